This is an optimization exercise on Yosys and OpenROAD, whose aim is small area, a short achievable clock period and few clock cycles, not a production implementation. RTL that was checked went through simulation tests only; none was proved equivalent to the original. Order is by start time. A run may have started before the one above it ended, and the first run may already hold edits. Some runs may be left out. An edit can pass the tests and still lose a function that they never use. Function not checked in run 2: the RTL went through the layout flow alone. No activity file was given, so power comes from the tool's default toggle rates.

[flow/config.mk]
export PLATFORM = sky130hd
export DESIGN_NAME = micro_riscv
export DESIGN_NICKNAME = micro_riscv
export VERILOG_FILES = /design/flow/design.v
export SDC_FILE = /design/flow/constraint.sdc
export NUM_CORES = 8
export LEC_CHECK = 0
export CAP_MARGIN = 40
export CORE_MARGIN = 2
export CORE_UTILIZATION = 30
export PLACE_DENSITY = 0.5
export SLEW_MARGIN = 40
[flow/constraint.sdc]
create_clock -name core_clock -period 16.0 [get_ports {clk_i}]
set_input_delay 3.2000 -clock core_clock [delete_from_list [all_inputs] [get_ports {clk_i}]]
set_output_delay 3.2000 -clock core_clock [all_outputs]
set_load 0.01 [all_outputs]
[flow/design.v]
package cpu_pkg;
parameter RESET_ADDR = 32'h00000000;
parameter OPC_LOAD   = 7'h03;
parameter OPC_IMM    = 7'h13;
parameter OPC_STORE  = 7'h23;
parameter OPC_ALSU   = 7'h33;
parameter OPC_BRANCH = 7'h63;
parameter OPC_SYSTEM = 7'h73;
parameter OPC_AUIPC  = 7'h17;
parameter OPC_LUI    = 7'h37;
parameter OPC_JALR   = 7'h67;
parameter OPC_JAL    = 7'h6F;
parameter F3_BEQ =  3'b000;
parameter F3_BNE =  3'b001;
parameter F3_BLT =  3'b100;
parameter F3_BGE =  3'b101;
parameter F3_ADD  = 3'b000;
parameter F3_SLL  = 3'b001;
parameter F3_SRL  = 3'b101;
parameter F3_OR   = 3'b110;
parameter F3_AND  = 3'b111;
parameter F3_XOR  = 3'b100;
parameter F3_LW   = 3'b010;
typedef enum logic [2:0] { IMM_I, IMM_U, IMM_UJ, IMM_SB, IMM_S } imm_t;
typedef enum logic [3:0] { ALU_ADD, ALU_SUB, ALU_XOR, ALU_OR,
                           ALU_AND, ALU_SRL, ALU_SRA, ALU_SLL,
                           ALU_EQ, ALU_NE, ALU_GES, ALU_LTS } alu_op_t;
endpackage
import cpu_pkg::*;
module alu(
  input logic [31:0]  alu_rs1_i,
  input logic [31:0]  alu_rs2_i,
  input cpu_pkg::alu_op_t alu_op_i,
  output logic        alu_branch_o,
  output logic [31:0] alu_result_o
);
  always_comb begin
    case(alu_op_i)
      default: alu_result_o = 32'b0;
      ALU_ADD: alu_result_o = alu_rs1_i + alu_rs2_i;             
      ALU_SUB: alu_result_o = alu_rs1_i - alu_rs2_i;             
      ALU_XOR: alu_result_o = alu_rs1_i ^ alu_rs2_i;             
      ALU_OR:  alu_result_o = alu_rs1_i | alu_rs2_i;             
      ALU_AND: alu_result_o = alu_rs1_i & alu_rs2_i;             
      ALU_SRL: alu_result_o = alu_rs1_i >> alu_rs2_i;            
      ALU_SRA: alu_result_o = $signed(alu_rs1_i) >>> alu_rs2_i;  
      ALU_SLL: alu_result_o = alu_rs1_i <<  alu_rs2_i;           
    endcase
  end
  logic is_equal, is_greater;
  assign is_equal = alu_rs1_i == alu_rs2_i;
  assign is_greater = $signed(alu_rs1_i) > $signed(alu_rs2_i);
  always_comb begin
    case(alu_op_i)
      default: alu_branch_o = 1'b0;
      ALU_EQ:  alu_branch_o = is_equal;
      ALU_NE:  alu_branch_o = ~is_equal;
      ALU_LTS: alu_branch_o = ~is_greater & ~is_equal;
      ALU_GES: alu_branch_o = is_greater | is_equal;
    endcase
  end
endmodule
module register_file (
  input  logic        clk_i,
  input  logic        reset_i,
  input  logic [4:0]  read_reg_1_i,
  output logic [31:0] read_data_1_o,
  input  logic [4:0]  read_reg_2_i,
  output logic [31:0] read_data_2_o,
  input  logic        write_i,
  input  logic [4:0]  write_reg_i,
  input  logic [31:0] write_data_i
);
  logic [31:0] regs [1:31];
  assign read_data_1_o = (read_reg_1_i == 5'd0) ? 32'd0 : regs[read_reg_1_i];
  assign read_data_2_o = (read_reg_2_i == 5'd0) ? 32'd0 : regs[read_reg_2_i];
  always_ff @(posedge clk_i or posedge reset_i) begin
    if (reset_i) begin
      for (int i = 1; i < 32; i++) regs[i] <= 32'd0;
    end else if (write_i && write_reg_i != 5'd0) begin
      regs[write_reg_i] <= write_data_i;
    end
  end
endmodule
import cpu_pkg::*;
module micro_riscv(
  input logic         clk_i,
  input logic         reset_i,
  output logic [31:0] cpu_data_addr_o,
  input  logic [31:0] cpu_data_rdata_i,
  output logic [31:0] cpu_data_wdata_o,
  output logic        cpu_data_re_o,
  output logic        cpu_data_we_o,
  output logic [31:0] cpu_instr_addr_o,
  input  logic [31:0] cpu_instr_rdata_i,
  output logic        cpu_finish_o
);
  logic illegal_insn, cpu_halt;
  assign cpu_finish_o = illegal_insn | cpu_halt;
  logic [31:0] PC_p, PC_n;  
  logic [31:0] PC_incr;
  logic [31:0] PC_alu;
  logic PC_src;
  assign PC_incr = PC_p + 4;
  always_comb begin
    PC_n = PC_p;
    casez({cpu_halt, PC_src})
      2'b1?: PC_n = PC_p;
      2'b01: PC_n = PC_alu;
      2'b00: PC_n = PC_incr;
    endcase
  end
  assign cpu_instr_addr_o = PC_p;
  always_ff @(posedge clk_i or posedge reset_i) begin
    if (reset_i) begin
      PC_p <= RESET_ADDR;
    end else begin
      PC_p <= PC_n;
    end
  end
  logic [6:0]  opcode;
  logic [2:0]  funct3;
  logic [6:0]  funct7;
  logic [11:0] funct12;
  logic [4:0]  rd;
  logic [4:0]  rs1;
  logic [4:0]  rs2;
  logic rs1_valid, rs2_valid;
  logic [31:0] Instruction;
  assign Instruction = cpu_instr_rdata_i;
  assign opcode  = Instruction[6:0];
  assign funct3  = Instruction[14:12];
  assign funct7  = Instruction[31:25];
  assign funct12 = Instruction[31:20];
  assign rd      = Instruction[11:7];
  assign rs1     = rs1_valid ? Instruction[19:15] : 5'b0;
  assign rs2     = rs2_valid ? Instruction[24:20] : 5'b0;
  logic signed [31:0] reg_data_1, reg_data_2, reg_write_data;
  logic alu_reg_write;
  register_file reg_file_i (
    .clk_i         (clk_i),
    .reset_i       (reset_i),
    .read_reg_1_i  (rs1),
    .read_data_1_o (reg_data_1),
    .read_reg_2_i  (rs2),
    .read_data_2_o (reg_data_2),
    .write_i       (alu_reg_write),
    .write_reg_i   (rd),
    .write_data_i  (reg_write_data)
  );
  logic alu_src, alu_is_branch, alu_is_jump, alu_mem_write, alu_mem_read,
        mem_to_reg, alu_pc_reg_src;
  cpu_pkg::imm_t imm_sel;
  cpu_pkg::alu_op_t alu_operator;
  always_comb begin
    alu_operator   = ALU_ADD;
    imm_sel        = IMM_I;
    alu_src        = 1'b0;
    alu_is_branch  = 1'b0;
    alu_is_jump    = 1'b0;
    alu_mem_read   = 1'b0;
    alu_mem_write  = 1'b0;
    alu_reg_write  = 1'b0;
    mem_to_reg     = 1'b0;
    alu_pc_reg_src = 1'b0;
    illegal_insn   = 1'b0;
    cpu_halt       = 1'b0;
    rs1_valid      = 1'b0;
    rs2_valid      = 1'b0;
    case(opcode)
      OPC_JAL: begin
        alu_operator  = ALU_ADD;
        imm_sel       = IMM_UJ;
        alu_is_jump   = 1'b1;
        alu_reg_write = 1'b1;
      end
      OPC_JALR: begin
        alu_operator   = ALU_ADD;
        imm_sel        = IMM_I;
        rs1_valid      = 1'b1;
        alu_is_jump    = 1'b1;
        alu_reg_write  = 1'b1;
        alu_pc_reg_src = 1'b1;
      end
      OPC_BRANCH: begin
        imm_sel       = IMM_SB;
        alu_is_branch = 1'b1;
        rs1_valid     = 1'b1;
        rs2_valid     = 1'b1;
        case (funct3)
          F3_BEQ:  alu_operator = ALU_EQ;
          F3_BNE:  alu_operator = ALU_NE;
          F3_BLT:  alu_operator = ALU_LTS;
          F3_BGE:  alu_operator = ALU_GES;
          default: illegal_insn = 1'b1;
        endcase
      end
      OPC_LOAD: begin
        alu_operator  = ALU_ADD;
        imm_sel       = IMM_I;
        rs1_valid     = 1'b1;
        alu_reg_write = 1'b1;
        alu_src       = 1'b1;
        alu_mem_read  = 1'b1;
        mem_to_reg    = 1'b1;
      end
      OPC_STORE: begin
        alu_operator  = ALU_ADD;
        imm_sel       = IMM_S;
        rs1_valid     = 1'b1;
        rs2_valid     = 1'b1;
        alu_src       = 1'b1;
        alu_mem_write = 1'b1;
      end
      OPC_LUI: begin
        alu_operator  = ALU_ADD;
        imm_sel       = IMM_U;
        alu_src       = 1'b1;
        alu_reg_write = 1'b1;
      end
      OPC_IMM: begin
        imm_sel       = IMM_I;
        rs1_valid     = 1'b1;
        alu_src       = 1'b1;
        alu_reg_write = 1'b1;
        case (funct3)
          default: illegal_insn = 1'b1;
          F3_ADD:  alu_operator = ALU_ADD;   
        endcase
      end
      OPC_ALSU: begin
        alu_reg_write = 1'b1;
        rs1_valid     = 1'b1;
        rs2_valid     = 1'b1;
        case ({funct7, funct3})
          {7'b000_0000, F3_ADD}: alu_operator = ALU_ADD;    
          {7'b010_0000, F3_ADD}: alu_operator = ALU_SUB;    
          {7'b000_0000, F3_XOR}: alu_operator = ALU_XOR;    
          {7'b000_0000, F3_OR }: alu_operator = ALU_OR;     
          {7'b000_0000, F3_AND}: alu_operator = ALU_AND;    
          {7'b000_0000, F3_SLL}: alu_operator = ALU_SLL;    
          {7'b000_0000, F3_SRL}: alu_operator = ALU_SRL;    
          {7'b010_0000, F3_SRL}: alu_operator = ALU_SRA;    
          default:               illegal_insn = 1'b1;
        endcase
      end
      OPC_SYSTEM: begin
        if({funct12, Instruction[19:15], funct3, rd } == 25'b0000000000010000000000000) begin
          cpu_halt = 1'b1;
        end else begin
          illegal_insn = 1'b1;
        end
      end
      default: begin
        illegal_insn = 1'b1;
      end
    endcase
    if(illegal_insn) begin
      alu_operator   = ALU_ADD;
      imm_sel        = IMM_I;
      alu_src        = 1'b0;
      alu_is_branch  = 1'b0;
      alu_is_jump    = 1'b0;
      alu_mem_write  = 1'b0;
      alu_mem_read   = 1'b0;
      alu_reg_write  = 1'b0;
      mem_to_reg     = 1'b0;
      alu_pc_reg_src = 1'b0;
      cpu_halt       = 1'b0;
      rs1_valid      = 1'b0;
      rs2_valid      = 1'b0;
    end
  end
  logic signed [31:0] i_imm;
  logic signed [31:0] s_imm;
  logic signed [31:0] sb_imm;
  logic signed [31:0] u_imm;
  logic signed [31:0] uj_imm;
  logic signed [31:0] alu_imm;
  assign i_imm = {{20{Instruction[31]}}, Instruction[31:20]};
  assign s_imm = {{20{Instruction[31]}}, Instruction[31:25], Instruction[11:7]};
  assign sb_imm = {{19{Instruction[31]}}, Instruction[31], Instruction[7], Instruction[30:25], Instruction[11:8], 1'b0};
  assign u_imm = {Instruction[31:12], 12'b0};
  assign uj_imm = {{12{Instruction[31]}}, Instruction[19:12], Instruction[20], Instruction[30:21], 1'b0};
  always_comb begin
    alu_imm = i_imm;  
    case(imm_sel)
      IMM_U:  alu_imm = u_imm;  
      IMM_UJ: alu_imm = uj_imm;  
      IMM_SB: alu_imm = sb_imm;  
      IMM_S:  alu_imm = s_imm;   
    endcase
  end
  logic signed [31:0] alu_data_2;
  logic signed [31:0] alu_result;
  logic alu_branch_o;
  assign alu_data_2 = alu_src? alu_imm : reg_data_2;
  alu alu_i (
    .alu_rs1_i    (reg_data_1),
    .alu_rs2_i    (alu_data_2),
    .alu_op_i     (alu_operator),
    .alu_branch_o (alu_branch_o),
    .alu_result_o (alu_result)
  );
  assign PC_alu = (alu_pc_reg_src? reg_data_1 : PC_p) + alu_imm;
  assign PC_src = (alu_branch_o & alu_is_branch) |   
                   alu_is_jump;                      
  assign cpu_data_addr_o  = alu_result;
  assign cpu_data_wdata_o = reg_data_2;
  assign cpu_data_re_o    = alu_mem_read;
  assign cpu_data_we_o    = alu_mem_write;
  always_comb begin
    reg_write_data = alu_result;
    priority casez ({mem_to_reg, alu_is_jump})
      2'b?1: reg_write_data = PC_incr;
      2'b0?: reg_write_data = alu_result;
      2'b1?: reg_write_data = cpu_data_rdata_i;
    endcase
  end
endmodule
[flow/run.sh]
#!/bin/bash
# synth_recipe.tcl (not shown) runs the flow's synth.tcl, then flattens the netlist and writes it again
# the make line also repeats each setting of config.mk as NAME=value (left out here)
make -C /OpenROAD-flow-scripts/flow DESIGN_CONFIG=/design/flow/config.mk WORK_HOME=/design/flow/orfs CLKGATE_MAP_FILE= SYNTH_SCRIPT=/design/flow/synth_recipe.tcl finish
==> results.toml, run 1 <==
[run_status]
status = "finished clean"

[setup_path]
r2r-start = "reg_file_i.regs[18][17]"
startpoint = "cpu_instr_rdata_i[5]"
cp_common_cell = "buf_4"
required_ps = 12800
start_kind = "input pin"
cp_slowest_cell = "clkdlybuf4s50_1"
rr_worst_depth = 25
arrival_ps = 12400
crit_fanout = 32
slowest_delay_ps = 810
rrSetupSlack_ps = 7320
critPathCapture = "cpu_data_addr_o[31]"
path_class = "in2out"
r2r_end = "PC_p[23]"
endpoint_kind = "primary output"

[clocking]
clkSinkCount = 1024
cts_tree = "built"
clkTransAtPathRegs_ps = 60
cts_buffer_depth = 3
cts_hold_buf = 0
cts_setup_buffers = 0
cts_made_buffers = 131
cts_max_level = 4
cts-root-buf = "clkbuf_16"
cts-resized-gates = 0
clock_latency_ps = 870

[routing]
routed_wl_um = 644000
viasPerCell = 7.56
wire_per_inst_um = 52.8
dr_total_vias = 92169
drtPass1Iterations = 14
drc = 0
first_iter_violations = 18794
ant_nets = 0

[final_layout]
area_growth_pct = 20.1
instances_no_fill = 12191
drive_gt1_share_pct = 20.2
nNetsFinal = 8943

[sta]
fin_worst_skew_ps = 79.7
rsz0062_at_grt = "no"
final.period_utilization_pct = 97.5
slew_headroom_pct = 25.1
setup_viol = 0
clock.fmax_ghz = 0.0641
final_hold_viol_count = 0
period_needed_ps = 15600
maxSlewViolCount = 0
worstMarginPinSlew_ps = 1120
worst_slack_ps = 402

[die]
fp.dieW_um = 498
coreArea_mm2 = 0.243
std_cell_rows = 181
io_pins = 165
start_util_pct = 30.1
die_h_um = 498
fp.dieArea_mm2 = 0.248

[global_route]
grt_max_degree = 101
track_usage_pct = 50.0
grt_pass1_wl_um = 827000
overflow = 0
first_global_vias = 80951
antenna_found_initial = 119

[yosys]
netlist_top_cells_area = "dfrtp_1 35%, mux2_2 5.8%, o31ai_1 4.3%, nand2_1 4.2%, a21oi_1 3.8%"
avgSynthCellArea_um2 = 8.50
async_flop_share_pct = 100
ys_seq_elements = 1024
syn_area_mm2 = 0.0732
synth_cells = 8617
synth_nets = 8818
synth-edff-count = 0
ys_types = 116
yosysWarnings = 4
ys_seq_area_share_pct = 35.0
synth_flop_cell = "dfrtp_1"
synth_top_area_cell = "dfrtp_1"
synth.top_cell.area_share_pct = 35.0

[placed_design]
hpwlAfterDp_um = 470000
place_worst_setup_slack_ps = 715
port_buffers = 164
dpl.cell_count = 11799
place_congestion = 1.19

[job]
drv_cap = 0

[power]
ir_worst_vdd_uv = 94.1
pwr_density_cell_mw_per_mm2 = 83.2
power_mw = 7.31
p_leak_nw = 35.4

[worst_hold_path]
hold_path.class = "reg2reg"
-- cells in the mapped netlist (all sizes together), types with 82 or more instances --
master	number
mux2i	151
nand2	816
a211oi	82
a22oi	365
nand4	104
a22o	94
nand3	303
ha	132
inv	154
o21ai	486
o31ai	479
and3	98
nor4	94
buf	279
o211ai	82
a21oi	560
a221oi	85
mux2	378
nor2	701
dfrtp	1024
a31oi	161
nor3	235
clkbuf	602
-- layout make-up --
class                           instances  area [um^2]
Inverter                              154          583
Clock inverter                         45          688
Antenna cell                          146          365
Tap cell                             3202         4010
Sequential cell                      1024        25600
Timing Repair Buffer                  873         7740
Clock buffer                          189         3910
Multi-Input combinational cell       6558        45000
Fill cell                           24976       155000
-- power breakdown --
| part | switching [mW] | total (mW) | internal, mW |
|---|---|---|---|
| sequential | 0.105 | 2.73 | 2.63 |
| clock | 1.39 | 3.28 | 1.89 |
| combinational | 0.926 | 1.30 | 0.376 |
| total | 2.42 | 7.31 | 4.89 |
-- how the worst min path moves through the flow --
stage / cells past startpoint / endpoint / startpoint
2_1_floorplan: 2 / reg_file_i.regs[14][29] / reg_file_i.regs[14][29]
3_3_place_gp: 2 / reg_file_i.regs[1][0] / reg_file_i.regs[1][0]
3_5_place_dp: 2 / reg_file_i.regs[1][0] / reg_file_i.regs[1][0]
4_1_cts: 2 / reg_file_i.regs[1][0] / reg_file_i.regs[1][0]
5_1_grt: 2 / reg_file_i.regs[1][0] / reg_file_i.regs[1][0]
6_report: 2 / reg_file_i.regs[14][29] / reg_file_i.regs[14][29]
-- layer usage --
layer	track usage (%)	vias to the layer above	share of wire [%]
met2	65.3	9942	38
met3	27.7	3302	15
li1	-	33278	-
met1	59.1	45597	37
met5	3.20	-	0.15
met4	39.7	50	10
-- per-stage QoR --
step / hold slack, ps / utilization, % / TNS, ps / cell area (um^2)
after floorplan: 449 / - / -1345470 / 73200
after detailed placement: 475 / 34.0 / 0 / 82700
after global placement: 463 / 33.6 / 0 / 81600
final: 490 / 36.2 / 0 / 87900
after global routing: 527 / 36.1 / 0 / 87600
after CTS: 488 / 35.9 / 0 / 87300
-- critical path: cells and delay by family --
| kind | cells | cell delay (ps) |
|---|---|---|
| AOI/OAI and AO/OA | 14 | 4520 |
| buffers and inverters | 7 | 2810 |
| and+or+nand+nor | 6 | 1350 |
| adders and majority gates | 1 | 420 |
-- flip-flops by register name, indices dropped and copies added, names as in the netlist --
name and flops:
reg_file_i.regs 992, PC_p 32
-- layout by cell type, fill, tap and decap left out, drive strengths merged, types with 94 or more instances in the layout --
cell type and instances:
a21oi 560, a22o 94, a22oi 365, a31oi 161
and3 98, buf 717, clkbuf 191, clkdlybuf4s50 154
dfrtp 1024, diode 146, ha 132, inv 159
mux2 378, mux2i 151, nand2 816, nand3 303
nand4 104, nor2 701, nor3 235, nor4 94
o21ai 486, o31ai 479
-- logic make-up after synthesis --
group,count (synthesis),share of synthesized area (%)
AOI/OAI and AO/OA,3108,30.1
xor gates and xnor gates,65,0.777
adders and majority gates,135,2.34
buffers and inverters,1035,5.92
DFF,1024,35.0
muxes,536,8.09
and+or+nand+nor,2714,17.8
Testbench counts, summed over its fixed seeds: cycles 31,722.
==> inputs of run 2 (changes only) <==
==> flow/design.v (replaced) <==
package cpu_pkg;
parameter RESET_ADDR = 32'h00000000;
parameter OPC_LOAD   = 7'h03;
parameter OPC_IMM    = 7'h13;
parameter OPC_STORE  = 7'h23;
parameter OPC_ALSU   = 7'h33;
parameter OPC_BRANCH = 7'h63;
parameter OPC_SYSTEM = 7'h73;
parameter OPC_AUIPC  = 7'h17;
parameter OPC_LUI    = 7'h37;
parameter OPC_JALR   = 7'h67;
parameter OPC_JAL    = 7'h6F;
typedef enum logic [2:0] { RES_ADD, RES_XOR, RES_OR, RES_AND,
                           RES_SHIFT, RES_LUI, RES_LINK } res_sel_t;
endpackage
import cpu_pkg::*;
module alu(
  input  logic [31:0] alu_rs1_i,
  input  logic [31:0] alu_rs2_i,       
  input  logic [31:0] alu_imm_i,       
  input  logic        alu_use_imm_i,   
  input  logic        alu_sub_i,
  input  logic        alu_sra_i,       
  input  logic        alu_left_i,      
  input  cpu_pkg::res_sel_t alu_sel_i,
  input  logic [31:0] alu_link_i,
  input  logic [2:0]  alu_funct3_i,    
  output logic        alu_branch_o,
  output logic [31:0] alu_sum_o,
  output logic [31:0] alu_result_o
);
  logic [31:0] op2;
  assign op2 = alu_use_imm_i ? alu_imm_i : alu_rs2_i;
  assign alu_sum_o = alu_rs1_i + (alu_sub_i ? ~op2 : op2) + {31'd0, alu_sub_i};
  logic [31:0] sh_in, sh_out, sh_rev;
  logic        sh_big, sh_fill;
  always_comb begin
    for (int i = 0; i < 32; i++) sh_in[i] = alu_left_i ? alu_rs1_i[31-i] : alu_rs1_i[i];
  end
  assign sh_big  = |alu_rs2_i[31:5];
  assign sh_fill = alu_sra_i & alu_rs1_i[31];
  always_comb begin
    if (sh_big) sh_out = {32{sh_fill}};
    else        sh_out = 32'($signed({sh_fill, sh_in}) >>> alu_rs2_i[4:0]);
    for (int i = 0; i < 32; i++) sh_rev[i] = alu_left_i ? sh_out[31-i] : sh_out[i];
  end
  always_comb begin
    case (alu_sel_i)
      RES_XOR:   alu_result_o = alu_rs1_i ^ alu_rs2_i;
      RES_OR:    alu_result_o = alu_rs1_i | alu_rs2_i;
      RES_AND:   alu_result_o = alu_rs1_i & alu_rs2_i;
      RES_SHIFT: alu_result_o = sh_rev;
      RES_LUI:   alu_result_o = alu_imm_i;
      RES_LINK:  alu_result_o = alu_link_i;
      default:   alu_result_o = alu_sum_o;
    endcase
  end
  logic is_equal, is_less;
  assign is_equal = alu_rs1_i == alu_rs2_i;
  assign is_less  = $signed(alu_rs1_i) < $signed(alu_rs2_i);
  always_comb begin
    case (alu_funct3_i)
      3'b000:  alu_branch_o = is_equal;
      3'b001:  alu_branch_o = ~is_equal;
      3'b100:  alu_branch_o = is_less;
      default: alu_branch_o = ~is_less;    
    endcase
  end
endmodule
module register_file (
  input  logic        clk_i,
  input  logic        reset_i,
  input  logic [4:0]  read_reg_1_i,
  output logic [31:0] read_data_1_o,
  input  logic [4:0]  read_reg_2_i,
  output logic [31:0] read_data_2_o,
  input  logic        write_i,
  input  logic [4:0]  write_reg_i,
  input  logic [31:0] write_data_i
);
  logic [31:0] regs [1:31];
  logic [31:1] valid;
  always_comb begin
    read_data_1_o = 32'd0;
    read_data_2_o = 32'd0;
    for (int i = 1; i < 32; i++) begin
      if (read_reg_1_i == 5'(i) && valid[i]) read_data_1_o = regs[i];
      if (read_reg_2_i == 5'(i) && valid[i]) read_data_2_o = regs[i];
    end
  end
  always_ff @(posedge clk_i or posedge reset_i) begin
    if (reset_i) begin
      valid <= '0;
    end else if (write_i && write_reg_i != 5'd0) begin
      valid[write_reg_i] <= 1'b1;
    end
  end
  always_ff @(posedge clk_i) begin
    if (write_i && write_reg_i != 5'd0) begin
      regs[write_reg_i] <= write_data_i;
    end
  end
endmodule
import cpu_pkg::*;
module micro_riscv(
  input logic         clk_i,
  input logic         reset_i,
  output logic [31:0] cpu_data_addr_o,
  input  logic [31:0] cpu_data_rdata_i,
  output logic [31:0] cpu_data_wdata_o,
  output logic        cpu_data_re_o,
  output logic        cpu_data_we_o,
  output logic [31:0] cpu_instr_addr_o,
  input  logic [31:0] cpu_instr_rdata_i,
  output logic        cpu_finish_o
);
  logic [31:0] pc_f;                  
  logic        v_x;                   
  logic [31:0] ir_x;                  
  logic [31:0] res_m;                 
  logic [31:0] wd_m;                  
  logic [4:0]  rd_m;
  logic        we_m, ld_m, st_m, fin_m;
  assign cpu_instr_addr_o = pc_f;
  assign cpu_data_addr_o  = res_m;
  assign cpu_data_wdata_o = wd_m;
  assign cpu_data_re_o    = ld_m;
  assign cpu_data_we_o    = st_m;
  assign cpu_finish_o     = fin_m;
  logic [6:0] opcode;
  logic [2:0] funct3;
  logic [6:0] funct7;
  logic [4:0] rs1, rs2, rd;
  assign opcode = ir_x[6:0];
  assign funct3 = ir_x[14:12];
  assign funct7 = ir_x[31:25];
  assign rs1    = ir_x[19:15];
  assign rs2    = ir_x[24:20];
  assign rd     = ir_x[11:7];
  logic d_jal, d_jalr, d_br, d_ld, d_st, d_wr, d_use1, d_use2, d_fin;
  logic d_imm, d_sub, d_sra, d_left;
  cpu_pkg::res_sel_t d_sel;
  logic [31:0] d_immv;
  always_comb begin
    d_jal  = 1'b0; d_jalr = 1'b0; d_br = 1'b0; d_ld = 1'b0; d_st = 1'b0;
    d_wr   = 1'b0; d_use1 = 1'b0; d_use2 = 1'b0; d_fin = 1'b0;
    d_imm  = 1'b0; d_sub  = 1'b0; d_sra  = 1'b0; d_left = 1'b0;
    d_sel  = RES_ADD;
    d_immv = {{20{ir_x[31]}}, ir_x[31:20]};                           
    case (opcode)
      OPC_JAL:  begin d_jal = 1'b1; d_wr = 1'b1; d_sel = RES_LINK; end
      OPC_JALR: begin d_jalr = 1'b1; d_wr = 1'b1; d_use1 = 1'b1; d_imm = 1'b1; d_sel = RES_LINK; end
      OPC_BRANCH: begin
        d_use1 = 1'b1; d_use2 = 1'b1;
        if (funct3[1]) d_fin = 1'b1; else d_br = 1'b1;
      end
      OPC_LOAD: begin d_ld = 1'b1; d_wr = 1'b1; d_use1 = 1'b1; d_imm = 1'b1; end
      OPC_STORE: begin
        d_st = 1'b1; d_use1 = 1'b1; d_use2 = 1'b1; d_imm = 1'b1;
        d_immv = {{20{ir_x[31]}}, ir_x[31:25], ir_x[11:7]};             
      end
      OPC_LUI: begin
        d_wr = 1'b1; d_sel = RES_LUI;
        d_immv = {ir_x[31:12], 12'b0};                                   
      end
      OPC_IMM: begin
        if (funct3 == 3'b000) begin d_wr = 1'b1; d_use1 = 1'b1; d_imm = 1'b1; end
        else d_fin = 1'b1;
      end
      OPC_ALSU: begin
        d_use1 = 1'b1; d_use2 = 1'b1; d_wr = 1'b1;
        d_sub  = funct7[5];
        d_sra  = funct7[5];
        d_left = ~funct3[2];
        case (funct3)
          3'b000:  begin d_sel = RES_ADD;   if (funct7 != 7'h00 && funct7 != 7'h20) d_fin = 1'b1; end
          3'b101:  begin d_sel = RES_SHIFT; if (funct7 != 7'h00 && funct7 != 7'h20) d_fin = 1'b1; end
          3'b001:  begin d_sel = RES_SHIFT; if (funct7 != 7'h00) d_fin = 1'b1; end
          3'b100:  begin d_sel = RES_XOR;   if (funct7 != 7'h00) d_fin = 1'b1; end
          3'b110:  begin d_sel = RES_OR;    if (funct7 != 7'h00) d_fin = 1'b1; end
          3'b111:  begin d_sel = RES_AND;   if (funct7 != 7'h00) d_fin = 1'b1; end
          default: d_fin = 1'b1;
        endcase
      end
      default: d_fin = 1'b1;     
    endcase
    if (d_fin) begin
      d_jal = 1'b0; d_jalr = 1'b0; d_br = 1'b0; d_ld = 1'b0; d_st = 1'b0; d_wr = 1'b0;
      d_use1 = 1'b0; d_use2 = 1'b0;
    end
  end
  logic [31:0] rf_rd1, rf_rd2, rs1v, rs2v;
  logic        fwd1, fwd2, lu;
  logic        wb_we;
  logic [31:0] wb_data;
  register_file reg_file_i (
    .clk_i         (clk_i),
    .reset_i       (reset_i),
    .read_reg_1_i  (rs1),
    .read_data_1_o (rf_rd1),
    .read_reg_2_i  (rs2),
    .read_data_2_o (rf_rd2),
    .write_i       (wb_we),
    .write_reg_i   (rd_m),
    .write_data_i  (wb_data)
  );
  assign fwd1 = we_m & (rd_m == rs1);
  assign fwd2 = we_m & (rd_m == rs2);
  assign lu   = ld_m & ((fwd1 & d_use1) | (fwd2 & d_use2));    
  assign rs1v = fwd1 ? res_m : rf_rd1;
  assign rs2v = fwd2 ? res_m : rf_rd2;
  logic        br_cond;
  logic [31:0] sum, result;
  alu alu_i (
    .alu_rs1_i     (rs1v),
    .alu_rs2_i     (rs2v),
    .alu_imm_i     (d_immv),
    .alu_use_imm_i (d_imm),
    .alu_sub_i     (d_sub),
    .alu_sra_i     (d_sra),
    .alu_left_i    (d_left),
    .alu_sel_i     (d_sel),
    .alu_link_i    (pc_f),
    .alu_funct3_i  (funct3),
    .alu_branch_o  (br_cond),
    .alu_sum_o     (sum),
    .alu_result_o  (result)
  );
  logic [31:0] bj_imm, bj_imm_m4, bj_tgt;
  assign bj_imm    = opcode[3] ? {{12{ir_x[31]}}, ir_x[19:12], ir_x[20], ir_x[30:21], 1'b0}
                               : {{20{ir_x[31]}}, ir_x[7], ir_x[30:25], ir_x[11:8], 1'b0};
  assign bj_imm_m4 = bj_imm - 32'd4;
  assign bj_tgt    = pc_f + bj_imm_m4;
  logic fire, redirect;
  assign fire     = v_x & ~lu & ~fin_m;
  assign redirect = fire & (d_jal | d_jalr | (d_br & br_cond));
  assign wb_we   = we_m;
  assign wb_data = ld_m ? cpu_data_rdata_i : res_m;
  always_ff @(posedge clk_i or posedge reset_i) begin
    if (reset_i) begin
      pc_f  <= RESET_ADDR;
      v_x   <= 1'b0;
      we_m  <= 1'b0;
      ld_m  <= 1'b0;
      st_m  <= 1'b0;
      fin_m <= 1'b0;
    end else if (!fin_m) begin
      we_m  <= fire & d_wr & (rd != 5'd0);
      ld_m  <= fire & d_ld;
      st_m  <= fire & d_st;
      fin_m <= fire & d_fin;
      if (!(v_x & lu)) begin
        v_x  <= ~redirect;
        pc_f <= redirect ? (d_jalr ? sum : bj_tgt) : pc_f + 32'd4;
      end
    end
  end
  always_ff @(posedge clk_i) begin
    if (!(v_x & lu) && !fin_m) ir_x <= cpu_instr_rdata_i;
    res_m <= result;
    wd_m  <= rs2v;
    rd_m  <= rd;
  end
endmodule
==> run 2 against run 1 <==
Against the previous run: core utilization decreased by 0.73 points; setup slack gained 5900 ps; first-iteration DRC count is 33% lower; via count is 34% lower; clock-buffer cell count fell by 18; register-to-register slack worse by 1100 ps; critical path depth fell by 3; non-clock buffer count fell by 416; still clean on timing, DRC and antenna; maximum frequency grew 60%; clock skew is 15 ps lower.
==> results.toml, run 2 <==
[run_status]
status = "finished clean"

[global_route]
grt_use_met2_pct = 52.5
gr-usage-met1_pct = 46.4
overflow = 0
track_usage_pct = 36.8
top_usage_layer = "met2"
met3_usage_pct = 14.9
grt_max_degree = 70
first_global_vias = 55449
antenna_found_initial = 44
grt_pass1_wl_um = 535000

[sta]
rsz0062_at_grt = "no"
setup_viol = 0
period_needed_ps = 9750
final.period_utilization_pct = 60.9
slew_headroom_pct = 34.2
worstMarginPinSlew_ps = 985
fin_worst_skew_ps = 65.1
clock.fmax_ghz = 0.103
tns_ps = 0
maxSlewViolCount = 0
final_hold_viol_count = 0

[setup_path]
slowest_delay_ps = 930
path_class = "reg2reg"
crit_fanout = 69
required_ps = 16740
rr_worst_depth = 25
critical_path_depth = 25
cp_slowest_cell = "a21oi_1"
critPathBufInv = 4
start_kind = "flop"
arrival_ps = 10480
endpoint_kind = "flop"
cp_top_family = "simple AND/OR/NAND/NOR gates"
rrSetupSlack_ps = 6250
cp_common_cell = "buf_4"

[yosys]
synth-edff-count = 1024
ys_types = 114
yosysWarnings = 3
synth_commonest_cells = "1024 x edfxtp_1, 397 x nand2_1, 354 x a22oi_1"
avgSynthCellArea_um2 = 10.9
synth_most_common_cell = "edfxtp_1"
synth_top_area_cell = "edfxtp_1"
synth_nets = 6014
netlist_top_cells_area = "edfxtp_1 49%, a22oi_1 4.2%, ha_1 3.4%, nand3_1 2.7%, dfrtp_1 2.7%"
synth_flop_cell = "edfxtp_1"
async_flop_share_pct = 5.86
syn_area_mm2 = 0.0630
ys_seq_area_share_pct = 53.7
synth_cells = 5774
synth.top_cell.area_share_pct = 48.8
ys_seq_elements = 1161

[final_layout]
largest_register_ffs = 992
layout_common_cells = "1024 x edfxtp_1, 396 x nand2_1, 354 x a22oi_1, 340 x nand3_1, 285 x nor2_1"
final_common_cell = "edfxtp_1"
area_growth_pct = 17.7
top_register = "reg_file_i.regs"
nNetsFinal = 6184
drive_gt1_share_pct = 12.7
instances_no_fill = 8878

[placed_design]
place_congestion = 1.05
dpl.cell_count = 8600
port_buffers = 164
hpwlAfterDp_um = 291000

[clocking]
cts_max_level = 4
clkTransAtPathRegs_ps = 70
clkSinkCount = 1161
cts_buffer_depth = 3
cts_hold_buf = 0
cts_tree = "built"
cts_setup_buffers = 0
cts_made_buffers = 142
cts-root-buf = "clkbuf_16"
cts-resized-gates = 0
clock_latency_ps = 870

[routing]
ant_nets = 0
dr_total_vias = 60473
drc = 0
first_iter_violations = 12620
viasPerCell = 6.81
routed_wl_um = 410000
wire_per_inst_um = 46.2
drtPass1Iterations = 8

[die]
fp.dieArea_mm2 = 0.214
fp.dieW_um = 462
io_pins = 165
std_cell_rows = 168
start_util_pct = 30.1
die_h_um = 462
coreArea_mm2 = 0.209

[worst_hold_path]
hold_depth = 0
hold_path.class = "reg2reg"

[job]
drv_cap = 0
-- run 2: path summary, 6_finish.rpt --
| check | from | end |
|---|---|---|
| max reg2reg | ir_x[17] | pc_f[23] |
| max | ir_x[17] | pc_f[23] |
| min | ir_x[10] | rd_m[3] |
| min in group asynchronous | reset_i | pc_f[27] |
| min reg2reg | ir_x[10] | rd_m[3] |
| max in group asynchronous | reset_i | reg_file_i.valid[23] |
-- run 2: final cells by class --
cell class,count,area (um^2)
multi-input cells,4059,27700
well taps,2805,3510
flip-flops and latches,1161,33800
inverters,123,463
diodes,16,40.0
fillers,20861,135000
repair buffers,457,3950
clock buffers,171,3690
clock inverters,86,967
-- run 2: cell families (layout without fill, tap and decap cells) --
| family | count (synthesis) | after routing | synth area share [%] |
|---|---|---|---|
| flip-flops | 1161 | 1161 | 53.7 |
| adder cells (fa/ha/maj) | 174 | 174 | 3.48 |
| XOR/XNOR | 115 | 115 | 1.60 |
| buffers and inverters | 554 | 837 | 3.64 |
| other | 0 | 16 | 0 |
| AND/OR/NAND/NOR | 2027 | 2027 | 17.0 |
| multiplexers | 100 | 100 | 1.68 |
| AO/OA/AOI/OAI | 1643 | 1643 | 18.9 |
-- run 2: routing by layer --
metal | routed length (um) | vias to the layer above
met2 | 168000 | 5595
li1 | - | 23220
met3 | 57100 | 1309
met1 | 155000 | 30315
met4 | 29700 | 34
met5 | 463 | -
-- run 2: per-stage QoR --
step           utilization [%]  worst slack [ps]  area, um^2  hold WS (ps)
2_1_floorplan                -              9950       63000           381
3_5_place_dp              33.1              6950       69200           547
5_1_grt                   35.4              6300       74100           525
4_1_cts                   35.3              6910       73900           540
6_report                  35.5              6250       74200           532
3_3_place_gp              32.9              6190       68800           538
Power of run 2 is not shown: the default activity estimate is doubtful for this run.
==> inputs of run 3 (changes only) <==
--- a/flow/design.v
+++ b/flow/design.v
@@ -71,33 +71,35 @@
   input  logic        clk_i,
   input  logic        reset_i,
-  input  logic [4:0]  read_reg_1_i,
+  input  logic [31:1] read_sel_1_i,
   output logic [31:0] read_data_1_o,
-  input  logic [4:0]  read_reg_2_i,
+  input  logic [31:1] read_sel_2_i,
   output logic [31:0] read_data_2_o,
   input  logic        write_i,
   input  logic [4:0]  write_reg_i,
-  input  logic [31:0] write_data_i
+  input  logic [31:0] write_data_i,
+  output logic [31:1] write_en_o,      
+  output logic [31:1] valid_next_o     
 );
   logic [31:0] regs [1:31];
   logic [31:1] valid;
   always_comb begin
+    for (int i = 1; i < 32; i++) write_en_o[i] = write_i & (write_reg_i == 5'(i));
+  end
+  assign valid_next_o = valid | write_en_o;
+  always_comb begin
     read_data_1_o = 32'd0;
     read_data_2_o = 32'd0;
     for (int i = 1; i < 32; i++) begin
-      if (read_reg_1_i == 5'(i) && valid[i]) read_data_1_o = regs[i];
-      if (read_reg_2_i == 5'(i) && valid[i]) read_data_2_o = regs[i];
+      read_data_1_o = read_data_1_o | ({32{read_sel_1_i[i]}} & regs[i]);
+      read_data_2_o = read_data_2_o | ({32{read_sel_2_i[i]}} & regs[i]);
     end
   end
   always_ff @(posedge clk_i or posedge reset_i) begin
-    if (reset_i) begin
-      valid <= '0;
-    end else if (write_i && write_reg_i != 5'd0) begin
-      valid[write_reg_i] <= 1'b1;
-    end
-  end
-  always_ff @(posedge clk_i) begin
-    if (write_i && write_reg_i != 5'd0) begin
-      regs[write_reg_i] <= write_data_i;
-    end
+    if (reset_i) valid <= '0;
+    else         valid <= valid_next_o;
+  end
+  genvar g;
+  for (g = 1; g < 32; g++) begin : r
+    always_ff @(posedge clk_i) if (write_en_o[g]) regs[g] <= write_data_i;
   end
 endmodule
@@ -118,4 +120,9 @@
   logic        v_x;                   
   logic [31:0] ir_x;                  
+  logic        x_jal, x_jalr, x_br, x_ld, x_st, x_wr, x_fin, x_imm, x_sub, x_sra, x_left;
+  cpu_pkg::res_sel_t x_sel;
+  logic [31:1] sel1_x, sel2_x;        
+  logic        fwd1_x, fwd2_x;        
+  logic        lu_x;                  
   logic [31:0] res_m;                 
   logic [31:0] wd_m;                  
@@ -128,18 +135,19 @@
   assign cpu_data_we_o    = st_m;
   assign cpu_finish_o     = fin_m;
-  logic [6:0] opcode;
-  logic [2:0] funct3;
-  logic [6:0] funct7;
-  logic [4:0] rs1, rs2, rd;
-  assign opcode = ir_x[6:0];
-  assign funct3 = ir_x[14:12];
-  assign funct7 = ir_x[31:25];
-  assign rs1    = ir_x[19:15];
-  assign rs2    = ir_x[24:20];
-  assign rd     = ir_x[11:7];
+  logic [31:0] instr;
+  logic [6:0]  opcode;
+  logic [2:0]  funct3;
+  logic [6:0]  funct7;
+  logic [4:0]  rs1, rs2, rd;
+  assign instr  = cpu_instr_rdata_i;
+  assign opcode = instr[6:0];
+  assign funct3 = instr[14:12];
+  assign funct7 = instr[31:25];
+  assign rs1    = instr[19:15];
+  assign rs2    = instr[24:20];
+  assign rd     = instr[11:7];
   logic d_jal, d_jalr, d_br, d_ld, d_st, d_wr, d_use1, d_use2, d_fin;
   logic d_imm, d_sub, d_sra, d_left;
   cpu_pkg::res_sel_t d_sel;
-  logic [31:0] d_immv;
   always_comb begin
     d_jal  = 1'b0; d_jalr = 1'b0; d_br = 1'b0; d_ld = 1'b0; d_st = 1'b0;
@@ -147,5 +155,4 @@
     d_imm  = 1'b0; d_sub  = 1'b0; d_sra  = 1'b0; d_left = 1'b0;
     d_sel  = RES_ADD;
-    d_immv = {{20{ir_x[31]}}, ir_x[31:20]};                           
     case (opcode)
       OPC_JAL:  begin d_jal = 1'b1; d_wr = 1'b1; d_sel = RES_LINK; end
@@ -155,13 +162,7 @@
         if (funct3[1]) d_fin = 1'b1; else d_br = 1'b1;
       end
-      OPC_LOAD: begin d_ld = 1'b1; d_wr = 1'b1; d_use1 = 1'b1; d_imm = 1'b1; end
-      OPC_STORE: begin
-        d_st = 1'b1; d_use1 = 1'b1; d_use2 = 1'b1; d_imm = 1'b1;
-        d_immv = {{20{ir_x[31]}}, ir_x[31:25], ir_x[11:7]};             
-      end
-      OPC_LUI: begin
-        d_wr = 1'b1; d_sel = RES_LUI;
-        d_immv = {ir_x[31:12], 12'b0};                                   
-      end
+      OPC_LOAD:  begin d_ld = 1'b1; d_wr = 1'b1; d_use1 = 1'b1; d_imm = 1'b1; end
+      OPC_STORE: begin d_st = 1'b1; d_use1 = 1'b1; d_use2 = 1'b1; d_imm = 1'b1; end
+      OPC_LUI:   begin d_wr = 1'b1; d_sel = RES_LUI; end
       OPC_IMM: begin
         if (funct3 == 3'b000) begin d_wr = 1'b1; d_use1 = 1'b1; d_imm = 1'b1; end
@@ -189,25 +190,44 @@
       d_use1 = 1'b0; d_use2 = 1'b0;
     end
+    if (rd == 5'd0) d_wr = 1'b0;
+  end
+  logic [31:1] wen, valid_next, dec1, dec2;
+  logic        f_fwd1, f_fwd2, f_lu;
+  logic [4:0]  rd_x;
+  assign rd_x   = ir_x[11:7];
+  assign f_fwd1 = v_x & x_wr & (rd_x == rs1);
+  assign f_fwd2 = v_x & x_wr & (rd_x == rs2);
+  assign f_lu   = x_ld & ((f_fwd1 & d_use1) | (f_fwd2 & d_use2));
+  logic [31:1] rd_sel_ok;
+  always_comb begin
+    for (int i = 1; i < 32; i++) begin
+      rd_sel_ok[i] = valid_next[i] & ~(v_x & x_wr & (rd_x == 5'(i)));
+      dec1[i] = (rs1 == 5'(i)) & rd_sel_ok[i];
+      dec2[i] = (rs2 == 5'(i)) & rd_sel_ok[i];
+    end
   end
   logic [31:0] rf_rd1, rf_rd2, rs1v, rs2v;
-  logic        fwd1, fwd2, lu;
-  logic        wb_we;
   logic [31:0] wb_data;
   register_file reg_file_i (
     .clk_i         (clk_i),
     .reset_i       (reset_i),
-    .read_reg_1_i  (rs1),
+    .read_sel_1_i  (sel1_x),
     .read_data_1_o (rf_rd1),
-    .read_reg_2_i  (rs2),
+    .read_sel_2_i  (sel2_x),
     .read_data_2_o (rf_rd2),
-    .write_i       (wb_we),
+    .write_i       (we_m),
     .write_reg_i   (rd_m),
-    .write_data_i  (wb_data)
+    .write_data_i  (wb_data),
+    .write_en_o    (wen),
+    .valid_next_o  (valid_next)
   );
-  assign fwd1 = we_m & (rd_m == rs1);
-  assign fwd2 = we_m & (rd_m == rs2);
-  assign lu   = ld_m & ((fwd1 & d_use1) | (fwd2 & d_use2));    
-  assign rs1v = fwd1 ? res_m : rf_rd1;
-  assign rs2v = fwd2 ? res_m : rf_rd2;
+  assign rs1v = rf_rd1 | ({32{fwd1_x}} & res_m);
+  assign rs2v = rf_rd2 | ({32{fwd2_x}} & res_m);
+  logic [31:0] x_immv;
+  always_comb begin
+    if (x_st)                 x_immv = {{20{ir_x[31]}}, ir_x[31:25], ir_x[11:7]};    
+    else if (x_sel == RES_LUI) x_immv = {ir_x[31:12], 12'b0};                        
+    else                      x_immv = {{20{ir_x[31]}}, ir_x[31:20]};                
+  end
   logic        br_cond;
   logic [31:0] sum, result;
@@ -215,12 +235,12 @@
     .alu_rs1_i     (rs1v),
     .alu_rs2_i     (rs2v),
-    .alu_imm_i     (d_immv),
-    .alu_use_imm_i (d_imm),
-    .alu_sub_i     (d_sub),
-    .alu_sra_i     (d_sra),
-    .alu_left_i    (d_left),
-    .alu_sel_i     (d_sel),
+    .alu_imm_i     (x_immv),
+    .alu_use_imm_i (x_imm),
+    .alu_sub_i     (x_sub),
+    .alu_sra_i     (x_sra),
+    .alu_left_i    (x_left),
+    .alu_sel_i     (x_sel),
     .alu_link_i    (pc_f),
-    .alu_funct3_i  (funct3),
+    .alu_funct3_i  (ir_x[14:12]),
     .alu_branch_o  (br_cond),
     .alu_sum_o     (sum),
@@ -228,12 +248,12 @@
   );
   logic [31:0] bj_imm, bj_imm_m4, bj_tgt;
-  assign bj_imm    = opcode[3] ? {{12{ir_x[31]}}, ir_x[19:12], ir_x[20], ir_x[30:21], 1'b0}
-                               : {{20{ir_x[31]}}, ir_x[7], ir_x[30:25], ir_x[11:8], 1'b0};
+  assign bj_imm    = lu_x  ? 32'd0 :
+                     x_jal ? {{12{ir_x[31]}}, ir_x[19:12], ir_x[20], ir_x[30:21], 1'b0}
+                           : {{20{ir_x[31]}}, ir_x[7], ir_x[30:25], ir_x[11:8], 1'b0};
   assign bj_imm_m4 = bj_imm - 32'd4;
   assign bj_tgt    = pc_f + bj_imm_m4;
   logic fire, redirect;
-  assign fire     = v_x & ~lu & ~fin_m;
-  assign redirect = fire & (d_jal | d_jalr | (d_br & br_cond));
-  assign wb_we   = we_m;
+  assign fire     = v_x & ~lu_x & ~fin_m;
+  assign redirect = fire & (x_jal | x_jalr | (x_br & br_cond)) | (v_x & lu_x);
   assign wb_data = ld_m ? cpu_data_rdata_i : res_m;
   always_ff @(posedge clk_i or posedge reset_i) begin
@@ -245,20 +265,26 @@
       st_m  <= 1'b0;
       fin_m <= 1'b0;
-    end else if (!fin_m) begin
-      we_m  <= fire & d_wr & (rd != 5'd0);
-      ld_m  <= fire & d_ld;
-      st_m  <= fire & d_st;
-      fin_m <= fire & d_fin;
-      if (!(v_x & lu)) begin
-        v_x  <= ~redirect;
-        pc_f <= redirect ? (d_jalr ? sum : bj_tgt) : pc_f + 32'd4;
-      end
+    end else begin
+      we_m  <= fire & x_wr;
+      ld_m  <= fire & x_ld;
+      st_m  <= fire & x_st;
+      fin_m <= fin_m | (fire & x_fin);
+      v_x   <= ~redirect;
+      pc_f  <= redirect ? (x_jalr & ~lu_x ? sum : bj_tgt) : pc_f + 32'd4;
     end
   end
   always_ff @(posedge clk_i) begin
-    if (!(v_x & lu) && !fin_m) ir_x <= cpu_instr_rdata_i;
-    res_m <= result;
-    wd_m  <= rs2v;
-    rd_m  <= rd;
+    ir_x   <= instr;
+    x_jal  <= d_jal;  x_jalr <= d_jalr; x_br  <= d_br;  x_ld  <= d_ld;  x_st   <= d_st;
+    x_wr   <= d_wr;   x_fin  <= d_fin;  x_imm <= d_imm; x_sub <= d_sub; x_sra  <= d_sra;
+    x_left <= d_left; x_sel  <= d_sel;
+    sel1_x <= dec1;
+    sel2_x <= dec2;
+    fwd1_x <= f_fwd1;
+    fwd2_x <= f_fwd2;
+    lu_x   <= f_lu;
+    res_m  <= result;
+    wd_m   <= rs2v;
+    rd_m   <= rd_x;
   end
 endmodule
==> flow/flow/run.sh (new file) <==
#!/bin/bash
set -euo pipefail
export SETUP_SLACK_MARGIN=11.5
export BUFFER_PORTS_ARGS="-buffer_cell sky130_fd_sc_hd__buf_4"
bash standard.sh > standard_flow.log 2>&1
==> flow/standard.sh (new file) <==
#!/bin/bash
# synth_recipe.tcl (not shown) runs the flow's synth.tcl, then flattens the netlist and writes it again
# the make line also repeats each setting of config.mk as NAME=value (left out here)
make -C /OpenROAD-flow-scripts/flow DESIGN_CONFIG=/design/flow/config.mk WORK_HOME=/design/flow/orfs CLKGATE_MAP_FILE= SYNTH_SCRIPT=/design/flow/synth_recipe.tcl "${@:-finish}"
--- a/flow/config.mk
+++ b/flow/config.mk
@@ -11,2 +11,3 @@
 export PLACE_DENSITY = 0.5
 export SLEW_MARGIN = 40
+export TNS_END_PERCENT = 0
removed: flow/run.sh
==> run 3 against run 2 <==
Against the previous run: maximum frequency grew 92%; first-iteration DRC count grew 0.42%; highest routed layer unchanged; still clean on timing, DRC and antenna; core utilization grew 2.6 points; critical endpoint is now res_m[13].
==> results.toml, run 3 <==
[job]
drv_cap = 0

[global_route]
antenna_found_initial = 28
track_usage_pct = 34.0
gr-usage-met1_pct = 41.1
overflow = 0
first_global_vias = 52171
grt_use_met2_pct = 47.6
met3_usage_pct = 15.1
top_usage_layer = "met2"
grt_max_degree = 69
grt_pass1_wl_um = 470000

[die]
io_pins = 165
std_cell_rows = 163
coreArea_mm2 = 0.197
start_util_pct = 30.2
die_h_um = 450
fp.dieW_um = 450
fp.dieArea_mm2 = 0.202

[routing]
drtPass1Iterations = 12
wire_per_inst_um = 44.2
ant_nets = 0
routed_wl_um = 359000
drc = 0
first_iter_violations = 12673
dr_total_vias = 55607
viasPerCell = 6.85

[sta]
period_needed_ps = 5090
tns_ps = 0
worst_slack_ps = 10910
rsz0062_at_grt = "yes"
clock.fmax_ghz = 0.197
setup_viol = 0
final_hold_viol_count = 0
worstMarginPinSlew_ps = 1050
fin_worst_skew_ps = 71.3
final.period_utilization_pct = 31.8
maxSlewViolCount = 0
slew_headroom_pct = 29.8

[run_status]
status = "finished clean"

[setup_path]
arrival_ps = 5750
crit_fanout = 32
cp_slowest_cell = "or4_4"
cp_cell_sequence = "buf_6 > a22oi_1 > nand4_1 > or4_4 > buf_4 > clkinv_1 > nand4_1 > nor4_4 > nand4_4 > or2_2 > nand2_1 > o21ai_1 > o2111a_1 > a21oi_4"
path_class = "reg2reg"
slowest_delay_ps = 650
required_ps = 16660
start_kind = "flop"
cp_top_family = "simple AND/OR/NAND/NOR gates"
cp_common_cell = "nand4_1"
critPathBufInv = 3
endpoint_kind = "flop"

[clocking]
clkSinkCount = 1232
cts_tree = "built"
clock_latency_ps = 830
cts_buffer_depth = 3
cts-root-buf = "clkbuf_16"
cts_made_buffers = 136
clkTransAtPathRegs_ps = 60
cts_max_level = 4
cts_hold_buf = 0

[yosys]
synth_most_common_cell = "edfxtp_1"
yosysWarnings = 4
synth_cells = 4855
netlist_top_cells_area = "edfxtp_1 50%, a22oi_1 12%, dfxtp_1 5.8%, ha_1 3.8%, dfrtp_1 2.9%"
synth_commonest_cells = "992 x edfxtp_1, 991 x a22oi_1, 251 x nand4_1"
async_flop_share_pct = 5.52
ys_seq_elements = 1232
synth_nets = 5103
ys_types = 94
synth.top_cell.area_share_pct = 49.9
synth-edff-count = 992
synth_flop_cell = "edfxtp_1"
synth_top_area_cell = "edfxtp_1"
avgSynthCellArea_um2 = 12.3
syn_area_mm2 = 0.0597
ys_seq_area_share_pct = 58.5

[power]
ir_worst_vdd_uv = 107
pwr_density_cell_mw_per_mm2 = 96.6
p_leak_nw = 26.4

[final_layout]
multi_input_area_mm2 = 0.0237
drive_gt1_share_pct = 24.4
fillCellCount = 19027
seq_area_mm2 = 0.0352
area_growth_pct = 26.0
largest_register_ffs = 992
top_register = "reg_file_i.regs"
layout_common_cells = "992 x edfxtp_1, 962 x a22oi_1, 472 x buf_4, 251 x nand4_1, 194 x nand2_1"
nNetsFinal = 5600
final_common_cell = "edfxtp_1"

[placed_design]
place_congestion = 1.02
port_buffers = 164
place_worst_setup_slack_ps = 9580
hpwlAfterDp_um = 202000

[worst_hold_path]
hold_path.class = "reg2reg"
## run 3: kinds of logic (layout without fill, tap and decap cells)
group	after synthesis	count (layout)	share of synthesized area, %
adder cells (fa/ha/maj)	182	182	3.84
other	0	17	0
XOR/XNOR	127	127	1.86
AND/OR/NAND/NOR	1085	1085	9.83
multiplexers	115	115	2.48
buffers and inverters	500	1103	3.90
AO/OA/AOI/OAI	1614	1614	19.5
flip-flops	1232	1232	58.5
## run 3: metal layers
layer	routed length, um	share of wire (%)	vias to the layer above
met4	34500	9.6	28
li1	-	-	20521
met5	713	0.20	-
met3	55300	15	1893
met2	142000	40	6070
met1	126000	35	27095
## run 3: metrics by stage
| stage | cells | hold WS [ps] | power [mW] | utilization [%] | instance area [um^2] |
|---|---|---|---|---|---|
| 4_1_cts | 8077 | 446 | 7.26 | 37.9 | 74800 |
| 5_1_grt | 8099 | 458 | 7.44 | 38.1 | 75200 |
| 3_3_place_gp | 7517 | 413 | 4.05 | 32.6 | 64400 |
| 3_5_place_dp | 7524 | 425 | 4.05 | 32.7 | 64600 |
| 2_1_floorplan | 4855 | 329 | 3.86 | - | 59700 |
| 6_report | 8115 | 433 | 7.27 | 38.1 | 75200 |
## run 3: path summary, 6_finish.rpt
kind / endpoint / slack [ps] / startpoint / cells after the start
setup / recovery: res_m[13] / 10910 / sel2_x[15] / 14
max in group asynchronous: pc_f[29] / 12850 / reset_i / 3
hold / removal: fin_m / 430 / x_fin / 1
setup reg to reg: res_m[13] / 10910 / sel2_x[15] / 14
hold reg to reg: fin_m / 430 / x_fin / 1
min in group asynchronous: fin_m / 2630 / reset_i / 3
## run 3: where the power goes
part           internal (mW)  leakage [nW]  total [mW]  switching (mW)
registers               3.47          11.5        3.54          0.0689
clock network           1.87          2.19        3.27            1.41
logic                  0.176          12.7       0.451           0.275
## run 3: worst register-to-register path, cell delays in order, from the launching register on
cell and delay [ps]:
dfxtp_2 310, buf_6 290, a22oi_1 370, nand4_1 130, or4_4 650, buf_4 280, clkinv_1 160, nand4_1 280
nor4_4 340, nand4_4 250, or2_2 540, nand2_1 340, o21ai_1 320, o2111a_1 370, a21oi_4 330
## run 3: layout make-up
cell class              instances  area share [%]
flip-flops and latches       1232            46.8
multi-input cells            3123            31.6
repair buffers                675            10.2
clock buffers                 173            4.93
well taps                    2640            4.39
clock inverters                71            1.11
inverters                     184            1.01
diodes                         17          0.0566
## run 3: what timing repair did
action                                  in CTS  in global routing
pin swaps                                   90                 33
endpoints found under the setup margin     149                149
setup buffers                              272                 18
gates resized for setup                    466                 32
cloned                                      37                  3
endpoints found under the hold margin        0                  0
Testbench counts for the RTL of run 3, summed over its fixed seeds: cycles 35,011.
==> inputs of run 4 (changes only) <==
--- a/flow/design.v
+++ b/flow/design.v
@@ -32,5 +32,30 @@
   logic [31:0] op2;
   assign op2 = alu_use_imm_i ? alu_imm_i : alu_rs2_i;
-  assign alu_sum_o = alu_rs1_i + (alu_sub_i ? ~op2 : op2) + {31'd0, alu_sub_i};
+  logic [31:0] add_b, add_p, add_g, add_c;
+  logic [31:0] pg_g [0:5];
+  logic [31:0] pg_p [0:5];
+  assign add_b = alu_sub_i ? ~op2 : op2;
+  assign add_p = alu_rs1_i ^ add_b;
+  assign add_g = alu_rs1_i & add_b;
+  always_comb begin
+    for (int i = 0; i < 32; i++) begin
+      pg_g[0][i] = (i == 0) ? (add_g[0] | (add_p[0] & alu_sub_i)) : add_g[i];
+      pg_p[0][i] = (i == 0) ? 1'b0 : add_p[i];
+    end
+    for (int l = 0; l < 5; l++) begin
+      for (int i = 0; i < 32; i++) begin
+        if ((i >> l) & 1) begin
+          pg_g[l+1][i] = pg_g[l][i] | (pg_p[l][i] & pg_g[l][((i >> l) << l) - 1]);
+          pg_p[l+1][i] = pg_p[l][i] & pg_p[l][((i >> l) << l) - 1];
+        end else begin
+          pg_g[l+1][i] = pg_g[l][i];
+          pg_p[l+1][i] = pg_p[l][i];
+        end
+      end
+    end
+    add_c[0] = alu_sub_i;
+    for (int i = 1; i < 32; i++) add_c[i] = pg_g[5][i-1];
+  end
+  assign alu_sum_o = add_p ^ add_c;
   logic [31:0] sh_in, sh_out, sh_rev;
   logic        sh_big, sh_fill;
@@ -57,6 +82,33 @@
   end
   logic is_equal, is_less;
-  assign is_equal = alu_rs1_i == alu_rs2_i;
-  assign is_less  = $signed(alu_rs1_i) < $signed(alu_rs2_i);
+  logic [31:0] lt_l0, eq_l0;
+  logic [15:0] lt_l1, eq_l1;
+  logic [7:0]  lt_l2, eq_l2;
+  logic [3:0]  lt_l3, eq_l3;
+  logic [1:0]  lt_l4, eq_l4;
+  always_comb begin
+    for (int i = 0; i < 32; i++) begin
+      eq_l0[i] = ~(alu_rs1_i[i] ^ alu_rs2_i[i]);
+      lt_l0[i] = (i == 31) ? (alu_rs1_i[i] & ~alu_rs2_i[i]) : (~alu_rs1_i[i] & alu_rs2_i[i]);
+    end
+    for (int i = 0; i < 16; i++) begin
+      lt_l1[i] = lt_l0[2*i+1] | (eq_l0[2*i+1] & lt_l0[2*i]);
+      eq_l1[i] = eq_l0[2*i+1] & eq_l0[2*i];
+    end
+    for (int i = 0; i < 8; i++) begin
+      lt_l2[i] = lt_l1[2*i+1] | (eq_l1[2*i+1] & lt_l1[2*i]);
+      eq_l2[i] = eq_l1[2*i+1] & eq_l1[2*i];
+    end
+    for (int i = 0; i < 4; i++) begin
+      lt_l3[i] = lt_l2[2*i+1] | (eq_l2[2*i+1] & lt_l2[2*i]);
+      eq_l3[i] = eq_l2[2*i+1] & eq_l2[2*i];
+    end
+    for (int i = 0; i < 2; i++) begin
+      lt_l4[i] = lt_l3[2*i+1] | (eq_l3[2*i+1] & lt_l3[2*i]);
+      eq_l4[i] = eq_l3[2*i+1] & eq_l3[2*i];
+    end
+    is_less  = lt_l4[1] | (eq_l4[1] & lt_l4[0]);
+    is_equal = eq_l4[1] & eq_l4[0];
+  end
   always_comb begin
     case (alu_funct3_i)
--- a/flow/config.mk
+++ b/flow/config.mk
@@ -6,8 +6,10 @@
 export NUM_CORES = 8
 export LEC_CHECK = 0
-export CAP_MARGIN = 40
+export CAP_MARGIN = 20
 export CORE_MARGIN = 2
-export CORE_UTILIZATION = 30
-export PLACE_DENSITY = 0.5
-export SLEW_MARGIN = 40
+export CORE_UTILIZATION = 45
+export CTS_CLUSTER_DIAMETER = 100
+export CTS_CLUSTER_SIZE = 20
+export PLACE_DENSITY = 0.65
+export SLEW_MARGIN = 20
 export TNS_END_PERCENT = 0
==> run 4 against run 3 <==
Against the previous run: sequential share of layout area is 4.5 points higher; core utilization is 14 points higher; global-route usage increased by 11 points; clock-buffer cell count shrank 70; clock power fell by 37%; routed wire length is 11% lower; register-to-register slack better by 160 ps; synthesized cell count fell by 0.74%; final cell count shrank 15%.
==> results.toml, run 4 <==
[placed_design]
place_congestion = 1.02
hpwlAfterDp_um = 180000
port_buffers = 164
place_worst_setup_slack_ps = 9950

[die]
die_h_um = 369
start_util_pct = 45.4
io_pins = 165
fp.dieArea_mm2 = 0.136
fp.dieW_um = 369
std_cell_rows = 133
coreArea_mm2 = 0.132

[worst_hold_path]
hold_depth = 2
hold_start = "x_ld"
whs_endpoint = "lu_x"
hold_path.class = "reg2reg"

[yosys]
netlist_top_cells_area = "edfxtp_1 50%, a22oi_1 13%, dfxtp_1 5.8%, ha_1 3.9%, dfrtp_1 2.8%"
avgSynthCellArea_um2 = 12.4
synth.top_cell.area_share_pct = 49.8
ys_seq_elements = 1232
synth_nets = 5076
synth_xor_area_share_pct = 1.79
ys_types = 86
async_flop_share_pct = 5.52
synth_cells = 4819
synth_commonest_cells = "1036 x a22oi_1, 992 x edfxtp_1, 263 x nand4_1"
synth_fa_ha_area_share_pct = 4.07
synth_flop_cell = "edfxtp_1"
synthSimpleGateAreaFrac_pct = 10.1
synth_most_common_cell = "a22oi_1"
synth-edff-count = 992
yosysWarnings = 6
syn_area_mm2 = 0.0599
synth_top_area_cell = "edfxtp_1"
synth_compound_area_share_pct = 18.5
synth.area.mux_share_pct = 3.34
ys_seq_area_share_pct = 58.4
synth_top_family_by_area = "compound AO/OA/AOI/OAI gates"

[sta]
tns_ps = 0
slew_headroom_pct = 19.2
worst_slack_ps = 11070
fin_worst_skew_ps = 69.0
period_needed_ps = 4930
maxSlewViolCount = 0
final.period_utilization_pct = 30.8
clock.fmax_ghz = 0.203
setup_viol = 0
rsz0062_at_grt = "yes"
final_hold_viol_count = 0
worstMarginPinSlew_ps = 1210

[job]
drv_cap = 0

[clocking]
clock_latency_ps = 760
clkSinkCount = 1232
clkTransAtPathRegs_ps = 90
cts_max_level = 3
cts-root-buf = "clkbuf_16"
cts_buffer_depth = 3
cts_made_buffers = 74
cts_hold_buf = 0
cts_tree = "built"

[final_layout]
nNetsFinal = 5335
largest_register_ffs = 992
final_common_cell = "a22oi_1"
area_growth_pct = 14.7
drive_gt1_share_pct = 19.0
top_register = "reg_file_i.regs"
layout_common_cells = "1021 x a22oi_1, 992 x edfxtp_1, 380 x buf_4, 263 x nand4_1, 205 x nand2_1"

[global_route]
track_usage_pct = 45.3
overflow = 0
first_global_vias = 49644
grt_max_degree = 58
antenna_found_initial = 21
grt_pass1_wl_um = 421000

[setup_path]
required_ps = 16560
path_class = "reg2reg"
cp_slowest_cell = "nor4_4"
start_kind = "flop"
cp_cell_sequence = "buf_8 > a22oi_1 > nand4_1 > nor4_4 > buf_6 > inv_1 > ha_1 > or3_4 > o2111ai_4 > a21boi_4 > o2111ai_2 > nand2_2 > o31a_1 > a221o_1 > a21oi_2 > xor2_2 > a22oi_1"
r2r_end = "res_m[31]"
crit_fanout = 25
slowest_delay_ps = 550
rr_worst_depth = 17
r2r-start = "sel1_x[19]"
rrSetupSlack_ps = 11070
endpoint_kind = "flop"
cp_common_cell = "a22oi_1"
arrival_ps = 5480

[routing]
first_iter_violations = 12309
ant_nets = 0
routed_wl_um = 319000
wire_per_inst_um = 46.3
drtPass1Iterations = 17
viasPerCell = 7.74
dr_total_vias = 53425
drc = 0

[run_status]
status = "finished clean"

[power]
p_leak_nw = 24.5
internal_power_mw = 4.53
clkPwrFrac_pct = 34.4
power.switching_mw = 1.46
pwr-share-seq_pct = 58.8
power_mw = 5.99
ir_worst_vdd_uv = 82.8
swShare_pct = 24.4
pwr_density_cell_mw_per_mm2 = 87.3
comb_power_share_pct = 6.8
## run 4: cell types whose count changed in the layout (fill, tap and decap cells not counted), sizes merged, moves of 24 or more
cell,change
a211oi,-26
nor2,-34
clkinv,-39
a22oi,+44
nand3,-24
buf,-168
clkbuf,-69
mux2i,+51
## run 4: critical path, delay by kind of cell (launching register included)
family | cells | cell delay, ps
compound gates | 8 | 1900
xor+xnor | 1 | 190
fa+ha+maj | 1 | 230
buf+inv | 3 | 710
flops | 1 | 490
simple gates | 4 | 1180
## run 4: repair_timing
action / in CTS / in global routing
pin swaps: 44 / 30
cloned: 15 / 5
endpoints found under the setup margin: 130 / 127
gates resized for setup: 273 / 45
buffers inserted: 112 / 22
## run 4: layout make-up
type,count,area (um^2)
clock inverters,12,218
fillers,11329,63200
well taps,1755,2200
diodes,26,65.1
flip-flops and latches,1232,35100
repair buffers,492,4920
multi-input cells,3091,23400
inverters,187,721
clock buffers,103,2000
## run 4: worst max-delay path by stage
stage,from,end,slack (ps),cells after the start
6_report,sel1_x[19],res_m[31],11070,17
4_1_cts,sel2_x[1],pc_f[31],11280,22
3_3_place_gp,sel2_x[1],pc_f[31],9920,21
3_5_place_dp,sel2_x[1],pc_f[31],9950,21
5_1_grt,x_sel[0],res_m[22],11070,20
2_1_floorplan,sel2_x[13],pc_f[31],11150,21
## run 4: per-layer routing
metal  vias to the layer above  part of all wire, %  track usage (%)
met2                      6006                   40             64.3
met3                      1981                   17             22.6
met4                        26                   11             34.6
li1                      19808                    -                -
met1                     25604                   32             51.9
met5                         -                 0.23             2.74
## run 4: power by group through the flow
stage          Sequential (mW)  Clock (mW)  Combinational, mW
3_5_place_dp              3.59           0              0.395
5_1_grt                   3.52        2.15              0.447
6_report                  3.52        2.06              0.406
2_1_floorplan             3.57           0              0.256
3_3_place_gp              3.59           0              0.392
4_1_cts                   3.52        2.05              0.398
## run 4: cells by family after synthesis
logic type                 Yosys count
xor gates and xnor gates           122
and+or+nand+nor                   1063
AOI/OAI and AO/OA                 1549
muxes                              166
buffers and inverters              496
adders and majority gates          191
DFF                               1232
## run 4: stage by stage
stage / cells / hold slack, ps / cell area, um^2 / util [%]
2_1_floorplan: 4819 / 329 / 59900 / -
6_report: 6898 / 434 / 68600 / 52.1
3_3_place_gp: 6603 / 423 / 63400 / 48.1
3_5_place_dp: 6603 / 426 / 63400 / 48.1
5_1_grt: 6876 / 463 / 68600 / 52.0
4_1_cts: 6845 / 440 / 68100 / 51.6
Testbench counts for the RTL of run 4, summed over its fixed seeds: cycles 35,011.
==> inputs of run 5 (changes only) <==
--- a/flow/config.mk
+++ b/flow/config.mk
@@ -10,5 +10,5 @@
 export CORE_UTILIZATION = 45
 export CTS_CLUSTER_DIAMETER = 100
-export CTS_CLUSTER_SIZE = 20
+export CTS_CLUSTER_SIZE = 16
 export PLACE_DENSITY = 0.65
 export SLEW_MARGIN = 20
==> run 5 against run 4 <==
Against the previous run: die area unchanged; non-clock buffer count decreased by 17; global-route usage increased by 0.069 points; maximum frequency increased by 0.53%; clock-buffer cell count increased by 21; routed wire length decreased by 0.55%; sequential power about the same; area after synthesis unchanged; core utilization about the same; largest power group unchanged.
==> results.toml, run 5 <==
[final_layout]
final_common_cell = "a22oi_1"
layout_common_cells = "1027 x a22oi_1, 992 x edfxtp_1, 376 x buf_4, 263 x nand4_1, 206 x nand2_1"
nNetsFinal = 5333
area_growth_pct = 14.6
instances_no_fill = 6884
drive_gt1_share_pct = 18.9
final_util_pct = 52.0
top_register = "reg_file_i.regs"
largest_register_ffs = 992

[yosys]
netlist_top_cells_area = "edfxtp_1 50%, a22oi_1 13%, dfxtp_1 5.8%, ha_1 3.9%, dfrtp_1 2.8%"
async_flop_share_pct = 5.52
ys_types = 86
avgSynthCellArea_um2 = 12.4
synth_nets = 5076
synth_cells = 4819
syn_area_mm2 = 0.0599
synth_top_area_cell = "edfxtp_1"
synth-edff-count = 992
synth.top_cell.area_share_pct = 49.8
yosysWarnings = 6
synth_most_common_cell = "a22oi_1"
ys_seq_elements = 1232
synth_flop_cell = "edfxtp_1"
synth_commonest_cells = "1036 x a22oi_1, 992 x edfxtp_1, 263 x nand4_1"
ys_seq_area_share_pct = 58.4

[sta]
tns_ps = 0
rsz0062_at_grt = "yes"
setup_viol = 0
worstMarginPinSlew_ps = 1320
final.period_utilization_pct = 30.6
fin_worst_skew_ps = 34.5
slew_headroom_pct = 11.1
final_hold_viol_count = 0
whs_ps = 435
clock.fmax_ghz = 0.204
maxSlewViolCount = 0
period_needed_ps = 4900

[clocking]
clock_latency_ps = 740
clkSinkCount = 1232
cts_hold_buf = 0
cts_max_level = 3
cts_tree = "built"
cts-root-buf = "clkbuf_16"
clkTransAtPathRegs_ps = 80
cts_made_buffers = 89
cts_buffer_depth = 3

[placed_design]
dpl.cell_count = 6603
port_buffers = 164
hpwlAfterDp_um = 180000
place_congestion = 1.02

[run_status]
status = "finished clean"

[setup_path]
start_kind = "flop"
required_ps = 16620
endpoint_kind = "flop"
cp_cell_sequence = "buf_4 > a22oi_1 > nand4_1 > nor4_2 > buf_6 > inv_1 > ha_1 > nor4_4 > nand3_2 > nor2_1 > nand4_1 > a21oi_1 > nor2b_1 > mux2i_1 > a31oi_4 > buf_12 > and3_1 > a311oi_1"
arrival_ps = 5520
cp_top_family = "simple AND/OR/NAND/NOR gates"
critPathBufInv = 4
slowest_delay_ps = 430
rrSetupSlack_ps = 11100
cp_slowest_cell = "nor4_2"
crit_fanout = 32
cp_common_cell = "nand4_1"
path_class = "reg2reg"

[global_route]
met3_usage_pct = 21.5
grt_use_met2_pct = 64.1
track_usage_pct = 45.4
grt_max_degree = 58
overflow = 0
grt_pass1_wl_um = 422000
gr-usage-met1_pct = 52.4
top_usage_layer = "met2"
antenna_found_initial = 16
first_global_vias = 49905

[power]
power.switching_mw = 1.49
clkPwrFrac_pct = 36.0
p_leak_nw = 24.5
ir_worst_vdd_uv = 80.8
pwr_density_cell_mw_per_mm2 = 89.5
swShare_pct = 24.2
internal_power_mw = 4.65
pwr-share-seq_pct = 57.4
comb_power_share_pct = 6.6

[routing]
dr_total_vias = 53254
drtPass1Iterations = 13
viasPerCell = 7.74
first_iter_violations = 12012
routed_wl_um = 317000
ant_nets = 0
wire_per_inst_um = 46.1
drc = 0

[worst_hold_path]
hold_path.class = "reg2reg"

[die]
io_pins = 165
coreArea_mm2 = 0.132
std_cell_rows = 133
fp.dieW_um = 369
start_util_pct = 45.4
die_h_um = 369
fp.dieArea_mm2 = 0.136

[job]
drv_cap = 0
## run 5: cell count changes in the layout (fill, tap and decap cells not counted), moves of 7 or more
cell       change
dfrtp_1        -7
clkbuf_1       +8
dfrtp_2        +7
diode_2       -15
clkbuf_16      +9
buf_6          -7
## run 5: tightest hold or removal path: stages, from the launching register on
cell	delay, ps
dfxtp_1	310
nand2_1	50
nor2_1	30
## run 5: kinds of logic after synthesis
kind of cell               after synthesis  synth area share, %
muxes                                  166                 3.34
DFF                                   1232                 58.4
xor gates and xnor gates               122                 1.79
buffers and inverters                  496                 3.78
and+or+nand+nor                       1063                 10.1
adders and majority gates              191                 4.07
AOI/OAI and AO/OA                     1549                 18.5
## run 5: metal layers
layer / part of all wire (%) / up-vias / routed length, um
met4: 11 / 39 / 34300
met1: 33 / 25786 / 103000
met5: 0.33 / - / 1060
met2: 40 / 5704 / 127000
met3: 16 / 1922 / 51700
li1: - / 19803 / -
## run 5: per-stage QoR
step | cell area [um^2] | worst slack, ps | total power, mW
finish | 68600 | 11100 | 6.14
floorplan | 59900 | 11150 | 3.82
global route | 68600 | 10960 | 6.27
CTS | 68500 | 11310 | 6.11
global placement | 63400 | 9920 | 3.99
detailed placement | 63400 | 9950 | 3.99
## run 5: worst paths after layout
path / cells after the start / end / startpoint
hold reg to reg: 2 / lu_x / x_ld
hold / removal: 2 / lu_x / x_ld
max in group asynchronous: 3 / ld_m / reset_i
min in group asynchronous: 2 / pc_f[19] / reset_i
setup / recovery: 18 / pc_f[31] / sel1_x[30]
setup reg to reg: 18 / pc_f[31] / sel1_x[30]
## run 5: layout make-up
class | instances | area, um^2
diodes | 11 | 27.5
fillers | 11360 | 63200
well taps | 1755 | 2200
clock buffers | 124 | 2360
repair buffers | 475 | 4630
flip-flops and latches | 1232 | 35200
inverters | 187 | 721
multi-input cells | 3091 | 23300
clock inverters | 9 | 158
## run 5: power by group through the flow
stage / Clock (mW) / Sequential, mW / Combinational (mW)
2_1_floorplan: 0 / 3.57 / 0.256
3_3_place_gp: 0 / 3.59 / 0.392
3_5_place_dp: 0 / 3.59 / 0.395
4_1_cts: 2.19 / 3.52 / 0.398
5_1_grt: 2.30 / 3.52 / 0.446
6_report: 2.21 / 3.52 / 0.405
## run 5: timing repair
item	in CTS	in global routing
endpoints found under the setup margin	131	128
gates cloned	15	1
gates resized for setup	299	15
buffers inserted	119	2
endpoints found under the hold margin	0	0
pin swaps	44	8
==> inputs of run 6 (changes only) <==
==> flow/flow/run.sh (replaced) <==
#!/bin/bash
set -euo pipefail
export SETUP_SLACK_MARGIN=11.5
export BUFFER_PORTS_ARGS="-buffer_cell sky130_fd_sc_hd__buf_4"
DONT_USE="sky130_fd_sc_hd__probe_p_8 sky130_fd_sc_hd__probec_p_8 sky130_fd_sc_hd__lpflow_bleeder_1 sky130_fd_sc_hd__lpflow_clkbufkapwr_1 sky130_fd_sc_hd__lpflow_clkbufkapwr_16 sky130_fd_sc_hd__lpflow_clkbufkapwr_2 sky130_fd_sc_hd__lpflow_clkbufkapwr_4 sky130_fd_sc_hd__lpflow_clkbufkapwr_8 sky130_fd_sc_hd__lpflow_clkinvkapwr_1 sky130_fd_sc_hd__lpflow_clkinvkapwr_16 sky130_fd_sc_hd__lpflow_clkinvkapwr_2 sky130_fd_sc_hd__lpflow_clkinvkapwr_4 sky130_fd_sc_hd__lpflow_clkinvkapwr_8 sky130_fd_sc_hd__lpflow_decapkapwr_12 sky130_fd_sc_hd__lpflow_decapkapwr_3 sky130_fd_sc_hd__lpflow_decapkapwr_4 sky130_fd_sc_hd__lpflow_decapkapwr_6 sky130_fd_sc_hd__lpflow_decapkapwr_8 sky130_fd_sc_hd__lpflow_inputiso0n_1 sky130_fd_sc_hd__lpflow_inputiso0p_1 sky130_fd_sc_hd__lpflow_inputiso1n_1 sky130_fd_sc_hd__lpflow_inputiso1p_1 sky130_fd_sc_hd__lpflow_inputisolatch_1 sky130_fd_sc_hd__lpflow_isobufsrc_1 sky130_fd_sc_hd__lpflow_isobufsrc_16 sky130_fd_sc_hd__lpflow_isobufsrc_2 sky130_fd_sc_hd__lpflow_isobufsrc_4 sky130_fd_sc_hd__lpflow_isobufsrc_8 sky130_fd_sc_hd__lpflow_isobufsrckapwr_16 sky130_fd_sc_hd__lpflow_lsbuf_lh_hl_isowell_tap_1 sky130_fd_sc_hd__lpflow_lsbuf_lh_hl_isowell_tap_2 sky130_fd_sc_hd__lpflow_lsbuf_lh_hl_isowell_tap_4 sky130_fd_sc_hd__lpflow_lsbuf_lh_isowell_4 sky130_fd_sc_hd__lpflow_lsbuf_lh_isowell_tap_1 sky130_fd_sc_hd__lpflow_lsbuf_lh_isowell_tap_2 sky130_fd_sc_hd__lpflow_lsbuf_lh_isowell_tap_4 sky130_fd_sc_hd__a2111o_1 sky130_fd_sc_hd__a2111o_2 sky130_fd_sc_hd__a2111o_4 sky130_fd_sc_hd__a2111oi_0 sky130_fd_sc_hd__a2111oi_1 sky130_fd_sc_hd__a2111oi_2 sky130_fd_sc_hd__a2111oi_4 sky130_fd_sc_hd__a222oi_1 sky130_fd_sc_hd__a311o_1 sky130_fd_sc_hd__a311o_2 sky130_fd_sc_hd__a311o_4 sky130_fd_sc_hd__a311oi_1 sky130_fd_sc_hd__a311oi_2 sky130_fd_sc_hd__a311oi_4 sky130_fd_sc_hd__a32o_1 sky130_fd_sc_hd__a32o_2 sky130_fd_sc_hd__a32o_4 sky130_fd_sc_hd__a32oi_1 sky130_fd_sc_hd__a32oi_2 sky130_fd_sc_hd__a32oi_4 sky130_fd_sc_hd__a41o_1 sky130_fd_sc_hd__a41o_2 sky130_fd_sc_hd__a41o_4 sky130_fd_sc_hd__a41oi_1 sky130_fd_sc_hd__a41oi_2 sky130_fd_sc_hd__a41oi_4 sky130_fd_sc_hd__nor4_1 sky130_fd_sc_hd__nor4_2 sky130_fd_sc_hd__nor4_4 sky130_fd_sc_hd__nor4b_1 sky130_fd_sc_hd__nor4b_2 sky130_fd_sc_hd__nor4b_4 sky130_fd_sc_hd__nor4bb_1 sky130_fd_sc_hd__nor4bb_2 sky130_fd_sc_hd__nor4bb_4 sky130_fd_sc_hd__o2111a_1 sky130_fd_sc_hd__o2111a_2 sky130_fd_sc_hd__o2111a_4 sky130_fd_sc_hd__o2111ai_1 sky130_fd_sc_hd__o2111ai_2 sky130_fd_sc_hd__o2111ai_4 sky130_fd_sc_hd__o311a_1 sky130_fd_sc_hd__o311a_2 sky130_fd_sc_hd__o311a_4 sky130_fd_sc_hd__o311ai_0 sky130_fd_sc_hd__o311ai_1 sky130_fd_sc_hd__o311ai_2 sky130_fd_sc_hd__o311ai_4 sky130_fd_sc_hd__o32a_1 sky130_fd_sc_hd__o32a_2 sky130_fd_sc_hd__o32a_4 sky130_fd_sc_hd__o32ai_1 sky130_fd_sc_hd__o32ai_2 sky130_fd_sc_hd__o32ai_4 sky130_fd_sc_hd__o41a_1 sky130_fd_sc_hd__o41a_2 sky130_fd_sc_hd__o41a_4 sky130_fd_sc_hd__o41ai_1 sky130_fd_sc_hd__o41ai_2 sky130_fd_sc_hd__o41ai_4 sky130_fd_sc_hd__or4_1 sky130_fd_sc_hd__or4_2 sky130_fd_sc_hd__or4_4 sky130_fd_sc_hd__or4b_1 sky130_fd_sc_hd__or4b_2 sky130_fd_sc_hd__or4b_4 sky130_fd_sc_hd__or4bb_1 sky130_fd_sc_hd__or4bb_2 sky130_fd_sc_hd__or4bb_4"
bash standard.sh "DONT_USE_CELLS=$DONT_USE" finish > standard_flow.log 2>&1
--- a/flow/config.mk
+++ b/flow/config.mk
@@ -10,5 +10,5 @@
 export CORE_UTILIZATION = 45
 export CTS_CLUSTER_DIAMETER = 100
-export CTS_CLUSTER_SIZE = 16
+export CTS_CLUSTER_SIZE = 20
 export PLACE_DENSITY = 0.65
 export SLEW_MARGIN = 20
==> run 6 against run 5 <==
Against the previous run: critical path type unchanged; final cell count rose by 0.16%; clock skew up 21 ps; clock-buffer cell count down 18; still clean on timing, DRC and antenna; sequential cell count did not move; largest cell class unchanged; sequential power is essentially flat; maximum frequency rose by 3.2%; die area is 0.63% higher; combinational power rose by 2%; hold slack improved by 17 ps; area after synthesis up 0.63%; cell area is 0.19% lower; via count grew 0.37%.
==> results.toml, run 6 <==
[global_route]
track_usage_pct = 43.4
antenna_found_initial = 29
grt_max_degree = 65
first_global_vias = 49157
grt_pass1_wl_um = 408000
overflow = 0

[clocking]
clkSinkCount = 1232
cts_max_level = 3
clock_latency_ps = 750
clkTransAtPathRegs_ps = 100
cts_hold_buf = 0
cts_tree = "built"
cts_buffer_depth = 3
cts-root-buf = "clkbuf_16"
cts_made_buffers = 73

[setup_path]
cp_common_cell = "mux2i_1"
slowest_delay_ps = 710
critPathBufInv = 3
endpoint_kind = "flop"
crit_fanout = 46
cp_cell_sequence = "buf_12 > a22oi_1 > and4_1 > nand4_4 > buf_16 > inv_6 > mux2i_2 > mux4_2 > mux2i_1 > mux2i_1 > a21oi_1 > a221oi_1 > nor2_1"
required_ps = 16600
cp_slowest_cell = "a21oi_1"
start_kind = "flop"
path_class = "reg2reg"
cp_top_family = "multiplexers"
arrival_ps = 5350

[yosys]
yosysWarnings = 6
synth_most_common_cell = "a22oi_1"
synth_flop_cell = "edfxtp_1"
ys_seq_area_share_pct = 58.0
synthSimpleGateAreaFrac_pct = 10.9
ys_types = 71
synth_nets = 5125
ys_seq_elements = 1232
async_flop_share_pct = 5.52
synth_compound_area_share_pct = 18.3
synth.top_cell.area_share_pct = 49.5
synth_cells = 4868
synth-edff-count = 992
netlist_top_cells_area = "edfxtp_1 49%, a22oi_1 13%, dfxtp_1 5.7%, ha_1 3.8%, and4_1 3.4%"
synth_top_family_by_area = "compound AO/OA/AOI/OAI gates"
synth_xor_area_share_pct = 1.82
synth_fa_ha_area_share_pct = 4.04
synth.area.mux_share_pct = 3.56
avgSynthCellArea_um2 = 12.4
synth_commonest_cells = "1032 x a22oi_1, 992 x edfxtp_1, 236 x and4_1"
syn_area_mm2 = 0.0602
synth_top_area_cell = "edfxtp_1"

[sta]
worstMarginPinSlew_ps = 1140
clock.fmax_ghz = 0.211
slew_headroom_pct = 23.7
maxSlewViolCount = 0
final.period_utilization_pct = 29.7
period_needed_ps = 4750
rsz0062_at_grt = "yes"
final_hold_viol_count = 0
tns_ps = 0
fin_worst_skew_ps = 55.2
setup_viol = 0

[worst_hold_path]
hold_path.class = "reg2reg"

[power]
pwr_density_cell_mw_per_mm2 = 87.0
ir_worst_vdd_uv = 93.9
p_leak_nw = 22.6
power_mw = 5.96

[final_layout]
drive_gt1_share_pct = 17.6
fillCellCount = 11474
final_common_cell = "a22oi_1"
layout_common_cells = "1029 x a22oi_1, 992 x edfxtp_1, 337 x buf_4, 235 x and4_1, 190 x nand2_1"
area_growth_pct = 13.7
largest_register_ffs = 992
nNetsFinal = 5328
top_register = "reg_file_i.regs"

[routing]
highest_layer = "met5"
drtPass1Iterations = 17
viasPerCell = 7.75
wire_per_inst_um = 44.8
met2WireLength_um = 125000
dr_total_vias = 53453
drc = 0
first_iter_violations = 13025
met1_length_um = 100000
ant_nets = 0
route.met3.wl_um = 51900
routed_wl_um = 309000

[die]
std_cell_rows = 134
coreArea_mm2 = 0.133
fp.dieW_um = 370
io_pins = 165
die_h_um = 370
start_util_pct = 45.2
fp.dieArea_mm2 = 0.137

[job]
drv_cap = 0

[placed_design]
place_congestion = 1.06
hpwlAfterDp_um = 176000
port_buffers = 164

[run_status]
status = "finished clean"
-- run 6: changes by cell type after synthesis, moves of 16 or more --
cell | before | now
nor4_2 | 41 | 0
nand4_1 | 263 | 84
clkbuf_1 | 201 | 162
and4_1 | 3 | 236
nor2_1 | 177 | 208
nor4_1 | 26 | 0
nand2_1 | 210 | 190
and4b_1 | 0 | 21
a21oi_1 | 118 | 102
a31oi_1 | 15 | 31
buf_6 | 39 | 4
a211oi_1 | 16 | 39
buf_2 | 38 | 120
-- run 6: final timing paths --
path / slack, ps / startpoint / to / cells past startpoint
worst max-delay path: 11250 / sel2_x[31] / res_m[14] / 13
worst min-delay path: 450 / x_fin / fin_m / 2
min in group asynchronous: 2560 / reset_i / st_m / 2
max in group asynchronous: 12310 / reset_i / ld_m / 3
worst min register to register: 450 / x_fin / fin_m / 2
worst max register to register: 11250 / sel2_x[31] / res_m[14] / 13
-- run 6: worst register-to-register path, cell delays in order (launching register included) --
cell      delay, ps
dfxtp_4         470
buf_12          250
a22oi_1         280
and4_1          270
nand4_4         130
buf_16          210
inv_6           440
mux2i_2         340
mux4_2          670
mux2i_1         250
mux2i_1         110
a21oi_1         710
a221oi_1        260
nor2_1          260
-- run 6: cell type report --
type / count / area (um^2) / share of cell area (%)
inverters: 185 / 714 / 1.04
multi-input cells: 3146 / 23900 / 34.9
flip-flops and latches: 1232 / 35200 / 51.4
clock buffers: 106 / 2010 / 2.94
diodes: 14 / 35.0 / 0.0512
clock inverters: 11 / 179 / 0.261
well taps: 1768 / 2210 / 3.23
repair buffers: 433 / 4250 / 6.21
-- run 6: metal layers --
metal  GRT usage [%]  up-vias
met4            30.7       20
li1                -    19833
met2            62.4     6069
met1            51.5    25584
met5           0.385        -
met3            19.5     1947
-- run 6: kinds of logic (layout without fill, tap and decap cells) --
kind of cell | Yosys count | count (layout)
and+or+nand+nor | 1119 | 1119
AOI/OAI and AO/OA | 1537 | 1537
buffers and inverters | 490 | 735
adders and majority gates | 191 | 191
DFF | 1232 | 1232
muxes | 174 | 174
other | 0 | 14
xor gates and xnor gates | 125 | 125
-- run 6: where the power goes --
| part | switching, mW | internal (mW) |
|---|---|---|
| Clock | 1.13 | 0.897 |
| Combinational | 0.255 | 0.157 |
| Sequential | 0.0469 | 3.47 |
-- run 6: timing repair --
action	in CTS	in global routing
setup buffers	56	61
hold endpoints to repair	0	0
endpoints found under the setup margin	129	124
gates cloned	1	6
pin swaps	17	17
resized for setup	241	132
-- run 6: per-stage QoR --
stage          setup WS (ps)  utilization (%)  hold WS (ps)  area [um^2]  cells
2_1_floorplan          11510                -           329        60200   4868
5_1_grt                11370             51.4           472        68400   6883
6_report               11250             51.4           452        68500   6895
3_5_place_dp           10140             47.9           435        63700   6640
3_3_place_gp           10170             47.9           433        63700   6640
4_1_cts                11370             50.6           454        67300   6814
==> inputs of run 7 (changes only) <==
--- a/flow/config.mk
+++ b/flow/config.mk
@@ -10,5 +10,5 @@
 export CORE_UTILIZATION = 45
 export CTS_CLUSTER_DIAMETER = 100
-export CTS_CLUSTER_SIZE = 20
+export CTS_CLUSTER_SIZE = 24
 export PLACE_DENSITY = 0.65
 export SLEW_MARGIN = 20
==> run 7 against run 6 <==
Against the previous run: still clean on timing, DRC and antenna; non-clock buffer count grew 17; via count shrank 0.21%; clock power shrank 12%; sequential power is essentially flat; die area is the same; routed wire length shrank 0.33%; synthesized cell count is the same; largest cell class unchanged.
==> results.toml, run 7 <==
[run_status]
status = "finished clean"

[routing]
first_iter_violations = 13302
drc = 0
dr_total_vias = 53343
ant_nets = 0
wire_per_inst_um = 44.7
drtPass1Iterations = 15
viasPerCell = 7.74
routed_wl_um = 308000

[placed_design]
place_congestion = 1.06
port_buffers = 164
hpwlAfterDp_um = 176000
placed_area_mm2 = 0.0637

[setup_path]
arrival_ps = 5280
start_kind = "flop"
endpoint_kind = "flop"
startpoint = "sel2_x[6]"
path_class = "reg2reg"
cp_cell_sequence = "buf_12 > a22oi_1 > and4_1 > nand4_4 > buf_16 > inv_6 > mux2i_1 > mux4_2 > mux2i_1 > nor3_1 > a221o_1 > o22ai_1"
crit_fanout = 46
r2r-start = "sel2_x[6]"
cp_slowest_cell = "mux4_2"
required_ps = 16560
slowest_delay_ps = 700
cp_common_cell = "mux2i_1"

[die]
std_cell_rows = 134
die_h_um = 370
start_util_pct = 45.2
fp.dieArea_mm2 = 0.137
fp.dieW_um = 370
coreArea_mm2 = 0.133
io_pins = 165

[yosys]
ys_seq_area_share_pct = 58.0
synthSimpleGateAreaFrac_pct = 10.9
synth_compound_area_share_pct = 18.3
synth_top_area_cell = "edfxtp_1"
synth_fa_ha_area_share_pct = 4.04
syn_area_mm2 = 0.0602
synth.top_cell.area_share_pct = 49.5
synth_flop_cell = "edfxtp_1"
ys_types = 71
synth.area.mux_share_pct = 3.56
ys_seq_elements = 1232
netlist_top_cells_area = "edfxtp_1 49%, a22oi_1 13%, dfxtp_1 5.7%, ha_1 3.8%, and4_1 3.4%"
synth_xor_area_share_pct = 1.82
yosysWarnings = 6
synth-edff-count = 992
avgSynthCellArea_um2 = 12.4
synth_commonest_cells = "1032 x a22oi_1, 992 x edfxtp_1, 236 x and4_1"
synth_cells = 4868
async_flop_share_pct = 5.52
synth_top_family_by_area = "compound AO/OA/AOI/OAI gates"
synth_nets = 5125
synth_most_common_cell = "a22oi_1"

[final_layout]
layout_common_cells = "1027 x a22oi_1, 992 x edfxtp_1, 352 x buf_4, 235 x and4_1, 190 x nand2_1"
area_growth_pct = 13.2
final_util_pct = 51.2
final_common_cell = "a22oi_1"
fin_area_mm2 = 0.0682
drive_gt1_share_pct = 17.6
top_register = "reg_file_i.regs"
nNetsFinal = 5331
largest_register_ffs = 992
fillCellCount = 11519

[sta]
worstMarginPinSlew_ps = 1120
final_hold_viol_count = 0
final.period_utilization_pct = 29.5
slew_headroom_pct = 25.5
fin_worst_skew_ps = 38.8
setup_viol = 0
whs_ps = 453
maxSlewViolCount = 0
clock.fmax_ghz = 0.212
tns_ps = 0
period_needed_ps = 4720
rsz0062_at_grt = "yes"

[worst_hold_path]
hold_path.class = "reg2reg"
hold_start = "x_fin"

[global_route]
grt_pass1_wl_um = 407000
overflow = 0
first_global_vias = 49049
track_usage_pct = 43.4
antenna_found_initial = 23
grt_max_degree = 65

[clocking]
cts_hold_buf = 0
cts-root-buf = "clkbuf_16"
clock_latency_ps = 780
cts_made_buffers = 59
clkTransAtPathRegs_ps = 100
clkSinkCount = 1232
cts_max_level = 2
cts_tree = "built"
cts_buffer_depth = 3

[power]
pwr_density_cell_mw_per_mm2 = 83.7
ir_worst_vdd_uv = 97.8
p_leak_nw = 22.5

[job]
drv_cap = 0
## run 7: cell count changes in the layout (fill, tap and decap cells not counted), moves of 3 or more
cell and delta:
clkbuf_16 -18, buf_4 +15, buf_6 +4, buf_8 -4, inv_12 +4, buf_12 +3, clkinv_8 -3, o21ai_0 -3
o21ai_1 +3
## run 7: path summary, 6_finish.rpt
check,to,slack (ps),depth (start not counted)
hold / removal,fin_m,450,2
setup / recovery,res_m[2],11280,12
max in group asynchronous,ld_m,12370,3
min in group asynchronous,pc_f[6],2530,2
setup reg to reg,res_m[2],11280,12
hold reg to reg,fin_m,450,2
## run 7: stage by stage
stage / total power, mW / worst slack, ps / instances
after floorplan: 3.82 / 11510 / 4868
after global placement: 3.98 / 10170 / 6640
after detailed placement: 3.98 / 10140 / 6640
after CTS: 5.68 / 11360 / 6802
after global routing: 5.84 / 11310 / 6878
final: 5.71 / 11280 / 6893
## run 7: repair_timing
action                     CTS  global route
setup endpoints to repair  129           124
gates resized for setup    258           122
pin swaps                   16            38
gates cloned                 1             5
setup buffers               65            70
## run 7: cells by family after synthesis
family | count (synthesis)
simple gates | 1119
buf+inv | 490
fa+ha+maj | 191
flops | 1232
compound gates | 1537
xor+xnor | 125
mux | 174
## run 7: cell type report
class	count	area [um^2]	area share, %
Clock buffer	89	1600	2.35
Antenna cell	16	40.0	0.0587
Clock inverter	7	120	0.176
Tap cell	1768	2210	3.24
Inverter	185	718	1.05
Timing Repair Buffer	450	4400	6.45
Sequential cell	1232	35200	51.6
Multi-Input combinational cell	3146	23900	35.1
## run 7: power breakdown
part,internal [mW],switching (mW)
Combinational,0.157,0.255
Sequential,3.47,0.0463
Clock,0.707,1.07
## run 7: per-layer routing
metal	global-route usage, %	routed length (um)	up-vias
met1	51.2	101000	25498
met4	31.4	30700	16
li1	-	-	19830
met3	19.9	51500	1996
met2	62.1	124000	6003
met5	2.06	657	-
## run 7: critical path: cells and delay by family, from the launching register on
| kind | cells | cell delay, ps |
|---|---|---|
| AOI/OAI and AO/OA | 3 | 1330 |
| buffers and inverters | 3 | 820 |
| muxes | 3 | 1320 |
| and+or+nand+nor | 3 | 510 |
| DFF | 1 | 340 |
==> inputs of run 8 (changes only) <==
--- a/flow/config.mk
+++ b/flow/config.mk
@@ -13,3 +13,3 @@
 export PLACE_DENSITY = 0.65
 export SLEW_MARGIN = 20
-export TNS_END_PERCENT = 0
+export TNS_END_PERCENT = 2
==> run 8 against run 7 <==
Against the previous run: register-to-register slack better by 20 ps; via count is 0.10% lower; first-iteration DRC count is 1.5% lower; die area stayed put; clock power hardly changed; critical path depth stayed put; highest routed layer unchanged.
==> results.toml, run 8 <==
[global_route]
first_global_vias = 49047
overflow = 0
top_usage_layer = "met2"
grt_max_degree = 65
track_usage_pct = 43.4
grt_use_met2_pct = 62.1
gr-usage-met1_pct = 51.1
grt_pass1_wl_um = 408000
met3_usage_pct = 19.8
antenna_found_initial = 19

[placed_design]
place_congestion = 1.06
hpwlAfterDp_um = 176000
port_buffers = 164
dpl.cell_count = 6640
placed_area_mm2 = 0.0637

[final_layout]
largest_register_ffs = 992
top_register = "reg_file_i.regs"
final_common_cell = "a22oi_1"
area_growth_pct = 13.2
final_util_pct = 51.2
drive_gt1_share_pct = 17.7
fin_area_mm2 = 0.0682
layout_common_cells = "1026 x a22oi_1, 992 x edfxtp_1, 351 x buf_4, 235 x and4_1, 190 x nand2_1"
instances_no_fill = 6893
nNetsFinal = 5330

[routing]
dr_total_vias = 53287
first_iter_violations = 13109
wire_per_inst_um = 44.8
routed_wl_um = 309000
ant_nets = 0
viasPerCell = 7.73
drc = 0
drtPass1Iterations = 11

[clocking]
cts_hold_buf = 0
clkTransAtPathRegs_ps = 110
clock_latency_ps = 770
cts-root-buf = "clkbuf_16"
cts_max_level = 2
cts_made_buffers = 59
cts_buffer_depth = 3
cts_tree = "built"
clkSinkCount = 1232

[setup_path]
arrival_ps = 5250
endpoint_kind = "flop"
slowest_delay_ps = 730
cp_slowest_cell = "mux4_2"
cp_top_family = "compound AO/OA/AOI/OAI gates"
path_class = "reg2reg"
critPathBufInv = 3
cp_cell_sequence = "buf_12 > a22oi_1 > and4_1 > nand4_4 > buf_16 > inv_6 > mux2i_2 > mux4_2 > mux2i_1 > nor3_1 > a221o_1 > o22ai_1"
required_ps = 16560
start_kind = "flop"
crit_fanout = 46

[sta]
maxSlewViolCount = 0
final.period_utilization_pct = 29.3
slew_headroom_pct = 21.9
final_hold_viol_count = 0
tns_ps = 0
setup_viol = 0
clock.fmax_ghz = 0.213
period_needed_ps = 4690
rsz0062_at_grt = "yes"
worstMarginPinSlew_ps = 1170
fin_worst_skew_ps = 42.2

[yosys]
async_flop_share_pct = 5.52
synth_cells = 4868
ys_seq_elements = 1232
synth-edff-count = 992
synth_top_area_cell = "edfxtp_1"
syn_area_mm2 = 0.0602
synth_most_common_cell = "a22oi_1"
synth_nets = 5125
synth.top_cell.area_share_pct = 49.5
synth_commonest_cells = "1032 x a22oi_1, 992 x edfxtp_1, 236 x and4_1"
ys_seq_area_share_pct = 58.0
ys_types = 71
yosysWarnings = 6
avgSynthCellArea_um2 = 12.4
netlist_top_cells_area = "edfxtp_1 49%, a22oi_1 13%, dfxtp_1 5.7%, ha_1 3.8%, and4_1 3.4%"
synth_flop_cell = "edfxtp_1"

[die]
fp.dieArea_mm2 = 0.137
std_cell_rows = 134
fp.dieW_um = 370
io_pins = 165
start_util_pct = 45.2
die_h_um = 370
coreArea_mm2 = 0.133

[worst_hold_path]
hold_path.class = "reg2reg"

[job]
drv_cap = 0

[power]
pwr_density_cell_mw_per_mm2 = 83.8
ir_worst_vdd_uv = 97.5
p_leak_nw = 22.5

[run_status]
status = "finished clean"
-- run 8: cell counts after synthesis --
Identical to the previous run, type by type.
-- run 8: power by group --
group | leakage [nW] | switching, mW | internal (mW)
Clock | 0.823 | 1.08 | 0.707
Sequential | 11.5 | 0.0461 | 3.47
Combinational | 10.2 | 0.256 | 0.157
Total | 22.5 | 1.38 | 4.33
-- run 8: area by class of cell --
| class | count | area, um^2 |
|---|---|---|
| fill | 11523 | 64900 |
| clock buffer | 89 | 1600 |
| sequential | 1232 | 35200 |
| multi-input combinational | 3146 | 23900 |
| tap | 1768 | 2210 |
| inverter | 185 | 718 |
| antenna | 17 | 42.5 |
| clock inverter | 7 | 120 |
| timing repair buffer | 449 | 4400 |
-- run 8: timing repair --
action                     CTS  global route
setup buffers               76            57
gates cloned                 3             4
pin swaps                   18            22
setup endpoints to repair  129           120
resized for setup          292            88
-- run 8: worst paths after layout --
check / startpoint / endpoint / slack [ps] / cells after the start
worst max-delay path: sel2_x[31] / res_m[2] / 11310 / 12
worst min-delay path: x_fin / fin_m / 450 / 2
worst max register to register: sel2_x[31] / res_m[2] / 11310 / 12
worst min register to register: x_fin / fin_m / 450 / 2
max in group asynchronous: reset_i / ld_m / 12350 / 3
min in group asynchronous: reset_i / pc_f[6] / 2540 / 2
-- run 8: per-layer routing --
metal	share of wire (%)	wire [um]
met1	33	101000
met2	41	125000
met3	17	51100
met4	10	30800
met5	0.20	607
-- run 8: through the flow --
stage               hold slack [ps]  power (mW)  worst slack [ps]
finish                          452        5.71             11310
global route                    472        5.84             11330
CTS                             456        5.68             11360
detailed placement              435        3.98             10140
global placement                433        3.98             10170
floorplan                       329        3.82             11510
-- run 8: cells by family (layout without fill, tap and decap cells) --
kind of cell	Yosys count	after routing	synth area share (%)
AOI/OAI and AO/OA	1537	1537	18.3
xor gates and xnor gates	125	125	1.82
adders and majority gates	191	191	4.04
buffers and inverters	490	730	3.41
DFF	1232	1232	58.0
muxes	174	174	3.56
other	0	17	0
and+or+nand+nor	1119	1119	10.9
-- run 8: worst register-to-register path: stages, from the launching register on --
cell	delay [ps]
dfxtp_4	420
buf_12	190
a22oi_1	270
and4_1	270
nand4_4	200
buf_16	230
inv_6	440
mux2i_2	310
mux4_2	730
mux2i_1	260
nor3_1	90
a221o_1	370
o22ai_1	690

static timing again, ports no longer ideal:
The flow's constraints put no driver on any port. The routed layouts listed below were extracted and timed again, unchanged, in two steps.
Step 1, drivers: a clkbuf_16 drives clk_i and a buf_2 each remaining input, both assumed.
Step 2 times the ports against the registers' clock, not the clock port: input delays grow and output delays shrink by t, the midpoint of the rising clock arrivals with the driver on.
Three values: ideal ports, drivers, drivers and shift; two values: the first two.
run	t, ns	setup slack, ns	worst slew at a driven data input, ns	cell pins on the clock port's net
run 1	0.929	0.402 / 0.332 / 0.332	0.10	1
run 2	0.935	6.255 / 6.255 / 6.255	0.08	1
run 3	0.889	10.911 / 10.911 / 10.435	0.11	1
run 4	0.802	11.073 / 11.073 / 10.857	0.05	1
run 5	0.801	11.099 / 11.099 / 10.921	0.05	1
run 6	0.801	11.253 / 11.253 / 10.891	0.06	1
run 7	0.839	11.283 / 11.240 / 10.843	0.05	1
run 8	0.834	11.307 / 11.251 / 10.804	0.05	1
After both steps every run listed still meets setup and hold. The setup slack of run 8, which loses most, moves by -0.056 ns with the drivers and by -0.503 ns with both steps.
